Context: an optimization exercise on an open-source flow, tuned for small area and a short achievable clock period. The choices shown serve that exercise and are no tape-out recipe. Only simulation tests tie the RTL to the original design; equivalence was not proved. Runs are listed by start time; runs that overlapped did not see each other's results, and the first one shown may already differ from the original design. The series may have gaps, and a smaller design here may also do less where the tests do not look.

===== flow/constraint.sdc =====
create_clock -name core_clock -period 250.0 [get_ports {clk}]
set_input_delay 50.0000 -clock core_clock [delete_from_list [all_inputs] [get_ports {clk}]]
set_output_delay 50.0000 -clock core_clock [all_outputs]
set_load 0.01 [all_outputs]

===== flow/run.sh =====
#!/bin/bash
# synth_recipe.tcl (not shown) runs the flow's synth.tcl, then flattens the netlist and writes it again
# the make line also repeats each setting of config.mk as NAME=value (left out here)
make -C /OpenROAD-flow-scripts/flow DESIGN_CONFIG=/design/flow/config.mk WORK_HOME=/design/flow/orfs CLKGATE_MAP_FILE= SYNTH_SCRIPT=/design/flow/synth_recipe.tcl finish

===== flow/config.mk =====
export PLATFORM = sky130hd
export DESIGN_NAME = RISCV_Top
export DESIGN_NICKNAME = RISCV_Top
export VERILOG_FILES = /design/flow/design.v
export SDC_FILE = /design/flow/constraint.sdc
export NUM_CORES = 4
export LEC_CHECK = 0
export CAP_MARGIN = 20
export CORE_MARGIN = 2
export CORE_UTILIZATION = 40
export SLEW_MARGIN = 20

===== flow/design.v =====
`timescale 1ns / 1ps
module Division(
    input  [31:0] A, B,
    output [31:0] Div, Rem
);
    wire [31:0] ua = A[31] ? -A : A;
    wire [31:0] ub = B[31] ? -B : B;
    wire [33:0] b3 = {2'b00, ub} + {1'b0, ub, 1'b0};
    wire [31:0] quo;
    wire [31:0] rr [0:16];
    assign rr[0] = 32'd0;
    genvar j;
    generate
        for (j = 0; j < 16; j = j + 1) begin : step
            localparam W = 2*j + 2;
            wire [W-1:0] t;
            if (j == 0) begin : t0
                assign t = ua[31:30];
            end else begin : tj
                assign t = {rr[j][W-3:0], ua[31-2*j:30-2*j]};
            end
            wire z1, z2, z3;
            if (j == 15) begin : h15
                assign z1 = 1'b1;
                assign z2 = ~ub[31];
                assign z3 = ~|b3[33:32];
            end else begin : hj
                assign z1 = ~|ub[31:W];
                assign z2 = ~|ub[31:W-1];
                assign z3 = ~|b3[33:W];
            end
            wire [W:0] d1 = {1'b0, t} - {1'b0, ub[W-1:0]};
            wire [W:0] d2 = {1'b0, t} - {1'b0, ub[W-2:0], 1'b0};
            wire [W:0] d3 = {1'b0, t} - {1'b0, b3[W-1:0]};
            wire g1 = z1 & ~d1[W];
            wire g2 = z2 & ~d2[W];
            wire g3 = z3 & ~d3[W];
            assign quo[31-2*j] = g2;
            assign quo[30-2*j] = g3 | (g1 & ~g2);
            wire [W-1:0] rn = g3 ? d3[W-1:0] : g2 ? d2[W-1:0] : g1 ? d1[W-1:0] : t;
            if (j == 15) begin : r15
                assign rr[16] = rn;
            end else begin : rj
                assign rr[j+1] = {{(32-W){1'b0}}, rn};
            end
        end
    endgenerate
    wire bz = ~|B;
    assign Div = bz ? 32'hFFFFFFFF : ((A[31] ^ B[31]) ? -quo : quo);
    assign Rem = A[31] ? -rr[16] : rr[16];
endmodule
`timescale 1ns / 1ps
module RISCV_Top(
    input clk,
    input rst,
    output [31:0] imem_addr,
    input  [31:0] imem_rdata,
    output [31:0] dmem_addr,
    output [31:0] dmem_wdata,
    output dmem_we,
    input  [31:0] dmem_rdata,
    output [31:0] ResultW
);
    reg  [31:0] PCF;
    reg  [31:0] InstrD, PCD;
    wire        PCSrcE;
    wire [31:0] PCTargetE;
    always @(posedge clk or posedge rst) begin
        if (rst) begin
            PCF    <= 32'd0;
            InstrD <= 32'd0;
            PCD    <= 32'd0;
        end else begin
            PCF    <= PCSrcE ? PCTargetE : PCF + 32'd4;
            InstrD <= imem_rdata;
            PCD    <= PCF;
        end
    end
    assign imem_addr = PCF;
    wire [6:0] op     = InstrD[6:0];
    wire [2:0] funct3 = InstrD[14:12];
    wire [6:0] funct7 = InstrD[31:25];
    wire [4:0] rs1D   = InstrD[19:15];
    wire [4:0] rs2D   = InstrD[24:20];
    wire [4:0] rdD    = InstrD[11:7];
    wire isLoad   = (op == 7'b0000011);
    wire isOpImm  = (op == 7'b0010011);
    wire isOp     = (op == 7'b0110011);
    wire isStore  = (op == 7'b0100011);
    wire isBranch = (op == 7'b1100011);
    wire RegWriteD = isLoad | isOpImm | isOp;
    wire ALUSrcD   = isLoad | isStore | isOpImm;
    wire f7_0 = funct7[0];
    wire f7_5 = funct7[5];
    wire r_and  = isOp & (funct3 == 3'b111);
    wire r_sltu = isOp & (funct3 == 3'b010);
    wire r_sll  = isOp & (funct3 == 3'b001);
    wire r_rem  = isOp & (funct3 == 3'b110) &  f7_0;
    wire r_or   = isOp & (funct3 == 3'b110) & ~f7_0;
    wire r_srl  = isOp & (funct3 == 3'b101);
    wire r_div  = isOp & (funct3 == 3'b100) &  f7_0;
    wire r_xor  = isOp & (funct3 == 3'b100) & ~f7_0;
    wire r_mul  = isOp & (funct3 == 3'b000) & ~f7_5 &  f7_0;
    wire r_sub  = isOp & (funct3 == 3'b000) &  f7_5 & ~f7_0;
    wire subD   = isBranch | r_sub;
    wire addsubD = ~(r_and | r_sltu | r_sll | r_rem | r_or | r_srl | r_div |
                     r_xor | r_mul);
    reg  [31:0] regs [1:31];
    reg  [31:1] valid;
    wire [31:0] RD1D = (rs1D != 5'd0 && valid[rs1D]) ? regs[rs1D] : 32'd0;
    wire [31:0] RD2D = (rs2D != 5'd0 && valid[rs2D]) ? regs[rs2D] : 32'd0;
    wire [31:0] immI = {{20{InstrD[31]}}, InstrD[31:20]};
    wire [31:0] immS = {{20{InstrD[31]}}, InstrD[31:25], InstrD[11:7]};
    wire [31:0] immB = {{20{InstrD[31]}}, InstrD[7], InstrD[30:25], InstrD[11:8], 1'b0};
    wire [31:0] BopD = ALUSrcD ? (isStore ? immS : immI) : RD2D;
    reg         RegWriteE, MemWriteE, ResultSrcE, BranchE, ALUSrcE;
    reg         subE, addsubE, mulE, divE, remE, xorE, orE, andE, sltuE, sllE, srlE;
    reg  [4:0]  RDE;
    reg  [31:0] RD1E, BopE, RD2E, PCTargetE_r;
    reg         fAM, fAW, fBM, fBW, fSM, fSW;
    reg         RegWriteM, MemWriteM, ResultSrcM;
    reg  [4:0]  RDM;
    reg  [31:0] ALUResultM, WriteDataM;
    reg         RegWriteW;
    reg  [4:0]  RDW;
    reg  [31:0] ResultW_r;
    wire mA = RegWriteE & (RDE != 5'd0) & (RDE == rs1D);
    wire wA = RegWriteM & (RDM != 5'd0) & (RDM == rs1D);
    wire mB = RegWriteE & (RDE != 5'd0) & (RDE == rs2D);
    wire wB = RegWriteM & (RDM != 5'd0) & (RDM == rs2D);
    always @(posedge clk or posedge rst) begin
        if (rst) begin
            RegWriteE <= 1'b0; MemWriteE <= 1'b0; ResultSrcE <= 1'b0;
            BranchE <= 1'b0; ALUSrcE <= 1'b0;
            subE <= 1'b0; addsubE <= 1'b1; mulE <= 1'b0; divE <= 1'b0;
            remE <= 1'b0; xorE <= 1'b0; orE <= 1'b0; andE <= 1'b0;
            sltuE <= 1'b0; sllE <= 1'b0; srlE <= 1'b0;
            RDE <= 5'd0;
            RD1E <= 32'd0; BopE <= 32'd0; RD2E <= 32'd0; PCTargetE_r <= 32'd0;
            fAM <= 1'b0; fAW <= 1'b0; fBM <= 1'b0; fBW <= 1'b0;
            fSM <= 1'b0; fSW <= 1'b0;
        end else begin
            RegWriteE <= RegWriteD; MemWriteE <= isStore; ResultSrcE <= isLoad;
            BranchE <= isBranch; ALUSrcE <= ALUSrcD;
            subE <= subD; addsubE <= addsubD; mulE <= r_mul; divE <= r_div;
            remE <= r_rem; xorE <= r_xor; orE <= r_or; andE <= r_and;
            sltuE <= r_sltu; sllE <= r_sll; srlE <= r_srl;
            RDE <= rdD;
            RD1E <= RD1D; BopE <= BopD; RD2E <= RD2D;
            PCTargetE_r <= PCD + immB;
            fAM <= mA; fAW <= ~mA & wA;
            fBM <= ~ALUSrcD & mB; fBW <= ~ALUSrcD & ~mB & wB;
            fSM <= mB; fSW <= ~mB & wB;
        end
    end
    wire [31:0] SrcA  = fAM ? ALUResultM : fAW ? ResultW_r : RD1E;
    wire [31:0] SrcB  = fBM ? ALUResultM : fBW ? ResultW_r : BopE;
    wire [31:0] WData = fSM ? ALUResultM : fSW ? ResultW_r : RD2E;
    wire [31:0] Div, Rem;
    Division DIV (.A(SrcA), .B(SrcB), .Div(Div), .Rem(Rem));
    wire [31:0] sum  = SrcA + (subE ? ~SrcB : SrcB) + {31'd0, subE};
    wire [31:0] prod = SrcA * SrcB;
    wire        big  = |SrcB[31:5];
    wire [31:0] shl  = big ? 32'd0 : (SrcA << SrcB[4:0]);
    wire [31:0] shr  = big ? 32'd0 : (SrcA >> SrcB[4:0]);
    wire [31:0] ALUResultE =
          ({32{addsubE}} & sum)
        | ({32{mulE}}    & prod)
        | ({32{divE}}    & Div)
        | ({32{remE}}    & Rem)
        | ({32{xorE}}    & (SrcA ^ SrcB))
        | ({32{orE}}     & (SrcA | SrcB))
        | ({32{andE}}    & (SrcA & SrcB))
        | ({32{sltuE}}   & {31'd0, SrcA < SrcB})
        | ({32{sllE}}    & shl)
        | ({32{srlE}}    & shr);
    assign PCSrcE    = BranchE & (SrcA == SrcB);
    assign PCTargetE = PCTargetE_r;
    always @(posedge clk or posedge rst) begin
        if (rst) begin
            RegWriteM <= 1'b0; MemWriteM <= 1'b0; ResultSrcM <= 1'b0;
            RDM <= 5'd0;
            ALUResultM <= 32'd0; WriteDataM <= 32'd0;
        end else begin
            RegWriteM <= RegWriteE; MemWriteM <= MemWriteE; ResultSrcM <= ResultSrcE;
            RDM <= RDE;
            ALUResultM <= ALUResultE; WriteDataM <= WData;
        end
    end
    always @(posedge clk or posedge rst) begin
        if (rst) begin
            RegWriteW <= 1'b0;
            RDW <= 5'd0;
            ResultW_r <= 32'd0;
        end else begin
            RegWriteW <= RegWriteM;
            RDW <= RDM;
            ResultW_r <= ResultSrcM ? dmem_rdata : ALUResultM;
        end
    end
    assign dmem_addr  = ALUResultM;
    assign dmem_wdata = WriteDataM;
    assign dmem_we    = MemWriteM;
    assign ResultW    = ResultW_r;
    always @(posedge clk or posedge rst) begin
        if (rst) valid <= 31'd0;
        else if (RegWriteW && RDW != 5'd0) valid[RDW] <= 1'b1;
    end
    always @(posedge clk) begin
        if (RegWriteW && RDW != 5'd0) regs[RDW] <= ResultW_r;
    end
endmodule

==> metrics.csv, run 1 <==
metric;value;unit
Worst-Skew Late Latency;0.84;ns
vias in the first global route;109998;
number of setup buffers added after CTS;0;
Seq/Total Area, Yosys;30.0;%
clk root buf;clkbuf_16;
Port-buffer cells;194;
critical path endpoint;ALUResultM[29];
Post-Route WL;566;mm
Critical Path RT;250.67;ns
CP Launch Type;flop;
reg-to-reg slack, setup;176.48;ns
Die H;579;um
Async S/R FF share, synth;28.3;%
outcome;finished clean;
CTS tree;yes;
maximum fanout along the worst path;38;
Post-synth EDFFs;992;
global route total overflow;0;
Core Rows;211;
largest net degree at the start of global routing;134;
slew margin rel.;18.8;%
cts repair resizes;0;
Avg Vias per Cell;6.23;
crit path from;fBW;
worst hold path type;reg -> reg;
fill count;31627;
Yosys warning count;2;
Final nets;15317;
top routing layer used;met5;
# hold bufs at CTS;0;
Layout area overhead;10.1;%
clock net sink count;1383;
FF/Latch Area;0.0396;mm2
Synth area leader;edfxtp_1;
Clock transition at path regs;0.07;ns
layout cells sized above 1;10.7;%
max-slew violations;0;
Die X;579;um
initial antenna violation count;26;
Worst setup EP type;flop;
Synth Flop Type;edfxtp_1;
Worst R2R Path Depth;260;
Tcrit/Tclk final;29.4;%
Final GP Congestion;1.10;
final setup fails;0;
vias;113287;
Core ar.;0.329;mm2
first-pass GRT wire length;804;mm
FF-to-FF Start;fBW;
FF-to-FF End;ALUResultM[29];
total track usage;33.2;%
critical path arrival;74.19;ns
clk buf depth;4;
Post-Synthesis Cells;13575;
max-cap violations;0;
Synth Cell Area;0.132;mm2
crit path time final;73.52;ns
DR pass1 iterations;7;
Setup Skew;0.100;ns
Residual DRC;0;
top cells by count, synth;1,341 x nand2_1, 1,188 x nor2_1, 1,110 x ha_1;
Yosys reg bits;1383;
post-route setup TNS;0;ns
Fin. Hold Viols;0;
detailed placement HPWL;415;mm
H-tree depth;4;
Synth top area share;22.5;%
critical path's slowest cell;nor2_1;
Worst Max-Slew Pin Slew;1.21;ns
met2 wire len;257;mm
Initial Util;40.1;%
cells taking the most area after synthesis;edfxtp_1 23%, ha_1 11%, mux4_2 9.5%, dfrtp_1 7.4%, fa_1 6.9%;
critical path class;reg -> reg;
met1 WL;213;mm
Die Area;0.335;mm2
CP dominant cell by count;o21ai_0;
DR WL met3;49.1;mm
drt initial violations;13027;
# IOs;195;
Antenna Nets Post-Route;0;
most numerous cell in the Yosys netlist;nand2_1;
routed length per placed instance;31.2;um
total CTS buffers;147;
Mapped Nets;15209;
unrepaired setup endpoints after global routing;no;
multi-input logic area;0.0868;mm2
post-synthesis cell type count;114;
Avg Inst Size Synth;9.73;um2
slowest stage delay, CP;0.83;ns
fmax;13.6;MHz
critical path: cells and delay by family, from the launching register on:
kind	cells	cell delay, ns
flip-flops	1	0.33
XOR/XNOR	2	0.50
AND/OR/NAND/NOR	68	19.63
AO/OA/AOI/OAI	146	37.59
multiplexers	11	5.63
buffers and inverters	17	4.11
adder cells (fa/ha/maj)	16	5.35
how the worst min path moves through the flow:
stage | start | endpoint | slack [ns] | depth (start not counted)
3_3_place_gp | PCD[0] | PCTargetE_r[0] | 0.33 | 0
6_report | PCD[0] | PCTargetE_r[0] | 0.35 | 0
3_5_place_dp | PCD[0] | PCTargetE_r[0] | 0.34 | 0
5_1_grt | PCD[0] | PCTargetE_r[0] | 0.36 | 0
4_1_cts | PCD[0] | PCTargetE_r[0] | 0.35 | 0
2_1_floorplan | MemWriteE | MemWriteM | 0.33 | 0
area by class of cell:
| cell class | count | area share (%) |
|---|---|---|
| Tap cell | 4366 | 3.75 |
| Antenna cell | 20 | 0.0344 |
| Inverter | 1039 | 2.69 |
| Clock inverter | 68 | 0.598 |
| Timing Repair Buffer | 574 | 3.33 |
| Sequential cell | 1383 | 27.2 |
| Multi-Input combinational cell | 10538 | 59.6 |
| Clock buffer | 191 | 2.73 |
per-layer routing:
layer / vias to the layer above / track usage [%]
met5: - / 0
met4: 18 / 22.8
met3: 1707 / 5.94
met2: 6110 / 53.4
met1: 55756 / 40.7
li1: 49696 / -
state kept, by name, indices dropped and copies added (netlist names), 5 cells and up:
register	count
RD2E	32
regs	992
PCF	32
InstrD	32
ALUResultM	32
RDW	5
RD1E	32
WriteDataM	32
RDE	5
PCD	32
PCTargetE_r	32
BopE	32
valid	31
ResultW_r	32
RDM	5
per-stage QoR:
stage	std cells	worst slack, ns	area, um2	hold WS, ns	util (%)
after detailed placement	17899	178.74	141000	0.345	42.7
final	18179	176.48	146000	0.351	44.2
after CTS	18158	178.40	145000	0.354	44.1
after floorplan	13575	189.13	132000	0.331	-
after global placement	17898	179.90	141000	0.333	42.7
after global routing	18175	171.65	146000	0.358	44.2
kinds of logic after synthesis:
| kind of cell | Yosys count | synth area share, % |
|---|---|---|
| buffers and inverters | 1654 | 4.79 |
| xor gates and xnor gates | 898 | 6.01 |
| muxes | 953 | 12.6 |
| and+or+nand+nor | 3734 | 12.7 |
| AOI/OAI and AO/OA | 3385 | 16.5 |
| adders and majority gates | 1568 | 17.5 |
| DFF | 1383 | 30.0 |
cells in the final DEF, fill, tap and decap left out, drive strengths merged, types with 39 or more instances in the layout:
master and n:
clkdlybuf4s50 194, xor2 256, xnor2 642, nor3 201, a21oi 832, a221oi 39, dfrtp 390, clkbuf 191
o21bai 143, buf 380, o31ai 55, clkinv 56, a21o 290, nand2b 152, nor2 1189, o22ai 110
edfxtp 992, o221ai 43, inv 1027, nand3 214, mux4 559, a21boi 135, nand2 1341, fa 458
mux2 82, nor2b 125, and2 68, a211oi 69, o21ai 856, or3 80, ha 1110, a31oi 106
o21a 184, nand4 66, and3 72, mux2i 312, o211ai 128, nor4 61
Power of run 1 is left out: the tool's default activity adds up to more than one toggle a clock period on the data nets, which glitch-free logic cannot reach.
==> run 2: changes to the inputs <==
--- a/flow/design.v
+++ b/flow/design.v
@@ -64,15 +64,21 @@
     reg  [31:0] PCF;
-    reg  [31:0] InstrD, PCD;
+    reg  [6:0]  InstrOpD;
+    reg  [31:7] InstrHiD;
+    reg  [31:0] PCD;
+    wire [31:0] InstrD = {InstrHiD, InstrOpD};
     wire        PCSrcE;
     wire [31:0] PCTargetE;
-    always @(posedge clk or posedge rst) begin
-        if (rst) begin
-            PCF    <= 32'd0;
-            InstrD <= 32'd0;
-            PCD    <= 32'd0;
-        end else begin
-            PCF    <= PCSrcE ? PCTargetE : PCF + 32'd4;
-            InstrD <= imem_rdata;
-            PCD    <= PCF;
-        end
+    wire [31:0] PCNext = PCSrcE ? PCTargetE : PCF + 32'd4;
+    always @(posedge clk or posedge rst) begin
+        if (rst) begin
+            PCF         <= 32'd0;
+            InstrOpD    <= 7'd0;
+        end else begin
+            PCF         <= {PCNext[31:1], 1'b0};
+            InstrOpD    <= imem_rdata[6:0];
+        end
+    end
+    always @(posedge clk) begin
+        InstrHiD     <= imem_rdata[31:7];
+        PCD          <= PCF;
     end
@@ -104,3 +110,3 @@
     wire r_sub  = isOp & (funct3 == 3'b000) &  f7_5 & ~f7_0;
-    wire subD   = isBranch | r_sub;
+    wire subD   = isBranch | r_sub | r_sltu;
     wire addsubD = ~(r_and | r_sltu | r_sll | r_rem | r_or | r_srl | r_div |
@@ -115,3 +121,3 @@
     wire [31:0] BopD = ALUSrcD ? (isStore ? immS : immI) : RD2D;
-    reg         RegWriteE, MemWriteE, ResultSrcE, BranchE, ALUSrcE;
+    reg         RegWriteE, MemWriteE, ResultSrcE, BranchE;
     reg         subE, addsubE, mulE, divE, remE, xorE, orE, andE, sltuE, sllE, srlE;
@@ -133,13 +139,9 @@
             RegWriteE <= 1'b0; MemWriteE <= 1'b0; ResultSrcE <= 1'b0;
-            BranchE <= 1'b0; ALUSrcE <= 1'b0;
-            subE <= 1'b0; addsubE <= 1'b1; mulE <= 1'b0; divE <= 1'b0;
+            BranchE <= 1'b0;
+            subE <= 1'b0; addsubE <= 1'b0; mulE <= 1'b0; divE <= 1'b0;
             remE <= 1'b0; xorE <= 1'b0; orE <= 1'b0; andE <= 1'b0;
             sltuE <= 1'b0; sllE <= 1'b0; srlE <= 1'b0;
-            RDE <= 5'd0;
-            RD1E <= 32'd0; BopE <= 32'd0; RD2E <= 32'd0; PCTargetE_r <= 32'd0;
-            fAM <= 1'b0; fAW <= 1'b0; fBM <= 1'b0; fBW <= 1'b0;
-            fSM <= 1'b0; fSW <= 1'b0;
         end else begin
             RegWriteE <= RegWriteD; MemWriteE <= isStore; ResultSrcE <= isLoad;
-            BranchE <= isBranch; ALUSrcE <= ALUSrcD;
+            BranchE <= isBranch;
             subE <= subD; addsubE <= addsubD; mulE <= r_mul; divE <= r_div;
@@ -147,9 +149,11 @@
             sltuE <= r_sltu; sllE <= r_sll; srlE <= r_srl;
-            RDE <= rdD;
-            RD1E <= RD1D; BopE <= BopD; RD2E <= RD2D;
-            PCTargetE_r <= PCD + immB;
-            fAM <= mA; fAW <= ~mA & wA;
-            fBM <= ~ALUSrcD & mB; fBW <= ~ALUSrcD & ~mB & wB;
-            fSM <= mB; fSW <= ~mB & wB;
-        end
+        end
+    end
+    always @(posedge clk) begin
+        RDE <= rdD;
+        RD1E <= RD1D; BopE <= BopD; RD2E <= RD2D;
+        PCTargetE_r <= PCD + immB;
+        fAM <= mA; fAW <= ~mA & wA;
+        fBM <= ~ALUSrcD & mB; fBW <= ~ALUSrcD & ~mB & wB;
+        fSM <= mB; fSW <= ~mB & wB;
     end
@@ -160,7 +164,22 @@
     Division DIV (.A(SrcA), .B(SrcB), .Div(Div), .Rem(Rem));
-    wire [31:0] sum  = SrcA + (subE ? ~SrcB : SrcB) + {31'd0, subE};
+    wire [31:0] sum;
+    wire        cout;
+    assign {cout, sum} = {1'b0, SrcA} + {1'b0, subE ? ~SrcB : SrcB} + {32'd0, subE};
     wire [31:0] prod = SrcA * SrcB;
-    wire        big  = |SrcB[31:5];
-    wire [31:0] shl  = big ? 32'd0 : (SrcA << SrcB[4:0]);
-    wire [31:0] shr  = big ? 32'd0 : (SrcA >> SrcB[4:0]);
+    wire        big = |SrcB[31:5];
+    wire [31:0] SrcAr;
+    genvar gi;
+    generate
+        for (gi = 0; gi < 32; gi = gi + 1) begin : rev_a
+            assign SrcAr[gi] = SrcA[31-gi];
+        end
+    endgenerate
+    wire [31:0] shin = sllE ? SrcAr : SrcA;
+    wire [31:0] shr  = shin >> SrcB[4:0];
+    wire [31:0] shl;
+    generate
+        for (gi = 0; gi < 32; gi = gi + 1) begin : rev_s
+            assign shl[gi] = shr[31-gi];
+        end
+    endgenerate
     wire [31:0] ALUResultE =
@@ -173,6 +192,6 @@
         | ({32{andE}}    & (SrcA & SrcB))
-        | ({32{sltuE}}   & {31'd0, SrcA < SrcB})
-        | ({32{sllE}}    & shl)
-        | ({32{srlE}}    & shr);
-    assign PCSrcE    = BranchE & (SrcA == SrcB);
+        | ({32{sltuE}}   & {31'd0, ~cout})
+        | ({32{sllE & ~big}} & shl)
+        | ({32{srlE & ~big}} & shr);
+    assign PCSrcE    = BranchE & ~|sum;
     assign PCTargetE = PCTargetE_r;
@@ -181,9 +200,11 @@
             RegWriteM <= 1'b0; MemWriteM <= 1'b0; ResultSrcM <= 1'b0;
-            RDM <= 5'd0;
-            ALUResultM <= 32'd0; WriteDataM <= 32'd0;
+            ALUResultM <= 32'd0;
         end else begin
             RegWriteM <= RegWriteE; MemWriteM <= MemWriteE; ResultSrcM <= ResultSrcE;
-            RDM <= RDE;
-            ALUResultM <= ALUResultE; WriteDataM <= WData;
-        end
+            ALUResultM <= ALUResultE;
+        end
+    end
+    always @(posedge clk) begin
+        RDM <= RDE;
+        WriteDataM <= WData;
     end
@@ -192,3 +213,2 @@
             RegWriteW <= 1'b0;
-            RDW <= 5'd0;
             ResultW_r <= 32'd0;
@@ -196,3 +216,2 @@
             RegWriteW <= RegWriteM;
-            RDW <= RDM;
             ResultW_r <= ResultSrcM ? dmem_rdata : ALUResultM;
@@ -200,2 +219,3 @@
     end
+    always @(posedge clk) RDW <= RDM;
     assign dmem_addr  = ALUResultM;
==> flow/flow/run.sh (new file) <==
#!/bin/bash
set -euo pipefail
bash standard.sh SETUP_SLACK_MARGIN=197 finish > standard_make.log 2>&1
==> flow/standard.sh (new file) <==
#!/bin/bash
# synth_recipe.tcl (not shown) runs the flow's synth.tcl, then flattens the netlist and writes it again
# the make line also repeats each setting of config.mk as NAME=value (left out here)
make -C /OpenROAD-flow-scripts/flow DESIGN_CONFIG=/design/flow/config.mk WORK_HOME=/design/flow/orfs CLKGATE_MAP_FILE= SYNTH_SCRIPT=/design/flow/synth_recipe.tcl "${@:-finish}"
--- a/flow/config.mk
+++ b/flow/config.mk
@@ -7,2 +7,3 @@
 export LEC_CHECK = 0
+export ABC_AREA = 1
 export CAP_MARGIN = 20
removed: flow/run.sh
==> run 2 against run 1 <==
  * Final cell count grew 19%
  * Critical path depth decreased by 259
  * Register-to-register slack better by 23 ns
  * Hold slack improved by 0.0013 ns
  * Setup slack improved by 21 ns
  * Via count increased by 14%
  * Sequential cell count down 3
  * Synthesized cell count rose by 25%
  * Critical endpoint is now ResultW[23]
==> metrics.csv, run 2 <==
metric;value;unit
Synth top area share;23.0;%
clk root buf;clkbuf_16;
max reg flops;992;
fmax;19.0;MHz
Top reg by flops;regs;
Final GP Congestion;1.05;
Worst Max-Slew Pin Slew;1.34;ns
Avg Vias per Cell;5.95;
first-pass GRT wire length;843;mm
fill count;31927;
Die Area;0.328;mm2
detailed placement HPWL;426;mm
top cells by count, synth;3,399 x nand2_1, 2,031 x inv_1, 1,606 x a21oi_1;
Synth area leader;edfxtp_1;
largest net degree at the start of global routing;194;
total CTS buffers;160;
critical path's slowest cell;clkdlybuf4s50_1;
Yosys warning count;2;
total track usage;35.4;%
initial antenna violation count;48;
Core ar.;0.321;mm2
crit path time final;52.70;ns
layout cells sized above 1;10.3;%
Worst Path Buf+Inv;1;
post-route setup TNS;0;ns
Layout area overhead;13.8;%
Mapped Nets;18567;
max-slew violations;0;
final setup fails;0;
Yosys reg bits;1380;
clk buf depth;4;
worst path cell trace;clkdlybuf4s50_1;
hold_sp;ResultSrcE;
DR pass1 iterations;11;
Tcrit/Tclk final;21.1;%
most numerous cell in the Yosys netlist;nand2_1;
CP top delay family;buffers and inverters;
Clock transition at path regs;0.06;ns
# hold bufs at CTS;0;
post-synthesis cell type count;85;
unrepaired setup endpoints after global routing;yes;
Final nets;18800;
Worst-Skew Late Latency;0.87;ns
global route total overflow;0;
reg-to-reg slack, setup;199.69;ns
Port-buffer cells;193;
FF/Latch Area;0.0384;mm2
Die X;573;um
drt initial violations;17829;
vias in the first global route;118506;
Avg Inst Size Synth;7.62;um2
Levels on crit path;1;
Synth Cell Area;0.129;mm2
hold path depth;0;
Setup Skew;0.0866;ns
Seq/Total Area, Yosys;29.6;%
Antenna Nets Post-Route;0;
critical path class;reg -> out;
worst hold path type;reg -> reg;
Async S/R FF share, synth;11.0;%
Post-synth EDFFs;992;
multi-input logic area;0.0830;mm2
Initial Util;40.2;%
FF-to-FF End;ALUResultM[17];
max-cap violations;0;
slowest stage delay, CP;1.03;ns
most common cell after layout, fill and taps aside;nand2_1;
vias;128658;
CTS tree;yes;
maximum fanout along the worst path;34;
most frequent cells in the layout;3,329 x nand2_1, 1,962 x inv_1, 1,556 x a21oi_1, 1,437 x o21ai_0, 1,101 x nor2_1;
Post-Synthesis Cells;16964;
Residual DRC;0;
Die H;573;um
Hold EP;ResultSrcM;
Fin. Hold Viols;0;
Synth Flop Type;edfxtp_1;
CP Launch Type;flop;
FF-to-FF Start;ALUResultM[30];
Core Rows;208;
Worst setup EP type;primary output;
slew margin rel.;9.79;%
routed length per placed instance;27.8;um
Post-Route WL;602;mm
critical path arrival;2.70;ns
H-tree depth;4;
# IOs;195;
Critical Path RT;200.00;ns
cells taking the most area after synthesis;edfxtp_1 23%, ha_1 10%, nand2_1 9.9%, fa_1 7.1%, a21oi_1 6.2%;
clock net sink count;1380;
outcome;finished clean;
Worst R2R Path Depth;337;
run 2: changes by cell type in the layout (fill, tap and decap cells not counted), sizes merged, moves of 236 or more:
cell / before / now
xnor2: 642 / 245
a21o: 290 / 38
nand3: 214 / 931
mux2i: 312 / 26
nand2: 1341 / 3476
dfxtp: 0 / 236
xor2: 256 / 526
a21oi: 832 / 1609
inv: 1027 / 2074
o21ai: 856 / 1627
dfrtp: 390 / 152
mux4: 559 / 0
run 2: cell type report:
cell class	count	share of cell area, %
Antenna cell	21	0.0357
Timing Repair inverter	9	0.0366
Sequential cell	1380	26.1
Inverter	2127	5.61
Tap cell	4305	3.66
Timing Repair Buffer	777	4.85
Clock buffer	221	2.99
Multi-Input combinational cell	12742	56.4
Clock inverter	58	0.305
run 2: worst max-delay path by stage:
stage / startpoint / to
final: ResultW_r[23] / ResultW[23]
after global routing: ResultW_r[4] / ALUResultM[31]
after CTS: fBW / ALUResultM[31]
after detailed placement: fBM / ALUResultM[23]
after global placement: fBM / ALUResultM[23]
after floorplan: rst / ALUResultM[0]
run 2: repair_timing:
| item | CTS | global route |
|---|---|---|
| gates cloned | 8 | 17 |
| endpoints found under the setup margin | 33 | 32 |
| pin swaps | 29 | 124 |
| gates resized for setup | 342 | 485 |
| buffers inserted | 60 | 155 |
run 2: per-layer routing:
layer  part of all wire [%]  vias to the layer above  GRT usage (%)
met1                     42                    61607           49.5
li1                       -                    58047              -
met5                  0.039                        -              0
met4                    5.9                       26           17.5
met2                     41                     7655           50.8
met3                     12                     1323           8.43
run 2: cell families (layout without fill, tap and decap cells):
group                      Yosys count  in the layout  share of synthesized area, %
and+or+nand+nor                   6063           6064                          19.7
buffers and inverters             2843           3192                          8.39
other                                1             22                       0.00290
muxes                               28             28                         0.219
adders and majority gates         1537           1537                          17.5
xor gates and xnor gates           771            771                          5.22
DFF                               1380           1380                          29.6
AOI/OAI and AO/OA                 4341           4341                          19.3
run 2: stage by stage:
stage	worst slack [ns]	area (um2)	hold slack, ns	utilization, %	std cells
3_5_place_dp	184.94	137000	0.335	42.6	21098
2_1_floorplan	198.08	129000	0.331	-	16964
6_report	197.30	147000	0.352	45.8	21640
5_1_grt	196.55	147000	0.368	45.8	21628
4_1_cts	197.01	143000	0.353	44.6	21445
3_3_place_gp	185.89	137000	0.334	42.6	21098
Power of run 2 is left out for the same reason.
==> run 3: changes to the inputs <==
--- a/flow/design.v
+++ b/flow/design.v
@@ -52,2 +52,871 @@
 `timescale 1ns / 1ps
+module Mul(
+    input  [31:0] A, B,
+    output [31:0] P
+);
+    wire one0 = B[0] ^ 1'b0;
+    wire two0 = (B[1] & ~B[0] & ~1'b0) | (~B[1] & B[0] & 1'b0);
+    wire neg0 = B[1];
+    wire pp0_0 = ((one0 & A[0]) | (two0 & 1'b0)) ^ neg0;
+    wire pp0_1 = ((one0 & A[1]) | (two0 & A[0])) ^ neg0;
+    wire pp0_2 = ((one0 & A[2]) | (two0 & A[1])) ^ neg0;
+    wire pp0_3 = ((one0 & A[3]) | (two0 & A[2])) ^ neg0;
+    wire pp0_4 = ((one0 & A[4]) | (two0 & A[3])) ^ neg0;
+    wire pp0_5 = ((one0 & A[5]) | (two0 & A[4])) ^ neg0;
+    wire pp0_6 = ((one0 & A[6]) | (two0 & A[5])) ^ neg0;
+    wire pp0_7 = ((one0 & A[7]) | (two0 & A[6])) ^ neg0;
+    wire pp0_8 = ((one0 & A[8]) | (two0 & A[7])) ^ neg0;
+    wire pp0_9 = ((one0 & A[9]) | (two0 & A[8])) ^ neg0;
+    wire pp0_10 = ((one0 & A[10]) | (two0 & A[9])) ^ neg0;
+    wire pp0_11 = ((one0 & A[11]) | (two0 & A[10])) ^ neg0;
+    wire pp0_12 = ((one0 & A[12]) | (two0 & A[11])) ^ neg0;
+    wire pp0_13 = ((one0 & A[13]) | (two0 & A[12])) ^ neg0;
+    wire pp0_14 = ((one0 & A[14]) | (two0 & A[13])) ^ neg0;
+    wire pp0_15 = ((one0 & A[15]) | (two0 & A[14])) ^ neg0;
+    wire pp0_16 = ((one0 & A[16]) | (two0 & A[15])) ^ neg0;
+    wire pp0_17 = ((one0 & A[17]) | (two0 & A[16])) ^ neg0;
+    wire pp0_18 = ((one0 & A[18]) | (two0 & A[17])) ^ neg0;
+    wire pp0_19 = ((one0 & A[19]) | (two0 & A[18])) ^ neg0;
+    wire pp0_20 = ((one0 & A[20]) | (two0 & A[19])) ^ neg0;
+    wire pp0_21 = ((one0 & A[21]) | (two0 & A[20])) ^ neg0;
+    wire pp0_22 = ((one0 & A[22]) | (two0 & A[21])) ^ neg0;
+    wire pp0_23 = ((one0 & A[23]) | (two0 & A[22])) ^ neg0;
+    wire pp0_24 = ((one0 & A[24]) | (two0 & A[23])) ^ neg0;
+    wire pp0_25 = ((one0 & A[25]) | (two0 & A[24])) ^ neg0;
+    wire pp0_26 = ((one0 & A[26]) | (two0 & A[25])) ^ neg0;
+    wire pp0_27 = ((one0 & A[27]) | (two0 & A[26])) ^ neg0;
+    wire pp0_28 = ((one0 & A[28]) | (two0 & A[27])) ^ neg0;
+    wire pp0_29 = ((one0 & A[29]) | (two0 & A[28])) ^ neg0;
+    wire pp0_30 = ((one0 & A[30]) | (two0 & A[29])) ^ neg0;
+    wire pp0_31 = ((one0 & A[31]) | (two0 & A[30])) ^ neg0;
+    wire one1 = B[2] ^ B[1];
+    wire two1 = (B[3] & ~B[2] & ~B[1]) | (~B[3] & B[2] & B[1]);
+    wire neg1 = B[3];
+    wire pp1_0 = ((one1 & A[0]) | (two1 & 1'b0)) ^ neg1;
+    wire pp1_1 = ((one1 & A[1]) | (two1 & A[0])) ^ neg1;
+    wire pp1_2 = ((one1 & A[2]) | (two1 & A[1])) ^ neg1;
+    wire pp1_3 = ((one1 & A[3]) | (two1 & A[2])) ^ neg1;
+    wire pp1_4 = ((one1 & A[4]) | (two1 & A[3])) ^ neg1;
+    wire pp1_5 = ((one1 & A[5]) | (two1 & A[4])) ^ neg1;
+    wire pp1_6 = ((one1 & A[6]) | (two1 & A[5])) ^ neg1;
+    wire pp1_7 = ((one1 & A[7]) | (two1 & A[6])) ^ neg1;
+    wire pp1_8 = ((one1 & A[8]) | (two1 & A[7])) ^ neg1;
+    wire pp1_9 = ((one1 & A[9]) | (two1 & A[8])) ^ neg1;
+    wire pp1_10 = ((one1 & A[10]) | (two1 & A[9])) ^ neg1;
+    wire pp1_11 = ((one1 & A[11]) | (two1 & A[10])) ^ neg1;
+    wire pp1_12 = ((one1 & A[12]) | (two1 & A[11])) ^ neg1;
+    wire pp1_13 = ((one1 & A[13]) | (two1 & A[12])) ^ neg1;
+    wire pp1_14 = ((one1 & A[14]) | (two1 & A[13])) ^ neg1;
+    wire pp1_15 = ((one1 & A[15]) | (two1 & A[14])) ^ neg1;
+    wire pp1_16 = ((one1 & A[16]) | (two1 & A[15])) ^ neg1;
+    wire pp1_17 = ((one1 & A[17]) | (two1 & A[16])) ^ neg1;
+    wire pp1_18 = ((one1 & A[18]) | (two1 & A[17])) ^ neg1;
+    wire pp1_19 = ((one1 & A[19]) | (two1 & A[18])) ^ neg1;
+    wire pp1_20 = ((one1 & A[20]) | (two1 & A[19])) ^ neg1;
+    wire pp1_21 = ((one1 & A[21]) | (two1 & A[20])) ^ neg1;
+    wire pp1_22 = ((one1 & A[22]) | (two1 & A[21])) ^ neg1;
+    wire pp1_23 = ((one1 & A[23]) | (two1 & A[22])) ^ neg1;
+    wire pp1_24 = ((one1 & A[24]) | (two1 & A[23])) ^ neg1;
+    wire pp1_25 = ((one1 & A[25]) | (two1 & A[24])) ^ neg1;
+    wire pp1_26 = ((one1 & A[26]) | (two1 & A[25])) ^ neg1;
+    wire pp1_27 = ((one1 & A[27]) | (two1 & A[26])) ^ neg1;
+    wire pp1_28 = ((one1 & A[28]) | (two1 & A[27])) ^ neg1;
+    wire pp1_29 = ((one1 & A[29]) | (two1 & A[28])) ^ neg1;
+    wire one2 = B[4] ^ B[3];
+    wire two2 = (B[5] & ~B[4] & ~B[3]) | (~B[5] & B[4] & B[3]);
+    wire neg2 = B[5];
+    wire pp2_0 = ((one2 & A[0]) | (two2 & 1'b0)) ^ neg2;
+    wire pp2_1 = ((one2 & A[1]) | (two2 & A[0])) ^ neg2;
+    wire pp2_2 = ((one2 & A[2]) | (two2 & A[1])) ^ neg2;
+    wire pp2_3 = ((one2 & A[3]) | (two2 & A[2])) ^ neg2;
+    wire pp2_4 = ((one2 & A[4]) | (two2 & A[3])) ^ neg2;
+    wire pp2_5 = ((one2 & A[5]) | (two2 & A[4])) ^ neg2;
+    wire pp2_6 = ((one2 & A[6]) | (two2 & A[5])) ^ neg2;
+    wire pp2_7 = ((one2 & A[7]) | (two2 & A[6])) ^ neg2;
+    wire pp2_8 = ((one2 & A[8]) | (two2 & A[7])) ^ neg2;
+    wire pp2_9 = ((one2 & A[9]) | (two2 & A[8])) ^ neg2;
+    wire pp2_10 = ((one2 & A[10]) | (two2 & A[9])) ^ neg2;
+    wire pp2_11 = ((one2 & A[11]) | (two2 & A[10])) ^ neg2;
+    wire pp2_12 = ((one2 & A[12]) | (two2 & A[11])) ^ neg2;
+    wire pp2_13 = ((one2 & A[13]) | (two2 & A[12])) ^ neg2;
+    wire pp2_14 = ((one2 & A[14]) | (two2 & A[13])) ^ neg2;
+    wire pp2_15 = ((one2 & A[15]) | (two2 & A[14])) ^ neg2;
+    wire pp2_16 = ((one2 & A[16]) | (two2 & A[15])) ^ neg2;
+    wire pp2_17 = ((one2 & A[17]) | (two2 & A[16])) ^ neg2;
+    wire pp2_18 = ((one2 & A[18]) | (two2 & A[17])) ^ neg2;
+    wire pp2_19 = ((one2 & A[19]) | (two2 & A[18])) ^ neg2;
+    wire pp2_20 = ((one2 & A[20]) | (two2 & A[19])) ^ neg2;
+    wire pp2_21 = ((one2 & A[21]) | (two2 & A[20])) ^ neg2;
+    wire pp2_22 = ((one2 & A[22]) | (two2 & A[21])) ^ neg2;
+    wire pp2_23 = ((one2 & A[23]) | (two2 & A[22])) ^ neg2;
+    wire pp2_24 = ((one2 & A[24]) | (two2 & A[23])) ^ neg2;
+    wire pp2_25 = ((one2 & A[25]) | (two2 & A[24])) ^ neg2;
+    wire pp2_26 = ((one2 & A[26]) | (two2 & A[25])) ^ neg2;
+    wire pp2_27 = ((one2 & A[27]) | (two2 & A[26])) ^ neg2;
+    wire one3 = B[6] ^ B[5];
+    wire two3 = (B[7] & ~B[6] & ~B[5]) | (~B[7] & B[6] & B[5]);
+    wire neg3 = B[7];
+    wire pp3_0 = ((one3 & A[0]) | (two3 & 1'b0)) ^ neg3;
+    wire pp3_1 = ((one3 & A[1]) | (two3 & A[0])) ^ neg3;
+    wire pp3_2 = ((one3 & A[2]) | (two3 & A[1])) ^ neg3;
+    wire pp3_3 = ((one3 & A[3]) | (two3 & A[2])) ^ neg3;
+    wire pp3_4 = ((one3 & A[4]) | (two3 & A[3])) ^ neg3;
+    wire pp3_5 = ((one3 & A[5]) | (two3 & A[4])) ^ neg3;
+    wire pp3_6 = ((one3 & A[6]) | (two3 & A[5])) ^ neg3;
+    wire pp3_7 = ((one3 & A[7]) | (two3 & A[6])) ^ neg3;
+    wire pp3_8 = ((one3 & A[8]) | (two3 & A[7])) ^ neg3;
+    wire pp3_9 = ((one3 & A[9]) | (two3 & A[8])) ^ neg3;
+    wire pp3_10 = ((one3 & A[10]) | (two3 & A[9])) ^ neg3;
+    wire pp3_11 = ((one3 & A[11]) | (two3 & A[10])) ^ neg3;
+    wire pp3_12 = ((one3 & A[12]) | (two3 & A[11])) ^ neg3;
+    wire pp3_13 = ((one3 & A[13]) | (two3 & A[12])) ^ neg3;
+    wire pp3_14 = ((one3 & A[14]) | (two3 & A[13])) ^ neg3;
+    wire pp3_15 = ((one3 & A[15]) | (two3 & A[14])) ^ neg3;
+    wire pp3_16 = ((one3 & A[16]) | (two3 & A[15])) ^ neg3;
+    wire pp3_17 = ((one3 & A[17]) | (two3 & A[16])) ^ neg3;
+    wire pp3_18 = ((one3 & A[18]) | (two3 & A[17])) ^ neg3;
+    wire pp3_19 = ((one3 & A[19]) | (two3 & A[18])) ^ neg3;
+    wire pp3_20 = ((one3 & A[20]) | (two3 & A[19])) ^ neg3;
+    wire pp3_21 = ((one3 & A[21]) | (two3 & A[20])) ^ neg3;
+    wire pp3_22 = ((one3 & A[22]) | (two3 & A[21])) ^ neg3;
+    wire pp3_23 = ((one3 & A[23]) | (two3 & A[22])) ^ neg3;
+    wire pp3_24 = ((one3 & A[24]) | (two3 & A[23])) ^ neg3;
+    wire pp3_25 = ((one3 & A[25]) | (two3 & A[24])) ^ neg3;
+    wire one4 = B[8] ^ B[7];
+    wire two4 = (B[9] & ~B[8] & ~B[7]) | (~B[9] & B[8] & B[7]);
+    wire neg4 = B[9];
+    wire pp4_0 = ((one4 & A[0]) | (two4 & 1'b0)) ^ neg4;
+    wire pp4_1 = ((one4 & A[1]) | (two4 & A[0])) ^ neg4;
+    wire pp4_2 = ((one4 & A[2]) | (two4 & A[1])) ^ neg4;
+    wire pp4_3 = ((one4 & A[3]) | (two4 & A[2])) ^ neg4;
+    wire pp4_4 = ((one4 & A[4]) | (two4 & A[3])) ^ neg4;
+    wire pp4_5 = ((one4 & A[5]) | (two4 & A[4])) ^ neg4;
+    wire pp4_6 = ((one4 & A[6]) | (two4 & A[5])) ^ neg4;
+    wire pp4_7 = ((one4 & A[7]) | (two4 & A[6])) ^ neg4;
+    wire pp4_8 = ((one4 & A[8]) | (two4 & A[7])) ^ neg4;
+    wire pp4_9 = ((one4 & A[9]) | (two4 & A[8])) ^ neg4;
+    wire pp4_10 = ((one4 & A[10]) | (two4 & A[9])) ^ neg4;
+    wire pp4_11 = ((one4 & A[11]) | (two4 & A[10])) ^ neg4;
+    wire pp4_12 = ((one4 & A[12]) | (two4 & A[11])) ^ neg4;
+    wire pp4_13 = ((one4 & A[13]) | (two4 & A[12])) ^ neg4;
+    wire pp4_14 = ((one4 & A[14]) | (two4 & A[13])) ^ neg4;
+    wire pp4_15 = ((one4 & A[15]) | (two4 & A[14])) ^ neg4;
+    wire pp4_16 = ((one4 & A[16]) | (two4 & A[15])) ^ neg4;
+    wire pp4_17 = ((one4 & A[17]) | (two4 & A[16])) ^ neg4;
+    wire pp4_18 = ((one4 & A[18]) | (two4 & A[17])) ^ neg4;
+    wire pp4_19 = ((one4 & A[19]) | (two4 & A[18])) ^ neg4;
+    wire pp4_20 = ((one4 & A[20]) | (two4 & A[19])) ^ neg4;
+    wire pp4_21 = ((one4 & A[21]) | (two4 & A[20])) ^ neg4;
+    wire pp4_22 = ((one4 & A[22]) | (two4 & A[21])) ^ neg4;
+    wire pp4_23 = ((one4 & A[23]) | (two4 & A[22])) ^ neg4;
+    wire one5 = B[10] ^ B[9];
+    wire two5 = (B[11] & ~B[10] & ~B[9]) | (~B[11] & B[10] & B[9]);
+    wire neg5 = B[11];
+    wire pp5_0 = ((one5 & A[0]) | (two5 & 1'b0)) ^ neg5;
+    wire pp5_1 = ((one5 & A[1]) | (two5 & A[0])) ^ neg5;
+    wire pp5_2 = ((one5 & A[2]) | (two5 & A[1])) ^ neg5;
+    wire pp5_3 = ((one5 & A[3]) | (two5 & A[2])) ^ neg5;
+    wire pp5_4 = ((one5 & A[4]) | (two5 & A[3])) ^ neg5;
+    wire pp5_5 = ((one5 & A[5]) | (two5 & A[4])) ^ neg5;
+    wire pp5_6 = ((one5 & A[6]) | (two5 & A[5])) ^ neg5;
+    wire pp5_7 = ((one5 & A[7]) | (two5 & A[6])) ^ neg5;
+    wire pp5_8 = ((one5 & A[8]) | (two5 & A[7])) ^ neg5;
+    wire pp5_9 = ((one5 & A[9]) | (two5 & A[8])) ^ neg5;
+    wire pp5_10 = ((one5 & A[10]) | (two5 & A[9])) ^ neg5;
+    wire pp5_11 = ((one5 & A[11]) | (two5 & A[10])) ^ neg5;
+    wire pp5_12 = ((one5 & A[12]) | (two5 & A[11])) ^ neg5;
+    wire pp5_13 = ((one5 & A[13]) | (two5 & A[12])) ^ neg5;
+    wire pp5_14 = ((one5 & A[14]) | (two5 & A[13])) ^ neg5;
+    wire pp5_15 = ((one5 & A[15]) | (two5 & A[14])) ^ neg5;
+    wire pp5_16 = ((one5 & A[16]) | (two5 & A[15])) ^ neg5;
+    wire pp5_17 = ((one5 & A[17]) | (two5 & A[16])) ^ neg5;
+    wire pp5_18 = ((one5 & A[18]) | (two5 & A[17])) ^ neg5;
+    wire pp5_19 = ((one5 & A[19]) | (two5 & A[18])) ^ neg5;
+    wire pp5_20 = ((one5 & A[20]) | (two5 & A[19])) ^ neg5;
+    wire pp5_21 = ((one5 & A[21]) | (two5 & A[20])) ^ neg5;
+    wire one6 = B[12] ^ B[11];
+    wire two6 = (B[13] & ~B[12] & ~B[11]) | (~B[13] & B[12] & B[11]);
+    wire neg6 = B[13];
+    wire pp6_0 = ((one6 & A[0]) | (two6 & 1'b0)) ^ neg6;
+    wire pp6_1 = ((one6 & A[1]) | (two6 & A[0])) ^ neg6;
+    wire pp6_2 = ((one6 & A[2]) | (two6 & A[1])) ^ neg6;
+    wire pp6_3 = ((one6 & A[3]) | (two6 & A[2])) ^ neg6;
+    wire pp6_4 = ((one6 & A[4]) | (two6 & A[3])) ^ neg6;
+    wire pp6_5 = ((one6 & A[5]) | (two6 & A[4])) ^ neg6;
+    wire pp6_6 = ((one6 & A[6]) | (two6 & A[5])) ^ neg6;
+    wire pp6_7 = ((one6 & A[7]) | (two6 & A[6])) ^ neg6;
+    wire pp6_8 = ((one6 & A[8]) | (two6 & A[7])) ^ neg6;
+    wire pp6_9 = ((one6 & A[9]) | (two6 & A[8])) ^ neg6;
+    wire pp6_10 = ((one6 & A[10]) | (two6 & A[9])) ^ neg6;
+    wire pp6_11 = ((one6 & A[11]) | (two6 & A[10])) ^ neg6;
+    wire pp6_12 = ((one6 & A[12]) | (two6 & A[11])) ^ neg6;
+    wire pp6_13 = ((one6 & A[13]) | (two6 & A[12])) ^ neg6;
+    wire pp6_14 = ((one6 & A[14]) | (two6 & A[13])) ^ neg6;
+    wire pp6_15 = ((one6 & A[15]) | (two6 & A[14])) ^ neg6;
+    wire pp6_16 = ((one6 & A[16]) | (two6 & A[15])) ^ neg6;
+    wire pp6_17 = ((one6 & A[17]) | (two6 & A[16])) ^ neg6;
+    wire pp6_18 = ((one6 & A[18]) | (two6 & A[17])) ^ neg6;
+    wire pp6_19 = ((one6 & A[19]) | (two6 & A[18])) ^ neg6;
+    wire one7 = B[14] ^ B[13];
+    wire two7 = (B[15] & ~B[14] & ~B[13]) | (~B[15] & B[14] & B[13]);
+    wire neg7 = B[15];
+    wire pp7_0 = ((one7 & A[0]) | (two7 & 1'b0)) ^ neg7;
+    wire pp7_1 = ((one7 & A[1]) | (two7 & A[0])) ^ neg7;
+    wire pp7_2 = ((one7 & A[2]) | (two7 & A[1])) ^ neg7;
+    wire pp7_3 = ((one7 & A[3]) | (two7 & A[2])) ^ neg7;
+    wire pp7_4 = ((one7 & A[4]) | (two7 & A[3])) ^ neg7;
+    wire pp7_5 = ((one7 & A[5]) | (two7 & A[4])) ^ neg7;
+    wire pp7_6 = ((one7 & A[6]) | (two7 & A[5])) ^ neg7;
+    wire pp7_7 = ((one7 & A[7]) | (two7 & A[6])) ^ neg7;
+    wire pp7_8 = ((one7 & A[8]) | (two7 & A[7])) ^ neg7;
+    wire pp7_9 = ((one7 & A[9]) | (two7 & A[8])) ^ neg7;
+    wire pp7_10 = ((one7 & A[10]) | (two7 & A[9])) ^ neg7;
+    wire pp7_11 = ((one7 & A[11]) | (two7 & A[10])) ^ neg7;
+    wire pp7_12 = ((one7 & A[12]) | (two7 & A[11])) ^ neg7;
+    wire pp7_13 = ((one7 & A[13]) | (two7 & A[12])) ^ neg7;
+    wire pp7_14 = ((one7 & A[14]) | (two7 & A[13])) ^ neg7;
+    wire pp7_15 = ((one7 & A[15]) | (two7 & A[14])) ^ neg7;
+    wire pp7_16 = ((one7 & A[16]) | (two7 & A[15])) ^ neg7;
+    wire pp7_17 = ((one7 & A[17]) | (two7 & A[16])) ^ neg7;
+    wire one8 = B[16] ^ B[15];
+    wire two8 = (B[17] & ~B[16] & ~B[15]) | (~B[17] & B[16] & B[15]);
+    wire neg8 = B[17];
+    wire pp8_0 = ((one8 & A[0]) | (two8 & 1'b0)) ^ neg8;
+    wire pp8_1 = ((one8 & A[1]) | (two8 & A[0])) ^ neg8;
+    wire pp8_2 = ((one8 & A[2]) | (two8 & A[1])) ^ neg8;
+    wire pp8_3 = ((one8 & A[3]) | (two8 & A[2])) ^ neg8;
+    wire pp8_4 = ((one8 & A[4]) | (two8 & A[3])) ^ neg8;
+    wire pp8_5 = ((one8 & A[5]) | (two8 & A[4])) ^ neg8;
+    wire pp8_6 = ((one8 & A[6]) | (two8 & A[5])) ^ neg8;
+    wire pp8_7 = ((one8 & A[7]) | (two8 & A[6])) ^ neg8;
+    wire pp8_8 = ((one8 & A[8]) | (two8 & A[7])) ^ neg8;
+    wire pp8_9 = ((one8 & A[9]) | (two8 & A[8])) ^ neg8;
+    wire pp8_10 = ((one8 & A[10]) | (two8 & A[9])) ^ neg8;
+    wire pp8_11 = ((one8 & A[11]) | (two8 & A[10])) ^ neg8;
+    wire pp8_12 = ((one8 & A[12]) | (two8 & A[11])) ^ neg8;
+    wire pp8_13 = ((one8 & A[13]) | (two8 & A[12])) ^ neg8;
+    wire pp8_14 = ((one8 & A[14]) | (two8 & A[13])) ^ neg8;
+    wire pp8_15 = ((one8 & A[15]) | (two8 & A[14])) ^ neg8;
+    wire one9 = B[18] ^ B[17];
+    wire two9 = (B[19] & ~B[18] & ~B[17]) | (~B[19] & B[18] & B[17]);
+    wire neg9 = B[19];
+    wire pp9_0 = ((one9 & A[0]) | (two9 & 1'b0)) ^ neg9;
+    wire pp9_1 = ((one9 & A[1]) | (two9 & A[0])) ^ neg9;
+    wire pp9_2 = ((one9 & A[2]) | (two9 & A[1])) ^ neg9;
+    wire pp9_3 = ((one9 & A[3]) | (two9 & A[2])) ^ neg9;
+    wire pp9_4 = ((one9 & A[4]) | (two9 & A[3])) ^ neg9;
+    wire pp9_5 = ((one9 & A[5]) | (two9 & A[4])) ^ neg9;
+    wire pp9_6 = ((one9 & A[6]) | (two9 & A[5])) ^ neg9;
+    wire pp9_7 = ((one9 & A[7]) | (two9 & A[6])) ^ neg9;
+    wire pp9_8 = ((one9 & A[8]) | (two9 & A[7])) ^ neg9;
+    wire pp9_9 = ((one9 & A[9]) | (two9 & A[8])) ^ neg9;
+    wire pp9_10 = ((one9 & A[10]) | (two9 & A[9])) ^ neg9;
+    wire pp9_11 = ((one9 & A[11]) | (two9 & A[10])) ^ neg9;
+    wire pp9_12 = ((one9 & A[12]) | (two9 & A[11])) ^ neg9;
+    wire pp9_13 = ((one9 & A[13]) | (two9 & A[12])) ^ neg9;
+    wire one10 = B[20] ^ B[19];
+    wire two10 = (B[21] & ~B[20] & ~B[19]) | (~B[21] & B[20] & B[19]);
+    wire neg10 = B[21];
+    wire pp10_0 = ((one10 & A[0]) | (two10 & 1'b0)) ^ neg10;
+    wire pp10_1 = ((one10 & A[1]) | (two10 & A[0])) ^ neg10;
+    wire pp10_2 = ((one10 & A[2]) | (two10 & A[1])) ^ neg10;
+    wire pp10_3 = ((one10 & A[3]) | (two10 & A[2])) ^ neg10;
+    wire pp10_4 = ((one10 & A[4]) | (two10 & A[3])) ^ neg10;
+    wire pp10_5 = ((one10 & A[5]) | (two10 & A[4])) ^ neg10;
+    wire pp10_6 = ((one10 & A[6]) | (two10 & A[5])) ^ neg10;
+    wire pp10_7 = ((one10 & A[7]) | (two10 & A[6])) ^ neg10;
+    wire pp10_8 = ((one10 & A[8]) | (two10 & A[7])) ^ neg10;
+    wire pp10_9 = ((one10 & A[9]) | (two10 & A[8])) ^ neg10;
+    wire pp10_10 = ((one10 & A[10]) | (two10 & A[9])) ^ neg10;
+    wire pp10_11 = ((one10 & A[11]) | (two10 & A[10])) ^ neg10;
+    wire one11 = B[22] ^ B[21];
+    wire two11 = (B[23] & ~B[22] & ~B[21]) | (~B[23] & B[22] & B[21]);
+    wire neg11 = B[23];
+    wire pp11_0 = ((one11 & A[0]) | (two11 & 1'b0)) ^ neg11;
+    wire pp11_1 = ((one11 & A[1]) | (two11 & A[0])) ^ neg11;
+    wire pp11_2 = ((one11 & A[2]) | (two11 & A[1])) ^ neg11;
+    wire pp11_3 = ((one11 & A[3]) | (two11 & A[2])) ^ neg11;
+    wire pp11_4 = ((one11 & A[4]) | (two11 & A[3])) ^ neg11;
+    wire pp11_5 = ((one11 & A[5]) | (two11 & A[4])) ^ neg11;
+    wire pp11_6 = ((one11 & A[6]) | (two11 & A[5])) ^ neg11;
+    wire pp11_7 = ((one11 & A[7]) | (two11 & A[6])) ^ neg11;
+    wire pp11_8 = ((one11 & A[8]) | (two11 & A[7])) ^ neg11;
+    wire pp11_9 = ((one11 & A[9]) | (two11 & A[8])) ^ neg11;
+    wire one12 = B[24] ^ B[23];
+    wire two12 = (B[25] & ~B[24] & ~B[23]) | (~B[25] & B[24] & B[23]);
+    wire neg12 = B[25];
+    wire pp12_0 = ((one12 & A[0]) | (two12 & 1'b0)) ^ neg12;
+    wire pp12_1 = ((one12 & A[1]) | (two12 & A[0])) ^ neg12;
+    wire pp12_2 = ((one12 & A[2]) | (two12 & A[1])) ^ neg12;
+    wire pp12_3 = ((one12 & A[3]) | (two12 & A[2])) ^ neg12;
+    wire pp12_4 = ((one12 & A[4]) | (two12 & A[3])) ^ neg12;
+    wire pp12_5 = ((one12 & A[5]) | (two12 & A[4])) ^ neg12;
+    wire pp12_6 = ((one12 & A[6]) | (two12 & A[5])) ^ neg12;
+    wire pp12_7 = ((one12 & A[7]) | (two12 & A[6])) ^ neg12;
+    wire one13 = B[26] ^ B[25];
+    wire two13 = (B[27] & ~B[26] & ~B[25]) | (~B[27] & B[26] & B[25]);
+    wire neg13 = B[27];
+    wire pp13_0 = ((one13 & A[0]) | (two13 & 1'b0)) ^ neg13;
+    wire pp13_1 = ((one13 & A[1]) | (two13 & A[0])) ^ neg13;
+    wire pp13_2 = ((one13 & A[2]) | (two13 & A[1])) ^ neg13;
+    wire pp13_3 = ((one13 & A[3]) | (two13 & A[2])) ^ neg13;
+    wire pp13_4 = ((one13 & A[4]) | (two13 & A[3])) ^ neg13;
+    wire pp13_5 = ((one13 & A[5]) | (two13 & A[4])) ^ neg13;
+    wire one14 = B[28] ^ B[27];
+    wire two14 = (B[29] & ~B[28] & ~B[27]) | (~B[29] & B[28] & B[27]);
+    wire neg14 = B[29];
+    wire pp14_0 = ((one14 & A[0]) | (two14 & 1'b0)) ^ neg14;
+    wire pp14_1 = ((one14 & A[1]) | (two14 & A[0])) ^ neg14;
+    wire pp14_2 = ((one14 & A[2]) | (two14 & A[1])) ^ neg14;
+    wire pp14_3 = ((one14 & A[3]) | (two14 & A[2])) ^ neg14;
+    wire one15 = B[30] ^ B[29];
+    wire two15 = (B[31] & ~B[30] & ~B[29]) | (~B[31] & B[30] & B[29]);
+    wire neg15 = B[31];
+    wire pp15_0 = ((one15 & A[0]) | (two15 & 1'b0)) ^ neg15;
+    wire pp15_1 = ((one15 & A[1]) | (two15 & A[0])) ^ neg15;
+    wire s0 = pp0_24 ^ pp1_22;
+    wire c0 = pp0_24 & pp1_22;
+    wire s1 = pp0_25 ^ pp1_23;
+    wire c1 = pp0_25 & pp1_23;
+    wire s2 = pp0_26 ^ pp1_24 ^ pp2_22;
+    wire c2 = (pp0_26 & pp1_24) | (pp0_26 & pp2_22) | (pp1_24 & pp2_22);
+    wire s3 = pp3_20 ^ pp4_18;
+    wire c3 = pp3_20 & pp4_18;
+    wire s4 = pp0_27 ^ pp1_25 ^ pp2_23;
+    wire c4 = (pp0_27 & pp1_25) | (pp0_27 & pp2_23) | (pp1_25 & pp2_23);
+    wire s5 = pp3_21 ^ pp4_19;
+    wire c5 = pp3_21 & pp4_19;
+    wire s6 = pp0_28 ^ pp1_26 ^ pp2_24;
+    wire c6 = (pp0_28 & pp1_26) | (pp0_28 & pp2_24) | (pp1_26 & pp2_24);
+    wire s7 = pp3_22 ^ pp4_20 ^ pp5_18;
+    wire c7 = (pp3_22 & pp4_20) | (pp3_22 & pp5_18) | (pp4_20 & pp5_18);
+    wire s8 = pp6_16 ^ pp7_14;
+    wire c8 = pp6_16 & pp7_14;
+    wire s9 = pp0_29 ^ pp1_27 ^ pp2_25;
+    wire c9 = (pp0_29 & pp1_27) | (pp0_29 & pp2_25) | (pp1_27 & pp2_25);
+    wire s10 = pp3_23 ^ pp4_21 ^ pp5_19;
+    wire c10 = (pp3_23 & pp4_21) | (pp3_23 & pp5_19) | (pp4_21 & pp5_19);
+    wire s11 = pp6_17 ^ pp7_15;
+    wire c11 = pp6_17 & pp7_15;
+    wire s12 = pp0_30 ^ pp1_28 ^ pp2_26;
+    wire c12 = (pp0_30 & pp1_28) | (pp0_30 & pp2_26) | (pp1_28 & pp2_26);
+    wire s13 = pp3_24 ^ pp4_22 ^ pp5_20;
+    wire c13 = (pp3_24 & pp4_22) | (pp3_24 & pp5_20) | (pp4_22 & pp5_20);
+    wire s14 = pp6_18 ^ pp7_16 ^ pp8_14;
+    wire c14 = (pp6_18 & pp7_16) | (pp6_18 & pp8_14) | (pp7_16 & pp8_14);
+    wire s15 = pp9_12 ^ pp10_10;
+    wire c15 = pp9_12 & pp10_10;
+    wire s16 = pp0_31 ^ pp1_29 ^ pp2_27;
+    wire c16 = (pp0_31 & pp1_29) | (pp0_31 & pp2_27) | (pp1_29 & pp2_27);
+    wire s17 = pp3_25 ^ pp4_23 ^ pp5_21;
+    wire c17 = (pp3_25 & pp4_23) | (pp3_25 & pp5_21) | (pp4_23 & pp5_21);
+    wire s18 = pp6_19 ^ pp7_17 ^ pp8_15;
+    wire c18 = (pp6_19 & pp7_17) | (pp6_19 & pp8_15) | (pp7_17 & pp8_15);
+    wire s19 = pp9_13 ^ pp10_11;
+    wire c19 = pp9_13 & pp10_11;
+    wire s20 = pp0_16 ^ pp1_14;
+    wire c20 = pp0_16 & pp1_14;
+    wire s21 = pp0_17 ^ pp1_15;
+    wire c21 = pp0_17 & pp1_15;
+    wire s22 = pp0_18 ^ pp1_16 ^ pp2_14;
+    wire c22 = (pp0_18 & pp1_16) | (pp0_18 & pp2_14) | (pp1_16 & pp2_14);
+    wire s23 = pp3_12 ^ pp4_10;
+    wire c23 = pp3_12 & pp4_10;
+    wire s24 = pp0_19 ^ pp1_17 ^ pp2_15;
+    wire c24 = (pp0_19 & pp1_17) | (pp0_19 & pp2_15) | (pp1_17 & pp2_15);
+    wire s25 = pp3_13 ^ pp4_11;
+    wire c25 = pp3_13 & pp4_11;
+    wire s26 = pp0_20 ^ pp1_18 ^ pp2_16;
+    wire c26 = (pp0_20 & pp1_18) | (pp0_20 & pp2_16) | (pp1_18 & pp2_16);
+    wire s27 = pp3_14 ^ pp4_12 ^ pp5_10;
+    wire c27 = (pp3_14 & pp4_12) | (pp3_14 & pp5_10) | (pp4_12 & pp5_10);
+    wire s28 = pp6_8 ^ pp7_6;
+    wire c28 = pp6_8 & pp7_6;
+    wire s29 = pp0_21 ^ pp1_19 ^ pp2_17;
+    wire c29 = (pp0_21 & pp1_19) | (pp0_21 & pp2_17) | (pp1_19 & pp2_17);
+    wire s30 = pp3_15 ^ pp4_13 ^ pp5_11;
+    wire c30 = (pp3_15 & pp4_13) | (pp3_15 & pp5_11) | (pp4_13 & pp5_11);
+    wire s31 = pp6_9 ^ pp7_7;
+    wire c31 = pp6_9 & pp7_7;
+    wire s32 = pp0_22 ^ pp1_20 ^ pp2_18;
+    wire c32 = (pp0_22 & pp1_20) | (pp0_22 & pp2_18) | (pp1_20 & pp2_18);
+    wire s33 = pp3_16 ^ pp4_14 ^ pp5_12;
+    wire c33 = (pp3_16 & pp4_14) | (pp3_16 & pp5_12) | (pp4_14 & pp5_12);
+    wire s34 = pp6_10 ^ pp7_8 ^ pp8_6;
+    wire c34 = (pp6_10 & pp7_8) | (pp6_10 & pp8_6) | (pp7_8 & pp8_6);
+    wire s35 = pp9_4 ^ pp10_2;
+    wire c35 = pp9_4 & pp10_2;
+    wire s36 = pp0_23 ^ pp1_21 ^ pp2_19;
+    wire c36 = (pp0_23 & pp1_21) | (pp0_23 & pp2_19) | (pp1_21 & pp2_19);
+    wire s37 = pp3_17 ^ pp4_15 ^ pp5_13;
+    wire c37 = (pp3_17 & pp4_15) | (pp3_17 & pp5_13) | (pp4_15 & pp5_13);
+    wire s38 = pp6_11 ^ pp7_9 ^ pp8_7;
+    wire c38 = (pp6_11 & pp7_9) | (pp6_11 & pp8_7) | (pp7_9 & pp8_7);
+    wire s39 = pp9_5 ^ pp10_3;
+    wire c39 = pp9_5 & pp10_3;
+    wire s40 = pp2_20 ^ pp3_18 ^ pp4_16;
+    wire c40 = (pp2_20 & pp3_18) | (pp2_20 & pp4_16) | (pp3_18 & pp4_16);
+    wire s41 = pp5_14 ^ pp6_12 ^ pp7_10;
+    wire c41 = (pp5_14 & pp6_12) | (pp5_14 & pp7_10) | (pp6_12 & pp7_10);
+    wire s42 = pp8_8 ^ pp9_6 ^ pp10_4;
+    wire c42 = (pp8_8 & pp9_6) | (pp8_8 & pp10_4) | (pp9_6 & pp10_4);
+    wire s43 = pp11_2 ^ pp12_0 ^ neg12;
+    wire c43 = (pp11_2 & pp12_0) | (pp11_2 & neg12) | (pp12_0 & neg12);
+    wire s44 = pp2_21 ^ pp3_19 ^ pp4_17;
+    wire c44 = (pp2_21 & pp3_19) | (pp2_21 & pp4_17) | (pp3_19 & pp4_17);
+    wire s45 = pp5_15 ^ pp6_13 ^ pp7_11;
+    wire c45 = (pp5_15 & pp6_13) | (pp5_15 & pp7_11) | (pp6_13 & pp7_11);
+    wire s46 = pp8_9 ^ pp9_7 ^ pp10_5;
+    wire c46 = (pp8_9 & pp9_7) | (pp8_9 & pp10_5) | (pp9_7 & pp10_5);
+    wire s47 = pp11_3 ^ pp12_1 ^ c0;
+    wire c47 = (pp11_3 & pp12_1) | (pp11_3 & c0) | (pp12_1 & c0);
+    wire s48 = pp5_16 ^ pp6_14 ^ pp7_12;
+    wire c48 = (pp5_16 & pp6_14) | (pp5_16 & pp7_12) | (pp6_14 & pp7_12);
+    wire s49 = pp8_10 ^ pp9_8 ^ pp10_6;
+    wire c49 = (pp8_10 & pp9_8) | (pp8_10 & pp10_6) | (pp9_8 & pp10_6);
+    wire s50 = pp11_4 ^ pp12_2 ^ pp13_0;
+    wire c50 = (pp11_4 & pp12_2) | (pp11_4 & pp13_0) | (pp12_2 & pp13_0);
+    wire s51 = neg13 ^ c1 ^ s2;
+    wire c51 = (neg13 & c1) | (neg13 & s2) | (c1 & s2);
+    wire s52 = pp5_17 ^ pp6_15 ^ pp7_13;
+    wire c52 = (pp5_17 & pp6_15) | (pp5_17 & pp7_13) | (pp6_15 & pp7_13);
+    wire s53 = pp8_11 ^ pp9_9 ^ pp10_7;
+    wire c53 = (pp8_11 & pp9_9) | (pp8_11 & pp10_7) | (pp9_9 & pp10_7);
+    wire s54 = pp11_5 ^ pp12_3 ^ pp13_1;
+    wire c54 = (pp11_5 & pp12_3) | (pp11_5 & pp13_1) | (pp12_3 & pp13_1);
+    wire s55 = c2 ^ c3 ^ s4;
+    wire c55 = (c2 & c3) | (c2 & s4) | (c3 & s4);
+    wire s56 = pp8_12 ^ pp9_10 ^ pp10_8;
+    wire c56 = (pp8_12 & pp9_10) | (pp8_12 & pp10_8) | (pp9_10 & pp10_8);
+    wire s57 = pp11_6 ^ pp12_4 ^ pp13_2;
+    wire c57 = (pp11_6 & pp12_4) | (pp11_6 & pp13_2) | (pp12_4 & pp13_2);
+    wire s58 = pp14_0 ^ neg14 ^ c4;
+    wire c58 = (pp14_0 & neg14) | (pp14_0 & c4) | (neg14 & c4);
+    wire s59 = c5 ^ s6 ^ s7;
+    wire c59 = (c5 & s6) | (c5 & s7) | (s6 & s7);
+    wire s60 = pp8_13 ^ pp9_11 ^ pp10_9;
+    wire c60 = (pp8_13 & pp9_11) | (pp8_13 & pp10_9) | (pp9_11 & pp10_9);
+    wire s61 = pp11_7 ^ pp12_5 ^ pp13_3;
+    wire c61 = (pp11_7 & pp12_5) | (pp11_7 & pp13_3) | (pp12_5 & pp13_3);
+    wire s62 = pp14_1 ^ c6 ^ c7;
+    wire c62 = (pp14_1 & c6) | (pp14_1 & c7) | (c6 & c7);
+    wire s63 = c8 ^ s9 ^ s10;
+    wire c63 = (c8 & s9) | (c8 & s10) | (s9 & s10);
+    wire s64 = pp11_8 ^ pp12_6 ^ pp13_4;
+    wire c64 = (pp11_8 & pp12_6) | (pp11_8 & pp13_4) | (pp12_6 & pp13_4);
+    wire s65 = pp14_2 ^ pp15_0 ^ neg15;
+    wire c65 = (pp14_2 & pp15_0) | (pp14_2 & neg15) | (pp15_0 & neg15);
+    wire s66 = c9 ^ c10 ^ c11;
+    wire c66 = (c9 & c10) | (c9 & c11) | (c10 & c11);
+    wire s67 = s12 ^ s13 ^ s14;
+    wire c67 = (s12 & s13) | (s12 & s14) | (s13 & s14);
+    wire s68 = pp11_9 ^ pp12_7 ^ pp13_5;
+    wire c68 = (pp11_9 & pp12_7) | (pp11_9 & pp13_5) | (pp12_7 & pp13_5);
+    wire s69 = pp14_3 ^ pp15_1 ^ c12;
+    wire c69 = (pp14_3 & pp15_1) | (pp14_3 & c12) | (pp15_1 & c12);
+    wire s70 = c13 ^ c14 ^ c15;
+    wire c70 = (c13 & c14) | (c13 & c15) | (c14 & c15);
+    wire s71 = s16 ^ s17 ^ s18;
+    wire c71 = (s16 & s17) | (s16 & s18) | (s17 & s18);
+    wire s72 = pp0_10 ^ pp1_8;
+    wire c72 = pp0_10 & pp1_8;
+    wire s73 = pp0_11 ^ pp1_9;
+    wire c73 = pp0_11 & pp1_9;
+    wire s74 = pp0_12 ^ pp1_10 ^ pp2_8;
+    wire c74 = (pp0_12 & pp1_10) | (pp0_12 & pp2_8) | (pp1_10 & pp2_8);
+    wire s75 = pp3_6 ^ pp4_4;
+    wire c75 = pp3_6 & pp4_4;
+    wire s76 = pp0_13 ^ pp1_11 ^ pp2_9;
+    wire c76 = (pp0_13 & pp1_11) | (pp0_13 & pp2_9) | (pp1_11 & pp2_9);
+    wire s77 = pp3_7 ^ pp4_5;
+    wire c77 = pp3_7 & pp4_5;
+    wire s78 = pp0_14 ^ pp1_12 ^ pp2_10;
+    wire c78 = (pp0_14 & pp1_12) | (pp0_14 & pp2_10) | (pp1_12 & pp2_10);
+    wire s79 = pp3_8 ^ pp4_6 ^ pp5_4;
+    wire c79 = (pp3_8 & pp4_6) | (pp3_8 & pp5_4) | (pp4_6 & pp5_4);
+    wire s80 = pp6_2 ^ pp7_0;
+    wire c80 = pp6_2 & pp7_0;
+    wire s81 = pp0_15 ^ pp1_13 ^ pp2_11;
+    wire c81 = (pp0_15 & pp1_13) | (pp0_15 & pp2_11) | (pp1_13 & pp2_11);
+    wire s82 = pp3_9 ^ pp4_7 ^ pp5_5;
+    wire c82 = (pp3_9 & pp4_7) | (pp3_9 & pp5_5) | (pp4_7 & pp5_5);
+    wire s83 = pp6_3 ^ pp7_1;
+    wire c83 = pp6_3 & pp7_1;
+    wire s84 = pp2_12 ^ pp3_10 ^ pp4_8;
+    wire c84 = (pp2_12 & pp3_10) | (pp2_12 & pp4_8) | (pp3_10 & pp4_8);
+    wire s85 = pp5_6 ^ pp6_4 ^ pp7_2;
+    wire c85 = (pp5_6 & pp6_4) | (pp5_6 & pp7_2) | (pp6_4 & pp7_2);
+    wire s86 = pp8_0 ^ neg8 ^ s20;
+    wire c86 = (pp8_0 & neg8) | (pp8_0 & s20) | (neg8 & s20);
+    wire s87 = pp2_13 ^ pp3_11 ^ pp4_9;
+    wire c87 = (pp2_13 & pp3_11) | (pp2_13 & pp4_9) | (pp3_11 & pp4_9);
+    wire s88 = pp5_7 ^ pp6_5 ^ pp7_3;
+    wire c88 = (pp5_7 & pp6_5) | (pp5_7 & pp7_3) | (pp6_5 & pp7_3);
+    wire s89 = pp8_1 ^ c20 ^ s21;
+    wire c89 = (pp8_1 & c20) | (pp8_1 & s21) | (c20 & s21);
+    wire s90 = pp5_8 ^ pp6_6 ^ pp7_4;
+    wire c90 = (pp5_8 & pp6_6) | (pp5_8 & pp7_4) | (pp6_6 & pp7_4);
+    wire s91 = pp8_2 ^ pp9_0 ^ neg9;
+    wire c91 = (pp8_2 & pp9_0) | (pp8_2 & neg9) | (pp9_0 & neg9);
+    wire s92 = c21 ^ s22 ^ s23;
+    wire c92 = (c21 & s22) | (c21 & s23) | (s22 & s23);
+    wire s93 = pp5_9 ^ pp6_7 ^ pp7_5;
+    wire c93 = (pp5_9 & pp6_7) | (pp5_9 & pp7_5) | (pp6_7 & pp7_5);
+    wire s94 = pp8_3 ^ pp9_1 ^ c22;
+    wire c94 = (pp8_3 & pp9_1) | (pp8_3 & c22) | (pp9_1 & c22);
+    wire s95 = c23 ^ s24 ^ s25;
+    wire c95 = (c23 & s24) | (c23 & s25) | (s24 & s25);
+    wire s96 = pp8_4 ^ pp9_2 ^ pp10_0;
+    wire c96 = (pp8_4 & pp9_2) | (pp8_4 & pp10_0) | (pp9_2 & pp10_0);
+    wire s97 = neg10 ^ c24 ^ c25;
+    wire c97 = (neg10 & c24) | (neg10 & c25) | (c24 & c25);
+    wire s98 = s26 ^ s27 ^ s28;
+    wire c98 = (s26 & s27) | (s26 & s28) | (s27 & s28);
+    wire s99 = pp8_5 ^ pp9_3 ^ pp10_1;
+    wire c99 = (pp8_5 & pp9_3) | (pp8_5 & pp10_1) | (pp9_3 & pp10_1);
+    wire s100 = c26 ^ c27 ^ c28;
+    wire c100 = (c26 & c27) | (c26 & c28) | (c27 & c28);
+    wire s101 = s29 ^ s30 ^ s31;
+    wire c101 = (s29 & s30) | (s29 & s31) | (s30 & s31);
+    wire s102 = pp11_0 ^ neg11 ^ c29;
+    wire c102 = (pp11_0 & neg11) | (pp11_0 & c29) | (neg11 & c29);
+    wire s103 = c30 ^ c31 ^ s32;
+    wire c103 = (c30 & c31) | (c30 & s32) | (c31 & s32);
+    wire s104 = s33 ^ s34 ^ s35;
+    wire c104 = (s33 & s34) | (s33 & s35) | (s34 & s35);
+    wire s105 = pp11_1 ^ c32 ^ c33;
+    wire c105 = (pp11_1 & c32) | (pp11_1 & c33) | (c32 & c33);
+    wire s106 = c34 ^ c35 ^ s36;
+    wire c106 = (c34 & c35) | (c34 & s36) | (c35 & s36);
+    wire s107 = s37 ^ s38 ^ s39;
+    wire c107 = (s37 & s38) | (s37 & s39) | (s38 & s39);
+    wire s108 = s0 ^ c36 ^ c37;
+    wire c108 = (s0 & c36) | (s0 & c37) | (c36 & c37);
+    wire s109 = c38 ^ c39 ^ s40;
+    wire c109 = (c38 & c39) | (c38 & s40) | (c39 & s40);
+    wire s110 = s41 ^ s42 ^ s43;
+    wire c110 = (s41 & s42) | (s41 & s43) | (s42 & s43);
+    wire s111 = s1 ^ c40 ^ c41;
+    wire c111 = (s1 & c40) | (s1 & c41) | (c40 & c41);
+    wire s112 = c42 ^ c43 ^ s44;
+    wire c112 = (c42 & c43) | (c42 & s44) | (c43 & s44);
+    wire s113 = s45 ^ s46 ^ s47;
+    wire c113 = (s45 & s46) | (s45 & s47) | (s46 & s47);
+    wire s114 = s3 ^ c44 ^ c45;
+    wire c114 = (s3 & c44) | (s3 & c45) | (c44 & c45);
+    wire s115 = c46 ^ c47 ^ s48;
+    wire c115 = (c46 & c47) | (c46 & s48) | (c47 & s48);
+    wire s116 = s49 ^ s50 ^ s51;
+    wire c116 = (s49 & s50) | (s49 & s51) | (s50 & s51);
+    wire s117 = s5 ^ c48 ^ c49;
+    wire c117 = (s5 & c48) | (s5 & c49) | (c48 & c49);
+    wire s118 = c50 ^ c51 ^ s52;
+    wire c118 = (c50 & c51) | (c50 & s52) | (c51 & s52);
+    wire s119 = s53 ^ s54 ^ s55;
+    wire c119 = (s53 & s54) | (s53 & s55) | (s54 & s55);
+    wire s120 = s8 ^ c52 ^ c53;
+    wire c120 = (s8 & c52) | (s8 & c53) | (c52 & c53);
+    wire s121 = c54 ^ c55 ^ s56;
+    wire c121 = (c54 & c55) | (c54 & s56) | (c55 & s56);
+    wire s122 = s57 ^ s58 ^ s59;
+    wire c122 = (s57 & s58) | (s57 & s59) | (s58 & s59);
+    wire s123 = s11 ^ c56 ^ c57;
+    wire c123 = (s11 & c56) | (s11 & c57) | (c56 & c57);
+    wire s124 = c58 ^ c59 ^ s60;
+    wire c124 = (c58 & c59) | (c58 & s60) | (c59 & s60);
+    wire s125 = s61 ^ s62 ^ s63;
+    wire c125 = (s61 & s62) | (s61 & s63) | (s62 & s63);
+    wire s126 = s15 ^ c60 ^ c61;
+    wire c126 = (s15 & c60) | (s15 & c61) | (c60 & c61);
+    wire s127 = c62 ^ c63 ^ s64;
+    wire c127 = (c62 & c63) | (c62 & s64) | (c63 & s64);
+    wire s128 = s65 ^ s66 ^ s67;
+    wire c128 = (s65 & s66) | (s65 & s67) | (s66 & s67);
+    wire s129 = s19 ^ c64 ^ c65;
+    wire c129 = (s19 & c64) | (s19 & c65) | (c64 & c65);
+    wire s130 = c66 ^ c67 ^ s68;
+    wire c130 = (c66 & c67) | (c66 & s68) | (c67 & s68);
+    wire s131 = s69 ^ s70 ^ s71;
+    wire c131 = (s69 & s70) | (s69 & s71) | (s70 & s71);
+    wire s132 = pp0_6 ^ pp1_4;
+    wire c132 = pp0_6 & pp1_4;
+    wire s133 = pp0_7 ^ pp1_5;
+    wire c133 = pp0_7 & pp1_5;
+    wire s134 = pp0_8 ^ pp1_6 ^ pp2_4;
+    wire c134 = (pp0_8 & pp1_6) | (pp0_8 & pp2_4) | (pp1_6 & pp2_4);
+    wire s135 = pp3_2 ^ pp4_0;
+    wire c135 = pp3_2 & pp4_0;
+    wire s136 = pp0_9 ^ pp1_7 ^ pp2_5;
+    wire c136 = (pp0_9 & pp1_7) | (pp0_9 & pp2_5) | (pp1_7 & pp2_5);
+    wire s137 = pp3_3 ^ pp4_1;
+    wire c137 = pp3_3 & pp4_1;
+    wire s138 = pp2_6 ^ pp3_4 ^ pp4_2;
+    wire c138 = (pp2_6 & pp3_4) | (pp2_6 & pp4_2) | (pp3_4 & pp4_2);
+    wire s139 = pp5_0 ^ neg5 ^ s72;
+    wire c139 = (pp5_0 & neg5) | (pp5_0 & s72) | (neg5 & s72);
+    wire s140 = pp2_7 ^ pp3_5 ^ pp4_3;
+    wire c140 = (pp2_7 & pp3_5) | (pp2_7 & pp4_3) | (pp3_5 & pp4_3);
+    wire s141 = pp5_1 ^ c72 ^ s73;
+    wire c141 = (pp5_1 & c72) | (pp5_1 & s73) | (c72 & s73);
+    wire s142 = pp5_2 ^ pp6_0 ^ neg6;
+    wire c142 = (pp5_2 & pp6_0) | (pp5_2 & neg6) | (pp6_0 & neg6);
+    wire s143 = c73 ^ s74 ^ s75;
+    wire c143 = (c73 & s74) | (c73 & s75) | (s74 & s75);
+    wire s144 = pp5_3 ^ pp6_1 ^ c74;
+    wire c144 = (pp5_3 & pp6_1) | (pp5_3 & c74) | (pp6_1 & c74);
+    wire s145 = c75 ^ s76 ^ s77;
+    wire c145 = (c75 & s76) | (c75 & s77) | (s76 & s77);
+    wire s146 = neg7 ^ c76 ^ c77;
+    wire c146 = (neg7 & c76) | (neg7 & c77) | (c76 & c77);
+    wire s147 = s78 ^ s79 ^ s80;
+    wire c147 = (s78 & s79) | (s78 & s80) | (s79 & s80);
+    wire s148 = c78 ^ c79 ^ c80;
+    wire c148 = (c78 & c79) | (c78 & c80) | (c79 & c80);
+    wire s149 = s81 ^ s82 ^ s83;
+    wire c149 = (s81 & s82) | (s81 & s83) | (s82 & s83);
+    wire s150 = c81 ^ c82 ^ c83;
+    wire c150 = (c81 & c82) | (c81 & c83) | (c82 & c83);
+    wire s151 = s84 ^ s85 ^ s86;
+    wire c151 = (s84 & s85) | (s84 & s86) | (s85 & s86);
+    wire s152 = c84 ^ c85 ^ c86;
+    wire c152 = (c84 & c85) | (c84 & c86) | (c85 & c86);
+    wire s153 = s87 ^ s88 ^ s89;
+    wire c153 = (s87 & s88) | (s87 & s89) | (s88 & s89);
+    wire s154 = c87 ^ c88 ^ c89;
+    wire c154 = (c87 & c88) | (c87 & c89) | (c88 & c89);
+    wire s155 = s90 ^ s91 ^ s92;
+    wire c155 = (s90 & s91) | (s90 & s92) | (s91 & s92);
+    wire s156 = c90 ^ c91 ^ c92;
+    wire c156 = (c90 & c91) | (c90 & c92) | (c91 & c92);
+    wire s157 = s93 ^ s94 ^ s95;
+    wire c157 = (s93 & s94) | (s93 & s95) | (s94 & s95);
+    wire s158 = c93 ^ c94 ^ c95;
+    wire c158 = (c93 & c94) | (c93 & c95) | (c94 & c95);
+    wire s159 = s96 ^ s97 ^ s98;
+    wire c159 = (s96 & s97) | (s96 & s98) | (s97 & s98);
+    wire s160 = c96 ^ c97 ^ c98;
+    wire c160 = (c96 & c97) | (c96 & c98) | (c97 & c98);
+    wire s161 = s99 ^ s100 ^ s101;
+    wire c161 = (s99 & s100) | (s99 & s101) | (s100 & s101);
+    wire s162 = c99 ^ c100 ^ c101;
+    wire c162 = (c99 & c100) | (c99 & c101) | (c100 & c101);
+    wire s163 = s102 ^ s103 ^ s104;
+    wire c163 = (s102 & s103) | (s102 & s104) | (s103 & s104);
+    wire s164 = c102 ^ c103 ^ c104;
+    wire c164 = (c102 & c103) | (c102 & c104) | (c103 & c104);
+    wire s165 = s105 ^ s106 ^ s107;
+    wire c165 = (s105 & s106) | (s105 & s107) | (s106 & s107);
+    wire s166 = c105 ^ c106 ^ c107;
+    wire c166 = (c105 & c106) | (c105 & c107) | (c106 & c107);
+    wire s167 = s108 ^ s109 ^ s110;
+    wire c167 = (s108 & s109) | (s108 & s110) | (s109 & s110);
+    wire s168 = c108 ^ c109 ^ c110;
+    wire c168 = (c108 & c109) | (c108 & c110) | (c109 & c110);
+    wire s169 = s111 ^ s112 ^ s113;
+    wire c169 = (s111 & s112) | (s111 & s113) | (s112 & s113);
+    wire s170 = c111 ^ c112 ^ c113;
+    wire c170 = (c111 & c112) | (c111 & c113) | (c112 & c113);
+    wire s171 = s114 ^ s115 ^ s116;
+    wire c171 = (s114 & s115) | (s114 & s116) | (s115 & s116);
+    wire s172 = c114 ^ c115 ^ c116;
+    wire c172 = (c114 & c115) | (c114 & c116) | (c115 & c116);
+    wire s173 = s117 ^ s118 ^ s119;
+    wire c173 = (s117 & s118) | (s117 & s119) | (s118 & s119);
+    wire s174 = c117 ^ c118 ^ c119;
+    wire c174 = (c117 & c118) | (c117 & c119) | (c118 & c119);
+    wire s175 = s120 ^ s121 ^ s122;
+    wire c175 = (s120 & s121) | (s120 & s122) | (s121 & s122);
+    wire s176 = c120 ^ c121 ^ c122;
+    wire c176 = (c120 & c121) | (c120 & c122) | (c121 & c122);
+    wire s177 = s123 ^ s124 ^ s125;
+    wire c177 = (s123 & s124) | (s123 & s125) | (s124 & s125);
+    wire s178 = c123 ^ c124 ^ c125;
+    wire c178 = (c123 & c124) | (c123 & c125) | (c124 & c125);
+    wire s179 = s126 ^ s127 ^ s128;
+    wire c179 = (s126 & s127) | (s126 & s128) | (s127 & s128);
+    wire s180 = c126 ^ c127 ^ c128;
+    wire c180 = (c126 & c127) | (c126 & c128) | (c127 & c128);
+    wire s181 = s129 ^ s130 ^ s131;
+    wire c181 = (s129 & s130) | (s129 & s131) | (s130 & s131);
+    wire s182 = pp0_4 ^ pp1_2;
+    wire c182 = pp0_4 & pp1_2;
+    wire s183 = pp0_5 ^ pp1_3;
+    wire c183 = pp0_5 & pp1_3;
+    wire s184 = pp2_2 ^ pp3_0 ^ neg3;
+    wire c184 = (pp2_2 & pp3_0) | (pp2_2 & neg3) | (pp3_0 & neg3);
+    wire s185 = pp2_3 ^ pp3_1 ^ c132;
+    wire c185 = (pp2_3 & pp3_1) | (pp2_3 & c132) | (pp3_1 & c132);
+    wire s186 = neg4 ^ c133 ^ s134;
+    wire c186 = (neg4 & c133) | (neg4 & s134) | (c133 & s134);
+    wire s187 = c134 ^ c135 ^ s136;
+    wire c187 = (c134 & c135) | (c134 & s136) | (c135 & s136);
+    wire s188 = c136 ^ c137 ^ s138;
+    wire c188 = (c136 & c137) | (c136 & s138) | (c137 & s138);
+    wire s189 = c138 ^ c139 ^ s140;
+    wire c189 = (c138 & c139) | (c138 & s140) | (c139 & s140);
+    wire s190 = c140 ^ c141 ^ s142;
+    wire c190 = (c140 & c141) | (c140 & s142) | (c141 & s142);
+    wire s191 = c142 ^ c143 ^ s144;
+    wire c191 = (c142 & c143) | (c142 & s144) | (c143 & s144);
+    wire s192 = c144 ^ c145 ^ s146;
+    wire c192 = (c144 & c145) | (c144 & s146) | (c145 & s146);
+    wire s193 = c146 ^ c147 ^ s148;
+    wire c193 = (c146 & c147) | (c146 & s148) | (c147 & s148);
+    wire s194 = c148 ^ c149 ^ s150;
+    wire c194 = (c148 & c149) | (c148 & s150) | (c149 & s150);
+    wire s195 = c150 ^ c151 ^ s152;
+    wire c195 = (c150 & c151) | (c150 & s152) | (c151 & s152);
+    wire s196 = c152 ^ c153 ^ s154;
+    wire c196 = (c152 & c153) | (c152 & s154) | (c153 & s154);
+    wire s197 = c154 ^ c155 ^ s156;
+    wire c197 = (c154 & c155) | (c154 & s156) | (c155 & s156);
+    wire s198 = c156 ^ c157 ^ s158;
+    wire c198 = (c156 & c157) | (c156 & s158) | (c157 & s158);
+    wire s199 = c158 ^ c159 ^ s160;
+    wire c199 = (c158 & c159) | (c158 & s160) | (c159 & s160);
+    wire s200 = c160 ^ c161 ^ s162;
+    wire c200 = (c160 & c161) | (c160 & s162) | (c161 & s162);
+    wire s201 = c162 ^ c163 ^ s164;
+    wire c201 = (c162 & c163) | (c162 & s164) | (c163 & s164);
+    wire s202 = c164 ^ c165 ^ s166;
+    wire c202 = (c164 & c165) | (c164 & s166) | (c165 & s166);
+    wire s203 = c166 ^ c167 ^ s168;
+    wire c203 = (c166 & c167) | (c166 & s168) | (c167 & s168);
+    wire s204 = c168 ^ c169 ^ s170;
+    wire c204 = (c168 & c169) | (c168 & s170) | (c169 & s170);
+    wire s205 = c170 ^ c171 ^ s172;
+    wire c205 = (c170 & c171) | (c170 & s172) | (c171 & s172);
+    wire s206 = c172 ^ c173 ^ s174;
+    wire c206 = (c172 & c173) | (c172 & s174) | (c173 & s174);
+    wire s207 = c174 ^ c175 ^ s176;
+    wire c207 = (c174 & c175) | (c174 & s176) | (c175 & s176);
+    wire s208 = c176 ^ c177 ^ s178;
+    wire c208 = (c176 & c177) | (c176 & s178) | (c177 & s178);
+    wire s209 = c178 ^ c179 ^ s180;
+    wire c209 = (c178 & c179) | (c178 & s180) | (c179 & s180);
+    wire s210 = pp0_2 ^ pp1_0;
+    wire c210 = pp0_2 & pp1_0;
+    wire s211 = pp0_3 ^ pp1_1;
+    wire c211 = pp0_3 & pp1_1;
+    wire s212 = pp2_0 ^ neg2 ^ s182;
+    wire c212 = (pp2_0 & neg2) | (pp2_0 & s182) | (neg2 & s182);
+    wire s213 = pp2_1 ^ c182 ^ s183;
+    wire c213 = (pp2_1 & c182) | (pp2_1 & s183) | (c182 & s183);
+    wire s214 = s132 ^ c183 ^ s184;
+    wire c214 = (s132 & c183) | (s132 & s184) | (c183 & s184);
+    wire s215 = s133 ^ c184 ^ s185;
+    wire c215 = (s133 & c184) | (s133 & s185) | (c184 & s185);
+    wire s216 = s135 ^ c185 ^ s186;
+    wire c216 = (s135 & c185) | (s135 & s186) | (c185 & s186);
+    wire s217 = s137 ^ c186 ^ s187;
+    wire c217 = (s137 & c186) | (s137 & s187) | (c186 & s187);
+    wire s218 = s139 ^ c187 ^ s188;
+    wire c218 = (s139 & c187) | (s139 & s188) | (c187 & s188);
+    wire s219 = s141 ^ c188 ^ s189;
+    wire c219 = (s141 & c188) | (s141 & s189) | (c188 & s189);
+    wire s220 = s143 ^ c189 ^ s190;
+    wire c220 = (s143 & c189) | (s143 & s190) | (c189 & s190);
+    wire s221 = s145 ^ c190 ^ s191;
+    wire c221 = (s145 & c190) | (s145 & s191) | (c190 & s191);
+    wire s222 = s147 ^ c191 ^ s192;
+    wire c222 = (s147 & c191) | (s147 & s192) | (c191 & s192);
+    wire s223 = s149 ^ c192 ^ s193;
+    wire c223 = (s149 & c192) | (s149 & s193) | (c192 & s193);
+    wire s224 = s151 ^ c193 ^ s194;
+    wire c224 = (s151 & c193) | (s151 & s194) | (c193 & s194);
+    wire s225 = s153 ^ c194 ^ s195;
+    wire c225 = (s153 & c194) | (s153 & s195) | (c194 & s195);
+    wire s226 = s155 ^ c195 ^ s196;
+    wire c226 = (s155 & c195) | (s155 & s196) | (c195 & s196);
+    wire s227 = s157 ^ c196 ^ s197;
+    wire c227 = (s157 & c196) | (s157 & s197) | (c196 & s197);
+    wire s228 = s159 ^ c197 ^ s198;
+    wire c228 = (s159 & c197) | (s159 & s198) | (c197 & s198);
+    wire s229 = s161 ^ c198 ^ s199;
+    wire c229 = (s161 & c198) | (s161 & s199) | (c198 & s199);
+    wire s230 = s163 ^ c199 ^ s200;
+    wire c230 = (s163 & c199) | (s163 & s200) | (c199 & s200);
+    wire s231 = s165 ^ c200 ^ s201;
+    wire c231 = (s165 & c200) | (s165 & s201) | (c200 & s201);
+    wire s232 = s167 ^ c201 ^ s202;
+    wire c232 = (s167 & c201) | (s167 & s202) | (c201 & s202);
+    wire s233 = s169 ^ c202 ^ s203;
+    wire c233 = (s169 & c202) | (s169 & s203) | (c202 & s203);
+    wire s234 = s171 ^ c203 ^ s204;
+    wire c234 = (s171 & c203) | (s171 & s204) | (c203 & s204);
+    wire s235 = s173 ^ c204 ^ s205;
+    wire c235 = (s173 & c204) | (s173 & s205) | (c204 & s205);
+    wire s236 = s175 ^ c205 ^ s206;
+    wire c236 = (s175 & c205) | (s175 & s206) | (c205 & s206);
+    wire s237 = s177 ^ c206 ^ s207;
+    wire c237 = (s177 & c206) | (s177 & s207) | (c206 & s207);
+    wire s238 = s179 ^ c207 ^ s208;
+    wire c238 = (s179 & c207) | (s179 & s208) | (c207 & s208);
+    wire s239 = s181 ^ c208 ^ s209;
+    wire c239 = (s181 & c208) | (s181 & s209) | (c208 & s209);
+    wire s240 = pp0_0 ^ neg0;
+    wire c240 = pp0_0 & neg0;
+    wire s241 = pp0_1 ^ c240;
+    wire c241 = pp0_1 & c240;
+    wire s242 = neg1 ^ s210 ^ c241;
+    wire c242 = (neg1 & s210) | (neg1 & c241) | (s210 & c241);
+    wire s243 = c210 ^ s211 ^ c242;
+    wire c243 = (c210 & s211) | (c210 & c242) | (s211 & c242);
+    wire s244 = c211 ^ s212 ^ c243;
+    wire c244 = (c211 & s212) | (c211 & c243) | (s212 & c243);
+    wire s245 = c212 ^ s213 ^ c244;
+    wire c245 = (c212 & s213) | (c212 & c244) | (s213 & c244);
+    wire s246 = c213 ^ s214 ^ c245;
+    wire c246 = (c213 & s214) | (c213 & c245) | (s214 & c245);
+    wire s247 = c214 ^ s215 ^ c246;
+    wire c247 = (c214 & s215) | (c214 & c246) | (s215 & c246);
+    wire s248 = c215 ^ s216 ^ c247;
+    wire c248 = (c215 & s216) | (c215 & c247) | (s216 & c247);
+    wire s249 = c216 ^ s217 ^ c248;
+    wire c249 = (c216 & s217) | (c216 & c248) | (s217 & c248);
+    wire s250 = c217 ^ s218 ^ c249;
+    wire c250 = (c217 & s218) | (c217 & c249) | (s218 & c249);
+    wire s251 = c218 ^ s219 ^ c250;
+    wire c251 = (c218 & s219) | (c218 & c250) | (s219 & c250);
+    wire s252 = c219 ^ s220 ^ c251;
+    wire c252 = (c219 & s220) | (c219 & c251) | (s220 & c251);
+    wire s253 = c220 ^ s221 ^ c252;
+    wire c253 = (c220 & s221) | (c220 & c252) | (s221 & c252);
+    wire s254 = c221 ^ s222 ^ c253;
+    wire c254 = (c221 & s222) | (c221 & c253) | (s222 & c253);
+    wire s255 = c222 ^ s223 ^ c254;
+    wire c255 = (c222 & s223) | (c222 & c254) | (s223 & c254);
+    wire s256 = c223 ^ s224 ^ c255;
+    wire c256 = (c223 & s224) | (c223 & c255) | (s224 & c255);
+    wire s257 = c224 ^ s225 ^ c256;
+    wire c257 = (c224 & s225) | (c224 & c256) | (s225 & c256);
+    wire s258 = c225 ^ s226 ^ c257;
+    wire c258 = (c225 & s226) | (c225 & c257) | (s226 & c257);
+    wire s259 = c226 ^ s227 ^ c258;
+    wire c259 = (c226 & s227) | (c226 & c258) | (s227 & c258);
+    wire s260 = c227 ^ s228 ^ c259;
+    wire c260 = (c227 & s228) | (c227 & c259) | (s228 & c259);
+    wire s261 = c228 ^ s229 ^ c260;
+    wire c261 = (c228 & s229) | (c228 & c260) | (s229 & c260);
+    wire s262 = c229 ^ s230 ^ c261;
+    wire c262 = (c229 & s230) | (c229 & c261) | (s230 & c261);
+    wire s263 = c230 ^ s231 ^ c262;
+    wire c263 = (c230 & s231) | (c230 & c262) | (s231 & c262);
+    wire s264 = c231 ^ s232 ^ c263;
+    wire c264 = (c231 & s232) | (c231 & c263) | (s232 & c263);
+    wire s265 = c232 ^ s233 ^ c264;
+    wire c265 = (c232 & s233) | (c232 & c264) | (s233 & c264);
+    wire s266 = c233 ^ s234 ^ c265;
+    wire c266 = (c233 & s234) | (c233 & c265) | (s234 & c265);
+    wire s267 = c234 ^ s235 ^ c266;
+    wire c267 = (c234 & s235) | (c234 & c266) | (s235 & c266);
+    wire s268 = c235 ^ s236 ^ c267;
+    wire c268 = (c235 & s236) | (c235 & c267) | (s236 & c267);
+    wire s269 = c236 ^ s237 ^ c268;
+    wire c269 = (c236 & s237) | (c236 & c268) | (s237 & c268);
+    wire s270 = c237 ^ s238 ^ c269;
+    wire c270 = (c237 & s238) | (c237 & c269) | (s238 & c269);
+    assign P = {(c238 ^ s239 ^ c270), s270, s269, s268, s267, s266, s265, s264, s263, s262, s261, s260, s259, s258, s257, s256, s255, s254, s253, s252, s251, s250, s249, s248, s247, s246, s245, s244, s243, s242, s241, s240};
+endmodule
+`timescale 1ns / 1ps
 module RISCV_Top(
@@ -167,3 +1036,4 @@
     assign {cout, sum} = {1'b0, SrcA} + {1'b0, subE ? ~SrcB : SrcB} + {32'd0, subE};
-    wire [31:0] prod = SrcA * SrcB;
+    wire [31:0] prod;
+    Mul MUL (.A(SrcA), .B(SrcB), .P(prod));
     wire        big = |SrcB[31:5];
==> run 3 against run 2 <==
  * Clock skew up 0.018 ns
  * Clock-buffer cell count fell by 20
  * Setup slack better by 0.19 ns
  * Critical path depth unchanged
  * Critical path type unchanged
  * Largest cell class unchanged
  * Highest routed layer unchanged
==> metrics.csv, run 3 <==
metric;value;unit
critical path arrival;2.50;ns
hold slack;0.340;ns
# IOs;195;
routed length per placed instance;27.4;um
Die Area;0.314;mm2
DR pass1 iterations;8;
Avg Inst Size Synth;7.79;um2
H-tree depth;4;
Worst Path Buf+Inv;1;
post-route setup TNS;0;ns
layout cells sized above 1;12.3;%
Clock transition at path regs;0.06;ns
unrepaired setup endpoints after global routing;no;
Core Rows;204;
Top reg by flops;regs;
Die X;560;um
crit path from;ResultW_r[8];
pre-CTS setup slack;184.74;ns
outcome;finished clean;
Port-buffer cells;193;
Critical Path RT;200.00;ns
Synth top area share;24.1;%
global route total overflow;0;
final setup fails;0;
vias;122518;
Residual DRC;0;
Core ar.;0.308;mm2
FF-to-FF Start;fBM;
Post-Synthesis Cells;15896;
Post-synth EDFFs;992;
Initial Util;40.2;%
final worst slack;197.50;ns
Antenna Nets Post-Route;0;
Worst setup EP type;primary output;
Synth Flop Type;edfxtp_1;
Mapped Nets;17230;
first-pass GRT wire length;782;mm
largest net degree at the start of global routing;163;
cells taking the most area after synthesis;edfxtp_1 24%, ha_1 10%, nand2_1 8.4%, a21oi_1 6.4%, o21ai_0 6.1%;
fmax;19.0;MHz
Yosys warning count;2;
initial antenna violation count;28;
most frequent cells in the layout;2,672 x nand2_1, 1,599 x inv_1, 1,502 x a21oi_1, 1,425 x o21ai_0, 992 x edfxtp_1;
top cells by count, synth;2,759 x nand2_1, 1,661 x inv_1, 1,578 x a21oi_1;
maximum fanout along the worst path;34;
drt initial violations;14926;
Final nets;17478;
Final GP Congestion;1.14;
Layout area overhead;15.4;%
detailed placement HPWL;382;mm
max reg flops;992;
CP top delay family;buffers and inverters;
hold_sp;ResultSrcE;
Setup Skew;0.104;ns
vias in the first global route;112542;
Fin. Hold Viols;0;
max-slew violations;0;
Die H;560;um
critical path class;reg -> out;
clock net sink count;1380;
most numerous cell in the Yosys netlist;nand2_1;
Avg Vias per Cell;6.00;
Layout Utilization;46.4;%
Yosys reg bits;1380;
Worst-Skew Late Latency;0.85;ns
Post-Route WL;559;mm
crit path time final;52.50;ns
clk buf depth;4;
Worst Max-Slew Pin Slew;1.20;ns
slew margin rel.;19.7;%
critical path's slowest cell;clkdlybuf4s50_1;
most common cell after layout, fill and taps aside;nand2_1;
worst path cell trace;clkdlybuf4s50_1;
Async S/R FF share, synth;11.0;%
post-synthesis cell type count;84;
clk root buf;clkbuf_16;
slowest stage delay, CP;0.94;ns
Synth area leader;edfxtp_1;
CP Launch Type;flop;
Synth Cell Area;0.124;mm2
Tcrit/Tclk final;21.0;%
CTS tree;yes;
max-cap violations;0;
total track usage;33.6;%
total CTS buffers;151;
Seq/Total Area, Yosys;30.9;%
worst hold path type;reg -> reg;
==> run 3: cell types whose count changed after synthesis, moves of 39 or more <==
cell | before | now
inv_1 | 2031 | 1661
nand3_1 | 920 | 770
a211oi_1 | 70 | 115
xnor2_1 | 245 | 284
xor2_1 | 526 | 754
fa_1 | 458 | 265
o21ai_1 | 84 | 177
nand2_1 | 3399 | 2759
o22ai_1 | 31 | 283
clkbuf_1 | 546 | 611
ha_1 | 1079 | 1003
or2_2 | 188 | 146
nor2_1 | 1172 | 876
==> run 3: worst paths after layout <==
check | end | slack [ns] | cells past startpoint
max | ResultW[8] | 197.50 | 1
min | ResultSrcM | 0.34 | 0
max reg2reg | ALUResultM[29] | 199.88 | 344
min reg2reg | ResultSrcM | 0.34 | 0
max in group asynchronous | ALUResultM[22] | 197.84 | 5
min in group asynchronous | PCF[10] | 49.61 | 2
==> run 3: repair_timing <==
item                                    CTS  global route
endpoints found under the setup margin   32            32
hold endpoints to repair                  0             0
hold buffers                              0             0
gates resized for setup                 342           614
pin swaps                                34           185
gates cloned                              8            27
buffers inserted                         64           220
==> run 3: metal layers <==
metal / track usage [%] / wire (um) / vias up
li1: - / - / 55647
met1: 41.0 / 205000 / 57723
met2: 52.5 / 244000 / 7203
met3: 6.19 / 55700 / 1937
met4: 26.0 / 53400 / 8
met5: 0 / 55 / -
==> run 3: final cells by class <==
class,instances,area [um2]
antenna,24,60.1
clock buffer,201,4180
clock inverter,67,661
fill,30581,165000
inverter,1756,6850
multi-input combinational,12015,79700
sequential,1380,38400
tap,4120,5150
timing repair buffer,833,7870
timing repair inverter,7,48.8
==> run 3: cells by family (layout without fill, tap and decap cells) <==
family / Yosys count / after routing / share of synthesized area (%)
xor+xnor: 1041 / 1041 / 7.39
fa+ha+maj: 1268 / 1268 / 14.4
mux: 53 / 53 / 0.451
flops: 1380 / 1380 / 30.9
compound gates: 4642 / 4642 / 21.7
other cells: 1 / 25 / 0.00303
simple gates: 5003 / 5010 / 17.4
buf+inv: 2508 / 2864 / 7.71
==> run 3: metrics by stage <==
step                area [um2]  cells
global placement        131000  19791
detailed placement      131000  19791
finish                  143000  20403
floorplan               124000  15896
CTS                     138000  20131
global route            143000  20394
Power of run 3 is left out for the same reason.
==> run 4: changes to the inputs <==
--- a/flow/design.v
+++ b/flow/design.v
@@ -998,2 +998,3 @@
     reg  [31:0] ALUResultM, WriteDataM;
+    reg  [31:0] ALUResultMi;    
     reg         RegWriteW;
@@ -1001,2 +1002,3 @@
     reg  [31:0] ResultW_r;
+    reg  [31:0] ResultWi;       
     wire mA = RegWriteE & (RDE != 5'd0) & (RDE == rs1D);
@@ -1028,5 +1030,5 @@
     end
-    wire [31:0] SrcA  = fAM ? ALUResultM : fAW ? ResultW_r : RD1E;
-    wire [31:0] SrcB  = fBM ? ALUResultM : fBW ? ResultW_r : BopE;
-    wire [31:0] WData = fSM ? ALUResultM : fSW ? ResultW_r : RD2E;
+    wire [31:0] SrcA  = fAM ? ALUResultMi : fAW ? ResultWi : RD1E;
+    wire [31:0] SrcB  = fBM ? ALUResultMi : fBW ? ResultWi : BopE;
+    wire [31:0] WData = fSM ? ALUResultMi : fSW ? ResultWi : RD2E;
     wire [31:0] Div, Rem;
@@ -1077,2 +1079,3 @@
     always @(posedge clk) begin
+        ALUResultMi <= ALUResultE;
         RDM <= RDE;
@@ -1089,3 +1092,6 @@
     end
-    always @(posedge clk) RDW <= RDM;
+    always @(posedge clk) begin
+        RDW <= RDM;
+        ResultWi <= ResultSrcM ? dmem_rdata : ALUResultMi;
+    end
     assign dmem_addr  = ALUResultM;
@@ -1099,3 +1105,3 @@
     always @(posedge clk) begin
-        if (RegWriteW && RDW != 5'd0) regs[RDW] <= ResultW_r;
+        if (RegWriteW && RDW != 5'd0) regs[RDW] <= ResultWi;
     end
==> flow/flow/run.sh (replaced) <==
#!/bin/bash
set -euo pipefail
bash standard.sh SETUP_SLACK_MARGIN=198 SKIP_PIN_SWAP=1 SKIP_GATE_CLONING=1 finish > standard_make.log 2>&1
--- a/flow/config.mk
+++ b/flow/config.mk
@@ -11,2 +11,3 @@
 export CORE_UTILIZATION = 40
+export CTS_BUF_LIST = sky130_fd_sc_hd__clkbuf_4 sky130_fd_sc_hd__clkbuf_8
 export SLEW_MARGIN = 20
==> run 4 against run 3 <==
  * Final cell count increased by 2.9%
  * Synthesized cell count is 2.3% higher
  * Global-route usage increased by 1.2 points
  * Die area rose by 1.4%
  * Critical path depth stayed put
  * Highest routed layer unchanged
==> metrics.csv, run 4 <==
metric;value;unit
outcome;finished clean;
routed length per placed instance;27.6;um
clk root buf;clkbuf_8;
maximum fanout along the worst path;1;
vias;125215;
Worst Max-Slew Pin Slew;1.36;ns
reg-to-reg slack, setup;200.40;ns
final setup fails;0;
most numerous cell in the Yosys netlist;nand2_1;
max-slew violations;0;
Antenna Nets Post-Route;0;
largest net degree at the start of global routing;137;
clk buf depth;4;
FF-to-FF Start;fBM;
slew margin rel.;9.13;%
Synth Flop Type;edfxtp_1;
Top reg by flops;regs;
clock net sink count;1444;
most frequent cells in the layout;2,857 x nand2_1, 1,735 x inv_1, 1,471 x o21ai_0, 1,450 x a21oi_1, 992 x edfxtp_1;
most common cell after layout, fill and taps aside;nand2_1;
Layout area overhead;14.9;%
Mapped Nets;17600;
Fin. Hold Viols;0;
worst hold path type;reg -> reg;
Core ar.;0.312;mm2
Worst setup EP type;primary output;
Core Rows;205;
H-tree depth;4;
CTS tree;yes;
top cells by count, synth;2,943 x nand2_1, 1,808 x inv_1, 1,578 x o21ai_0;
global route total overflow;0;
Port-buffer cells;193;
total CTS buffers;230;
Die H;564;um
post-route setup TNS;0;ns
drt initial violations;14909;
critical path's slowest cell;clkdlybuf4s50_1;
Worst Path Buf+Inv;1;
Worst-Skew Late Latency;1.03;ns
Clock transition at path regs;0.07;ns
first-pass GRT wire length;812;mm
Avg Inst Size Synth;7.72;um2
FF-to-FF End;ALUResultMi[31];
critical path arrival;1.92;ns
max-cap violations;0;
Synth Cell Area;0.126;mm2
Die Area;0.318;mm2
Synth area leader;edfxtp_1;
max reg flops;992;
Final nets;17933;
Post-Synthesis Cells;16266;
Synth top area share;23.7;%
Hold EP;MemWriteM;
fmax;19.3;MHz
Die X;564;um
Async S/R FF share, synth;10.5;%
unrepaired setup endpoints after global routing;no;
crit path time final;51.92;ns
initial antenna violation count;37;
Yosys reg bits;1444;
total track usage;34.8;%
worst path cell trace;clkdlybuf4s50_1;
vias in the first global route;116054;
cells taking the most area after synthesis;edfxtp_1 24%, ha_1 10%, nand2_1 8.8%, o21ai_0 6.3%, a21oi_1 6.1%;
CP top delay family;buffers and inverters;
Setup Skew;0.114;ns
CP Launch Type;flop;
detailed placement HPWL;404;mm
crit path from;ResultW_r[11];
layout cells sized above 1;12.4;%
slowest stage delay, CP;0.56;ns
Post-Route WL;579;mm
hold path depth;0;
DR pass1 iterations;8;
Yosys warning count;2;
Initial Util;40.2;%
Post-synth EDFFs;992;
Tcrit/Tclk final;20.8;%
hold_sp;MemWriteE;
Seq/Total Area, Yosys;31.5;%
Critical Path RT;200.00;ns
critical path class;reg -> out;
Worst R2R Path Depth;349;
Final GP Congestion;1.07;
# IOs;195;
post-synthesis cell type count;86;
Avg Vias per Cell;5.96;
Residual DRC;0;
[run 4: cell families (layout without fill, tap and decap cells)]
group	count (synthesis)	in the layout	synth area share, %
XOR/XNOR	1019	1019	7.12
multiplexers	51	51	0.428
flip-flops	1444	1444	31.5
other	1	69	0.00299
adder cells (fa/ha/maj)	1268	1268	14.2
AO/OA/AOI/OAI	4624	4624	21.2
AND/OR/NAND/NOR	5220	5220	17.5
buffers and inverters	2639	3164	7.97
[run 4: layout make-up]
class                           instances  area, um2
Clock inverter                         88        601
Inverter                             1886       7300
Tap cell                             4140       5180
Timing Repair Buffer                  854       7470
Multi-Input combinational cell      12183      79800
Clock buffer                          336       4120
Antenna cell                           68        170
Fill cell                           31113     168000
Sequential cell                      1444      39700
[run 4: stage by stage]
| step | instances | worst slack (ns) | hold slack [ns] | area, um2 | util (%) |
|---|---|---|---|---|---|
| floorplan | 16266 | 198.08 | 0.331 | 126000 | - |
| global placement | 20205 | 184.70 | 0.332 | 133000 | 42.7 |
| detailed placement | 20206 | 183.41 | 0.335 | 133000 | 42.7 |
| CTS | 20739 | 198.00 | 0.347 | 140000 | 45.0 |
| global route | 20985 | 197.31 | 0.369 | 144000 | 46.2 |
| finish | 20999 | 198.08 | 0.345 | 144000 | 46.2 |
[run 4: layer usage]
metal	vias to the layer above	wire length, um	track usage [%]
met5	-	81	0
li1	56821	-	-
met3	1970	54200	6.31
met1	59294	216000	41.8
met4	12	55700	28.4
met2	7118	253000	54.4
[run 4: worst register-to-register path: cells and delay by family, from the launching register on]
| family | cells | cell delay [ns] |
|---|---|---|
| AOI/OAI and AO/OA | 125 | 18.61 |
| adders and majority gates | 15 | 4.78 |
| buffers and inverters | 59 | 7.93 |
| DFF | 1 | 0.37 |
| muxes | 1 | 0.21 |
| and+or+nand+nor | 149 | 17.64 |
[run 4: how the worst max path moves through the flow]
stage,end,slack (ns),depth (start not counted)
2_1_floorplan,ALUResultM[0],198.08,1
3_3_place_gp,ALUResultM[31],184.70,365
3_5_place_dp,ALUResultM[30],183.41,356
4_1_cts,imem_addr[17],198.00,1
5_1_grt,ALUResultM[27],197.31,369
6_report,ResultW[11],198.08,1
[run 4: repair_timing]
item	in CTS	in global routing
endpoints found under the setup margin	123	64
resized for setup	515	463
endpoints found under the hold margin	0	0
buffers inserted	109	192
hold buffers	0	0
Power of run 4 is left out for the same reason.
==> run 5: changes to the inputs <==
==> flow/run.sh (new file) <==
#!/bin/bash
# synth_recipe.tcl (not shown) runs the flow's synth.tcl, then flattens the netlist and writes it again
# the make line also repeats each setting of config.mk as NAME=value (left out here)
make -C /OpenROAD-flow-scripts/flow DESIGN_CONFIG=/design/flow/config.mk WORK_HOME=/design/flow/orfs CLKGATE_MAP_FILE= SYNTH_SCRIPT=/design/flow/synth_recipe.tcl finish
removed: flow/flow/run.sh
removed: flow/standard.sh
==> run 5 against run 4 <==
  * Synthesized area unchanged
  * Hold slack improved by 0.013 ns
  * Still clean on timing, DRC and antenna
  * Setup slack got worse by 17 ns
  * Die area unchanged
  * Clock-buffer cell count decreased by 1
  * Sequential share of layout area increased by 1.2 points
  * Critical path depth increased by 355
  * Synthesized cell count unchanged
  * Cell area decreased by 4.2%
  * Clock skew increased by 0.056 ns
  * Utilization decreased by 1.9 points
  * First-iteration DRC count decreased by 3.6%
==> metrics.csv, run 5 <==
metric;value;unit
Core Rows;205;
Synth Cell Area;0.126;mm2
total CTS buffers;229;
Yosys reg bits;1444;
Yosys warning count;2;
slew margin rel.;14.6;%
layout cells sized above 1;7.47;%
clk buf depth;4;
Seq/Total Area, Yosys;31.5;%
DR pass1 iterations;6;
most numerous cell in the Yosys netlist;nand2_1;
max reg flops;992;
Synth Flop Type;edfxtp_1;
CP Launch Type;flop;
critical path arrival;70.21;ns
initial antenna violation count;44;
crit path time final;69.38;ns
CP dominant cell by count;nand2_1;
Residual DRC;0;
Die Area;0.318;mm2
Worst-Skew Late Latency;1.05;ns
routed length per placed instance;27.2;um
maximum fanout along the worst path;41;
Critical Path RT;250.83;ns
cells taking the most area after synthesis;edfxtp_1 24%, ha_1 10%, nand2_1 8.8%, o21ai_0 6.3%, a21oi_1 6.1%;
slowest stage delay, CP;0.97;ns
Avg Vias per Cell;5.93;
fmax;14.4;MHz
most frequent cells in the layout;2,941 x nand2_1, 1,794 x inv_1, 1,547 x o21ai_0, 1,522 x a21oi_1, 1,003 x ha_1;
critical path's slowest cell;clkinv_1;
clock net sink count;1444;
Setup Skew;0.169;ns
Port-buffer cells;193;
CTS tree;yes;
FF/Latch Area;0.0396;mm2
Mapped Nets;17600;
global route total overflow;0;
Async S/R FF share, synth;10.5;%
Worst Max-Slew Pin Slew;1.28;ns
final setup fails;0;
Fin. Hold Viols;0;
max-slew violations;0;
Avg Inst Size Synth;7.72;um2
unrepaired setup endpoints after global routing;no;
Tcrit/Tclk final;27.8;%
cts repair resizes;0;
drt initial violations;14369;
number of setup buffers added after CTS;0;
Post-Route WL;562;mm
first-pass GRT wire length;797;mm
Synth top area share;23.7;%
vias;122515;
H-tree depth;4;
post-synthesis cell type count;86;
Synth area leader;edfxtp_1;
detailed placement HPWL;396;mm
Antenna Nets Post-Route;0;
Worst setup EP type;flop;
Final GP Congestion;1.08;
Die H;564;um
Core ar.;0.312;mm2
Top reg by flops;regs;
post-route setup TNS;0;ns
outcome;finished clean;
vias in the first global route;114477;
Clock transition at path regs;0.06;ns
largest net degree at the start of global routing;187;
worst hold path type;reg -> reg;
# IOs;195;
clk root buf;clkbuf_8;
Final nets;17619;
Initial Util;40.2;%
top cells by count, synth;2,943 x nand2_1, 1,808 x inv_1, 1,578 x o21ai_0;
multi-input logic area;0.0767;mm2
# hold bufs at CTS;0;
fill count;31403;
Post-synth EDFFs;992;
total track usage;34.0;%
max-cap violations;0;
most common cell after layout, fill and taps aside;nand2_1;
Layout area overhead;10.1;%
Post-Synthesis Cells;16266;
Die X;564;um
critical path class;reg -> reg;
-- run 5: logic make-up after synthesis --
group / Yosys count / synth area share [%]
compound gates: 4624 / 21.2
xor+xnor: 1019 / 7.12
fa+ha+maj: 1268 / 14.2
buf+inv: 2639 / 7.97
flops: 1444 / 31.5
mux: 51 / 0.428
other cells: 1 / 0.00299
simple gates: 5220 / 17.5
-- run 5: per-layer routing --
layer	share of wire, %	GRT usage [%]	vias up
li1	-	-	56164
met1	37	40.6	57782
met2	45	54.1	6736
met3	9.2	6.36	1803
met4	8.9	26.7	30
met5	0.032	0	-
-- run 5: metrics by stage --
step	utilization (%)	cells	area, um2	setup WS (ns)	hold slack, ns
floorplan	-	16266	126000	195.91	0.331
global placement	42.7	20192	133000	183.71	0.342
detailed placement	42.7	20192	133000	182.72	0.343
CTS	44.2	20614	138000	182.55	0.359
global route	44.3	20636	138000	174.84	0.367
finish	44.3	20650	138000	180.63	0.358
-- run 5: critical path: cells and delay by family (launching register included) --
kind	cells	cell delay [ns]
AOI/OAI and AO/OA	130	28.06
and+or+nand+nor	157	24.16
DFF	1	0.31
adders and majority gates	19	6.18
buffers and inverters	50	10.32
-- run 5: area by class of cell --
type,count,share of cell area (%)
Antenna cell,34,0.0615
Clock inverter,87,0.550
Inverter,1886,5.15
Sequential cell,1444,28.7
Timing Repair Buffer,541,3.33
Multi-Input combinational cell,12183,55.5
Tap cell,4140,3.75
Clock buffer,335,3.00
-- run 5: worst paths after layout --
path                       cells after the start             end  startpoint  slack, ns
max in group asynchronous                      4  ALUResultM[29]         rst     198.74
min in group asynchronous                      2         PCF[31]         rst      49.56
max                                          356  ALUResultM[28]         fBW     180.63
min reg2reg                                    0      ResultSrcM  ResultSrcE       0.36
min                                            0      ResultSrcM  ResultSrcE       0.36
max reg2reg                                  356  ALUResultM[28]         fBW     180.63
Power of run 5 is left out for the same reason.
==> run 6: changes to the inputs <==
--- a/flow/design.v
+++ b/flow/design.v
@@ -3,3 +3,4 @@
     input  [31:0] A, B,
-    output [31:0] Div, Rem
+    input         IsDiv,
+    output [31:0] Y
 );
@@ -47,5 +48,7 @@
     endgenerate
-    wire bz = ~|B;
-    assign Div = bz ? 32'hFFFFFFFF : ((A[31] ^ B[31]) ? -quo : quo);
-    assign Rem = A[31] ? -rr[16] : rr[16];
+    wire        bz  = ~|B;
+    wire [31:0] mag = IsDiv ? quo : rr[16];
+    wire        neg = A[31] ^ (IsDiv & B[31]);
+    wire [31:0] sgd = neg ? -mag : mag;
+    assign Y = (IsDiv & bz) ? 32'hFFFFFFFF : sgd;
 endmodule
@@ -1033,4 +1036,4 @@
     wire [31:0] WData = fSM ? ALUResultMi : fSW ? ResultWi : RD2E;
-    wire [31:0] Div, Rem;
-    Division DIV (.A(SrcA), .B(SrcB), .Div(Div), .Rem(Rem));
+    wire [31:0] DivRem;
+    Division DIV (.A(SrcA), .B(SrcB), .IsDiv(divE), .Y(DivRem));
     wire [31:0] sum;
@@ -1059,4 +1062,3 @@
         | ({32{mulE}}    & prod)
-        | ({32{divE}}    & Div)
-        | ({32{remE}}    & Rem)
+        | ({32{divE | remE}} & DivRem)
         | ({32{xorE}}    & (SrcA ^ SrcB))
==> flow/flow/run.sh (new file) <==
#!/bin/bash
set -euo pipefail
bash standard.sh SETUP_SLACK_MARGIN=198 SKIP_PIN_SWAP=1 SKIP_GATE_CLONING=1 finish > standard_make.log 2>&1
==> flow/standard.sh (new file) <==
#!/bin/bash
# synth_recipe.tcl (not shown) runs the flow's synth.tcl, then flattens the netlist and writes it again
# the make line also repeats each setting of config.mk as NAME=value (left out here)
make -C /OpenROAD-flow-scripts/flow DESIGN_CONFIG=/design/flow/config.mk WORK_HOME=/design/flow/orfs CLKGATE_MAP_FILE= SYNTH_SCRIPT=/design/flow/synth_recipe.tcl "${@:-finish}"
removed: flow/run.sh
==> run 6 against run 5 <==
  * Clock-buffer cell count rose by 23
  * Synthesized area fell by 0.23%
  * Clock skew rose by 0.0035 ns
  * Routed wire length fell by 3.0%
  * Via count barely moved
  * Final cell count rose by 0.65%
  * Sequential cell count did not move
  * Highest routed layer unchanged
  * Critical endpoint is now dmem_addr[9]
  * Global-route usage fell by 1.2 points
  * Utilization rose by 1.7 points
  * Register-to-register slack improved by 20 ns
  * Cell area rose by 3.8%
  * Synthesized cell count fell by 0.81%
==> metrics.csv, run 6 <==
metric;value;unit
Initial Util;40.2;%
Synth top area share;23.8;%
largest net degree at the start of global routing;161;
outcome;finished clean;
CTS tree;yes;
GRT Max-Usage Layer;met2;
Avg Inst Size Synth;7.77;um2
Fin. Hold Viols;0;
Final GP Congestion;1.03;
slew margin rel.;12.8;%
Clock transition at path regs;0.07;ns
Avg Vias per Cell;5.89;
cells taking the most area after synthesis;edfxtp_1 24%, ha_1 10%, nand2_1 8.9%, a21oi_1 6.2%, o21ai_0 6.2%;
Mapped Nets;17467;
detailed placement HPWL;377;mm
Async S/R FF share, synth;10.5;%
most common cell after layout, fill and taps aside;nand2_1;
Core ar.;0.312;mm2
vias;122458;
routing usage on met1;44.5;%
Tcrit/Tclk final;20.8;%
Residual DRC;0;
top cells by count, synth;2,963 x nand2_1, 1,682 x inv_1, 1,540 x a21oi_1, 1,540 x o21ai_0, 1,002 x ha_1;
Synth area leader;edfxtp_1;
Post-synth EDFFs;992;
critical path class;reg -> out;
critical path arrival;1.98;ns
Core Rows;205;
Layout area overhead;14.5;%
DR pass1 iterations;6;
Port-buffer cells;193;
met2 Usage GRT;49.8;%
initial antenna violation count;23;
Yosys warning count;2;
Post-Synthesis Cells;16134;
fill count;31104;
multi-input logic area;0.0795;mm2
unrepaired setup endpoints after global routing;no;
Yosys reg bits;1444;
crit path from;ALUResultM[9];
crit path time final;51.98;ns
clk buf depth;4;
Post-Route WL;545;mm
Worst setup EP type;primary output;
Worst R2R Path Depth;360;
Worst Path Buf+Inv;1;
FF-to-FF End;ALUResultM[31];
Top reg by flops;regs;
FF-to-FF Start;fBM;
clock net sink count;1444;
Setup Skew;0.173;ns
most numerous cell in the Yosys netlist;nand2_1;
worst path cell trace;clkdlybuf4s50_1;
FF/Latch Area;0.0397;mm2
max-cap violations;0;
CP top delay family;buffers and inverters;
GR Util met3;5.09;%
vias in the first global route;112997;
Die H;564;um
worst hold path type;reg -> reg;
CP Launch Type;flop;
Worst Max-Slew Pin Slew;1.29;ns
fmax;19.2;MHz
max-slew violations;0;
Synth Flop Type;edfxtp_1;
critical path's slowest cell;clkdlybuf4s50_1;
# IOs;195;
first-pass GRT wire length;774;mm
drt initial violations;15011;
Seq/Total Area, Yosys;31.6;%
clk root buf;clkbuf_8;
Critical Path RT;200.00;ns
routed length per placed instance;26.2;um
reg-to-reg slack, setup;200.86;ns
Levels on crit path;1;
global route total overflow;0;
pre-CTS setup slack;187.10;ns
critical path endpoint;dmem_addr[9];
Worst-Skew Late Latency;1.05;ns
slowest stage delay, CP;0.58;ns
most frequent cells in the layout;2,869 x nand2_1, 1,626 x inv_1, 1,476 x a21oi_1, 1,450 x o21ai_0, 992 x edfxtp_1;
layout cells sized above 1;12.9;%
# hold bufs at CTS;0;
max reg flops;992;
H-tree depth;4;
Die Area;0.318;mm2
post-synthesis cell type count;88;
post-route setup TNS;0;ns
Antenna Nets Post-Route;0;
Synth Cell Area;0.125;mm2
final worst slack;198.02;ns
Die X;564;um
Final nets;17751;
final setup fails;0;
maximum fanout along the worst path;2;
total track usage;32.8;%
total CTS buffers;234;
run 6: metrics by stage:
stage | std cells | instance area [um2] | util, % | hold WS [ns]
floorplan | 16134 | 125000 | - | 0.331
global placement | 20042 | 133000 | 42.5 | 0.333
detailed placement | 20045 | 133000 | 42.5 | 0.335
CTS | 20561 | 139000 | 44.7 | 0.350
global route | 20778 | 143000 | 46.0 | 0.371
finish | 20784 | 144000 | 46.0 | 0.349
run 6: worst min-delay path by stage:
stage	start	to	slack, ns	depth (start not counted)
detailed placement	ResultSrcE	ResultSrcM	0.33	0
floorplan	MemWriteE	MemWriteM	0.33	0
CTS	ResultSrcE	ResultSrcM	0.35	0
global placement	ResultSrcE	ResultSrcM	0.33	0
finish	ResultSrcE	ResultSrcM	0.35	0
global route	ResultSrcE	ResultSrcM	0.37	0
run 6: logic make-up after synthesis:
family	Yosys count	share of synthesized area (%)
compound gates	4531	20.8
fa+ha+maj	1267	14.2
mux	49	0.409
other cells	1	0.00299
buf+inv	2520	7.73
simple gates	5326	18.2
xor+xnor	996	6.99
flops	1444	31.6
run 6: timing repair:
item / CTS / global route
setup buffers: 82 / 194
gates resized for setup: 387 / 530
endpoints found under the setup margin: 105 / 64
run 6: cell type report:
type / count / share of cell area, %
flip-flops and latches: 1444 / 27.7
clock inverters: 76 / 0.385
inverters: 1761 / 4.79
clock buffers: 358 / 3.07
well taps: 4140 / 3.61
diodes: 28 / 0.0488
repair buffers: 807 / 5.05
multi-input cells: 12170 / 55.4
run 6: routing by layer:
layer,up-vias,wire [um]
met5,-,50
met4,8,36400
met3,1305,52300
met2,6473,233000
met1,58270,223000
li1,56402,-
Power of run 6 is left out for the same reason.

## what the ideal ports hide
The flow's constraints put no driver on any port. The routed layouts listed below were extracted and timed again, unchanged, in two steps. Step 1, drivers: a clkbuf_16 drives clk and a buf_2 each remaining input, both assumed. Step 2 adds t to the input delays and takes it off the output delays; t is the mean of the earliest and latest rising clock arrival at the registers after step 1. Input paths then give back, and output paths get back, about the clock's delay inside the block. Slacks: ideal ports / drivers / drivers and shift; pairs: ideal ports / drivers.
run | t (ns) | slack for setup (ns) | worst hold slack (ns)
run 1 | 0.867 | 176.477 / 176.477 / 176.477 | 0.351 / 0.351 / 0.351
run 2 | 0.929 | 197.304 / 197.196 / 197.579 | 0.352 / 0.352 / 0.352
run 3 | 0.883 | 197.498 / 197.414 / 197.025 | 0.340 / 0.340 / 0.340
run 4 | 1.058 | 198.083 / 197.996 / 197.947 | 0.345 / 0.345 / 0.345
run 5 | 1.052 | 180.625 / 180.625 / 180.625 | 0.358 / 0.358 / 0.358
run 6 | 1.024 | 198.022 / 197.962 / 197.863 | 0.349 / 0.349 / 0.349
After both steps setup and hold are still met in every run listed. The setup slack of run 3, which loses most, moves by -0.084 ns with the drivers and by -0.473 ns with both steps. The worst setup slack also covers recovery checks on asynchronous resets.
